This design comes from an exercise in tuning for small area on the open sky130 flow, not from production work. Only simulation tests tie the RTL to the original design; equivalence was not proved. The runs stand in the order in which they began. Some may have run side by side, so a run need not build on the results above it, and the first need not be the original design. The series may have gaps, and a smaller design here may also do less where the tests do not look. Power and IR drop assume default switching activity.

==> flow/run.sh <==
#!/bin/bash
# synth_recipe.tcl (not shown) runs the flow's synth.tcl, then flattens the netlist and writes it again
# the make line also repeats each setting of config.mk as NAME=value (left out here)
make -C /OpenROAD-flow-scripts/flow DESIGN_CONFIG=/design/flow/config.mk WORK_HOME=/design/flow/orfs CLKGATE_MAP_FILE= SYNTH_SCRIPT=/design/flow/synth_recipe.tcl finish
==> flow/config.mk <==
export PLATFORM = sky130hd
export DESIGN_NAME = cpu
export DESIGN_NICKNAME = cpu
export VERILOG_FILES = /design/flow/design.v
export SDC_FILE = /design/flow/constraint.sdc
export NUM_CORES = 4
export LEC_CHECK = 0
export ABC_AREA = 1
export CAP_MARGIN = 20
export CORE_MARGIN = 2
export CORE_UTILIZATION = 40
export CTS_BUF_LIST = sky130_fd_sc_hd__clkbuf_4 sky130_fd_sc_hd__clkbuf_8
export GPL_TIMING_DRIVEN = 0
export SLEW_MARGIN = 20
==> flow/constraint.sdc <==
create_clock -name core_clock -period 4.2 [get_ports {clk}]
set_input_delay 0.8400 -clock core_clock [delete_from_list [all_inputs] [get_ports {clk}]]
set_output_delay 0.8400 -clock core_clock [all_outputs]
set_load 0.01 [all_outputs]
==> flow/design.v <==
module cpu(input clk, reset, interrupt,
           input [7:0] datamem_data, usermem_data_in,
           output [7:0] datamem_address, usermem_address, usermem_data_out,
           output rw);
    localparam S0  = 4'b0000;   
    localparam S1S = 4'b0001;   
    localparam S1L = 4'b0100;   
    localparam S1U = 4'b0110;   
    localparam S3  = 4'b0010;   
    localparam S2J = 4'b1000;   
    localparam S2N = 4'b1010;   
    localparam S4  = 4'b1100;   
    localparam S5  = 4'b1110;   
    reg [7:0] pc, jaddr, sp, ua, udo, wbdata;
    reg [7:0] r0, r1, r2, r3;
    reg [3:0] st;
    reg [3:0] ins;
    reg rw_r, wbwrite;
    assign datamem_address = pc;
    assign usermem_address = ua;
    assign usermem_data_out = udo;
    assign rw = rw_r;
    wire [7:0] dd = datamem_data;
    wire [7:0] udi = usermem_data_in;
    wire s0  = ~|st;
    wire s1s = st[0];
    wire s1l = ~st[3] & st[2] & ~st[1];
    wire s1u = ~st[3] & st[2] & st[1];
    wire s1  = st[0] | (~st[3] & st[2]);
    wire s3  = ~st[3] & ~st[2] & st[1];
    wire s4  = st[3] & st[2] & ~st[1];
    wire s5  = st[3] & st[2] & st[1];
    wire jump = st[3] & ~st[1];
    wire [1:0] ra = s1s ? ins[3:2] : dd[3:2];
    wire [1:0] rb = dd[1:0];
    reg [7:0] a, b;
    always @* begin
        case (ra)
            2'd0: a = r0;
            2'd1: a = r1;
            2'd2: a = r2;
            default: a = r3;
        endcase
        case (rb)
            2'd0: b = r0;
            2'd1: b = r1;
            2'd2: b = r2;
            default: b = r3;
        endcase
    end
    wire [3:0] op = dd[7:4];
    reg [3:0] tt;
    always @* begin
        case (op[2:0])
            3'd0: tt = 4'b1110;   
            3'd1: tt = 4'b1000;   
            3'd2: tt = 4'b0011;   
            3'd3: tt = 4'b0110;   
            3'd4: tt = 4'b0110;   
            3'd5: tt = 4'b1001;   
            3'd6: tt = 4'b1010;   
            default: tt = 4'b0000;   
        endcase
    end
    wire arith = op[2] & ~op[1];
    wire [8:0] cy;
    wire [7:0] lg;
    assign cy[0] = op[0];
    genvar i;
    generate for (i = 0; i < 8; i = i + 1) begin : g_alu
        assign lg[i] = tt[{a[i], b[i]}] ^ (arith & cy[i]);
        assign cy[i+1] = (a[i] & (b[i] ^ op[0])) | (cy[i] & (a[i] ^ b[i] ^ op[0]));
    end endgenerate
    wire sh_en = (op[2:0] == 3'd7) & ~|b[7:3];
    wire [7:0] sh1 = b[0] ? {1'b0, a[7:1]} : a;
    wire [7:0] sh2 = b[1] ? {2'b0, sh1[7:2]} : sh1;
    wire [7:0] sh3 = b[2] ? {4'b0, sh2[7:4]} : sh2;
    wire [7:0] alu = lg | (sh3 & {8{sh_en}});
    wire eq = (a == b);
    wire sp_down = op[0] & ~dd[3];
    wire [8:0] spc, pcc;
    wire [7:0] sp_pm, pc_inc;
    assign spc[0] = 1'b1;
    assign pcc[0] = 1'b1;
    generate for (i = 0; i < 8; i = i + 1) begin : g_inc
        assign sp_pm[i] = sp[i] ^ spc[i];
        assign spc[i+1] = spc[i] & (sp[i] ^ sp_down);
        assign pc_inc[i] = pc[i] ^ pcc[i];
        assign pcc[i+1] = pcc[i] & pc[i];
    end endgenerate
    wire act = ~interrupt & ~reset;
    wire x0 = act & s0;
    wire o_alu = ~op[3];
    wire o_ld  = (op == 4'h8);
    wire o_jmp = (op == 4'h9);
    wire o_call = (op == 4'ha);
    wire o_b   = (op == 4'hb);
    wire o_ieq = (op == 4'hc);
    wire o_ine = (op == 4'hd);
    wire o_st  = (op == 4'he);
    wire o_ldu = (op == 4'hf);
    wire o_rts  = o_b & (dd[3:0] == 4'h0);
    wire o_stsp = o_b & (dd[3:0] == 4'h1);
    wire o_pop  = o_b & (dd[3:0] == 4'h2);
    wire o_ldsp = o_b & (dd[3:0] == 4'h4);
    wire o_push = o_b & (dd[3:0] == 4'h8);
    wire sp_step = x0 & (o_call | o_push | o_rts | o_pop);
    wire sp_lda  = x0 & o_ldsp;
    wire sp_en   = reset | sp_step | sp_lda;
    wire [7:0] sp_d = ({8{sp_step}} & sp_pm) | ({8{sp_lda}} & a);
    wire ua_sp  = x0 & (o_call | o_rts | o_pop);
    wire ua_spi = x0 & o_push;
    wire ua_dd  = act & (s1s | s1u);
    wire ua_en  = reset | ua_sp | ua_spi | ua_dd;
    wire [7:0] ua_d = ({8{ua_sp}} & sp) | ({8{ua_spi}} & sp_pm) | ({8{ua_dd}} & dd);
    wire udo_pc = x0 & o_call;
    wire udo_a  = (x0 & o_push) | (act & s1s);
    wire udo_en = reset | udo_pc | udo_a;
    wire [7:0] udo_d = ({8{udo_pc}} & pc) | ({8{udo_a}} & a);
    wire ja_b   = x0 & (o_jmp | o_call);
    wire ja_udi = act & s4;
    wire ja_en  = interrupt | reset | ja_b | ja_udi;
    wire [7:0] ja_d = {interrupt, interrupt, interrupt, interrupt, interrupt, interrupt, 1'b0, interrupt}
                    | ({8{ja_b}} & b) | ({8{ja_udi}} & udi);
    wire wb_alu = x0 & o_alu;
    wire wb_sp  = x0 & o_stsp;
    wire wb_dd  = act & s1l;
    wire wb_udi = act & s5;
    wire wb_en  = reset | wb_alu | wb_sp | wb_dd | wb_udi;
    wire [7:0] wb_d = ({8{wb_alu}} & alu) | ({8{wb_sp}} & sp) | ({8{wb_dd}} & dd) | ({8{wb_udi}} & udi);
    wire wbw_set = (x0 & (o_alu | o_stsp)) | (act & (s1l | s1u));
    wire wbw_clr = reset | (x0 & (o_jmp | o_call | o_rts | o_pop | o_ldsp | o_ieq | o_ine)) | (act & s1s);
    wire wbwrite_d = wbw_set | (wbwrite & ~wbw_clr);
    wire rw_d = interrupt ? rw_r : ((x0 & (o_call | o_push)) | (act & s1s));
    reg [3:0] st_d;
    always @* begin
        st_d = S0;
        if (interrupt | reset)
            st_d = S2J;
        else if (s0) begin
            if (o_ld) st_d = S1L;
            else if (o_jmp | o_call) st_d = S2J;
            else if (o_rts) st_d = S4;
            else if (o_pop) st_d = S5;
            else if ((o_ieq & eq) | (o_ine & ~eq)) st_d = S3;
            else if (o_st) st_d = S1S;
            else if (o_ldu) st_d = S1U;
        end else if (s1u)
            st_d = S5;
        else if (s3) begin
            if (op[3] & op[2] & op[1]) st_d = S2N;
        end else if (s4)
            st_d = S2J;
    end
    wire [1:0] wsel = s1 ? ins[1:0] : dd[1:0];
    wire rf_we = wbwrite_d & ~interrupt;
    wire [7:0] rf_d = wb_en ? wb_d : wbdata;
    always @(posedge clk) begin
        if (sp_en) sp <= sp_d;
        if (ua_en) ua <= ua_d;
        if (udo_en) udo <= udo_d;
        if (ja_en) jaddr <= ja_d;
        if (wb_en) wbdata <= wb_d;
        wbwrite <= wbwrite_d;
        rw_r <= rw_d;
        st <= st_d;
        if (!s1) ins <= dd[3:0];
        if (reset | ~s5) pc <= reset ? 8'h00 : jump ? jaddr : pc_inc;
        if (rf_we && wsel == 2'd0) r0 <= rf_d;
        if (rf_we && wsel == 2'd1) r1 <= rf_d;
        if (rf_we && wsel == 2'd2) r2 <= rf_d;
        if (rf_we && wsel == 2'd3) r3 <= rf_d;
    end
endmodule  
==> impl.org, run 1 <==
** Timing
- Static timing analysis puts the maximum clock frequency at 253 MHz.
- Setup slack on the critical path of the routed design comes to between 0.2 and 0.25 ns.
- Hold is met by roughly 0.52 ns.
- The final number of hold-violating endpoints was 0.
- Transition time of the tightest slew-check pin :: 0.792 ns
- Setup violators final :: 0
- The clock arrives with 0.0113 ns of skew.
- The final critical path takes up between 90% and 100% of the cycle.
- Minimum clock period after layout :: 3.95 ns
- Pins over their slew limit :: 0
- Setup repair after global routing missed its margin :: false
- Headroom to the max-slew limit came out at 46.8%.

** Layout
- The number of antenna diodes in the final layout is 0.
- Share of layout cells above drive strength 1 :: 10.3%
- The multi-input combinational cells in the finished layout cover a total of between 0.002 and 0.003 sq mm.
- Measured on the finished design, the core utilization comes to 47.2%.
- Fill cells in the final layout number 1366.
- Layout area overhead :: 16.0%
- FF+latch area :: 0.00257 sq mm
- After the last flow step, the layout net total stands at around 760.

** Worst setup path
- Worst-case reg-to-reg path depth :: 16
- Worst Setup Start Kind :: primary input
- Of all nets on the critical path, the largest fanout is 6.
- At the worst endpoint, the required time is 4.24 ns.
- STA classifies the critical path endpoint as a flop.
- The setup path with the least slack is of type in2reg.
- Arrival time at the worst endpoint :: 3.99 ns

** Yosys
- Yosys mapped a number of flops with a built-in enable equal to 77.
- Most instantiated cells after synthesis :: sky130_fd_sc_hd__nand2_1, sky130_fd_sc_hd__edfxtp_1, sky130_fd_sc_hd__nor2_1
- The number of different library cells used by synthesis comes to 48.
- The cell area that synthesis handed to floorplanning was 0.00560 sq mm.
- In the synthesized netlist the dominant register cell turns out to be sky130_fd_sc_hd__edfxtp_1.
- In the post-synthesis netlist, the biggest area contributors are sky130_fd_sc_hd__edfxtp_1, sky130_fd_sc_hd__nand2_1, sky130_fd_sc_hd__o21ai_0, sky130_fd_sc_hd__dfxtp_1, sky130_fd_sc_hd__nor2_1.
- Synthesis produced a netlist with a net count of around 700.
- Warning count from the yosys run :: 1
- Top-area cell type share of the netlist area :: 41.3%
- Sequential-to-total area share from yosys stat :: 45.9%
- Counting every instance in the synthesized netlist gives 678.
- In the synthesized netlist the async set-or-reset flop fraction comes to 0%.
- The biggest area contributor in the post-synthesis netlist is sky130_fd_sc_hd__edfxtp_1.
- Among all cell types in the netlist, the one instantiated most often is sky130_fd_sc_hd__nand2_1.
- Number of register bits inferred by synthesis :: 90
- Avg Cell Area, Syn :: 8.26 sq um

** Clock tree
- Cts bufs inserted :: 9
- Post-CTS Resized :: 0
- Clock slew at reported path FFs :: about 0.090 ns
- Quantity of hold-fixing buffers added after cts :: 0
- TritonCTS built the clock tree.
- Worst-case clock buffer depth :: 2
- Post-CTS Repair Setup Buffers :: 0
- Clock tree synthesis selected as its root buffer the cell sky130_fd_sc_hd__clkbuf_8.
- For this design, the sink count on the clock tree is 90.
- The later pin in the worst-skew pair is clocked with a latency of 0.38 ns.
- The clock tree synthesis step divided the H-tree into 3 levels.

** Placed design
- Worst Setup Slack post-DPL :: -0.133 ns
- Number of input and output port buffers inserted :: 41
- Gp weighted congestion :: around 0.97
- Final HPWL DP :: 13400 um

** Global routing
- The initial antenna violation count was 0.
- In the global route stage, met3 resource usage came out at 4.60%.
- The first global-routing pass estimated ~27000 um of wire.
- Global routing used 40.0% of the available met2 tracks.
- Overall fraction of global-route tracks in use :: roughly a quarter
- Busiest metal layer after global routing :: met2
- Largest net degree at the start of global routing :: 17
- M1 GR Usage :: 30.9%
- Global-route congestion overflow total :: 0
- The number of global-route vias before repair came to 4885.

** Floorplanning
- In this run the horizontal extent of the chip is around 120 um.
- Area of the core :: 0.0138 sq mm
- Floorplan die area :: 0.0150 sq mm
- Row generation in the floorplan step produced 43 rows.
- The initial utilization of the core area, before any placement, comes to 40.7%.
- I/O pins :: 44
- The die is around 120 um tall.

** Run status
- The run finished with no timing, DRC or antenna violations.

** Drt
- Across all layers, the routed design uses 5107 vias.
- In the final routed layout, each cell accounts on average for 19.0 um.
- Count of antenna-violating nets left after detailed routing :: 0
- For this run, design rule violations remaining after detail routing come to 0.
- After detailed routing, the number of vias per cell comes to approximately 5.6.
- Summed over all layers, the routed wires come to ~17000 um.
- For this block, the initial DRC count from the detailed router was 554.
- The first detailed-routing pass took 5 iterations.

** Power
- In this run the power density over the cells is 319 mW/mm^2.
- Total power :: 2.07 mW
- Leakage Power :: 2.52 nW
- VDD sags by at most 0.201 mV.

** Flow run
- Number of max-cap violations :: 0

** Hold path
- Number of stages on the worst hold path :: 2
- Hold/Removal Path Class :: reg2reg
[placed cells by master, fill, tap and decap left out, drive strengths merged, types with 2 or more instances in the layout]
cell             n
nor3            11
ha               6
a22oi            3
buf              7
o221ai           7
clkbuf          12
o21ai           79
inv             76
xnor2            5
o211ai          17
nand4            5
edfxtp          77
a21oi           24
clkdlybuf4s50   41
nor2            71
o2111ai          2
nor4             4
bufinv           2
xor2            21
nand2          176
o22ai            9
or2             10
nand3           42
clkinv           4
a211oi           2
dfxtp           13
a2111oi          3
[path summary, 6_finish.rpt]
path,slack [ns],end,startpoint
min,0.52,wbwrite,wbwrite
min reg2reg,0.52,wbwrite,wbwrite
max reg2reg,1.01,r3[1],st[0]
max,0.25,r3[3],datamem_data[3]
[where the power goes]
group	internal, mW	total (mW)	switching (mW)
registers	0.999	1.01	0.0155
logic	0.126	0.384	0.258
clock network	0.340	0.673	0.333
total	1.46	2.07	0.606
[flip-flops by register name, summed over array words and instances, names as in the netlist]
register / flops
ins: 4
jaddr: 8
pc: 8
r0: 8
r1: 8
r2: 8
r3: 8
rw_r: 1
sp: 8
st: 4
ua: 8
udo: 8
wbdata: 8
wbwrite: 1
[layer usage]
layer,wire [um],share of wire (%),vias up
met5,0,0,-
met1,7270,42,2409
met3,1260,7.2,40
met4,535,3.1,0
met2,8290,48,222
li1,-,-,2436
[cells by family after synthesis]
kind of cell    count (synthesis)  synth area share, %
mux                             1                0.179
xor+xnor                       26                 4.07
fa+ha+maj                       6                 1.34
simple gates                  320                 25.4
buf+inv                        86                 6.43
flops                          90                 45.9
compound gates                149                 16.6
[critical path: stages]
cell and delay [ns]:
sky130_fd_sc_hd__clkdlybuf4s50_1 0.66, sky130_fd_sc_hd__inv_2 0.16, sky130_fd_sc_hd__nand2_1 0.11, sky130_fd_sc_hd__nand2_2 0.08
sky130_fd_sc_hd__nor2_2 0.22, sky130_fd_sc_hd__inv_2 0.11, sky130_fd_sc_hd__or2_0 0.20, sky130_fd_sc_hd__nand2_1 0.29
sky130_fd_sc_hd__inv_2 0.11, sky130_fd_sc_hd__nand2_1 0.07, sky130_fd_sc_hd__o21ai_1 0.08, sky130_fd_sc_hd__a21oi_1 0.14
sky130_fd_sc_hd__o21ai_1 0.08, sky130_fd_sc_hd__o211ai_1 0.08, sky130_fd_sc_hd__nand2_1 0.12, sky130_fd_sc_hd__a21oi_1 0.28
sky130_fd_sc_hd__o2111ai_1 0.33
[layout make-up]
| cell class | instances | share of cell area (%) |
|---|---|---|
| clock buffer | 9 | 1.91 |
| multi-input combinational | 502 | 41.7 |
| inverter | 76 | 4.47 |
| buffer | 10 | 1.08 |
| sequential | 90 | 39.6 |
| timing repair buffer | 41 | 6.32 |
| clock inverter | 7 | 1.52 |
| tap | 180 | 3.47 |
[per-stage QoR]
step,area [sq um],std cells,TNS (ns)
2_1_floorplan,5600,678,0
4_1_cts,6470,915,0
3_3_place_gp,6240,899,-6.89
5_1_grt,6500,915,0
3_5_place_dp,6250,899,-4.59
6_report,6500,915,0
==> run 2, diff against run 1 <==
==> flow/flow/run.sh (new file) <==
#!/bin/bash
# Own layout flow: the standard flow (standard.sh) with three changes:
#  - synthesis maps the combinational logic with an area-oriented ABC script
#    (flow/area.abc) instead of ORFS's; registers are mapped exactly as in the
#    standard synthesis (dfflibmap runs before ABC), so names and cells match;
#  - port buffers use the smallest buffer cell (every port still gets one);

# Each tool's output stays in orfs/logs/ as ORFS writes it; make's own output
# goes to flow_make.log here.
set -euo pipefail
W=$PWD
F=$W/flow
sed "s|log_cmd abc {\*}\$abc_args|log_cmd abc -script $F/area.abc {*}[lrange \$abc_args 2 end]|" \
    "$FLOW_HOME/scripts/synth.tcl" > "$W/synth_area.tcl"
grep -q "area.abc" "$W/synth_area.tcl"
sed "s|\$::env(SCRIPTS_DIR)/synth.tcl|$W/synth_area.tcl|" "$W/synth_recipe.tcl" > "$W/synth_recipe_area.tcl"
grep -q "synth_area.tcl" "$W/synth_recipe_area.tcl"
sed "s|SYNTH_SCRIPT=[^ ]*|SYNTH_SCRIPT=$W/synth_recipe_area.tcl|; s|CLKGATE_MAP_FILE= |CLKGATE_MAP_FILE= 'BUFFER_PORTS_ARGS=-buffer_cell sky130_fd_sc_hd__buf_1' |" \
    "$W/standard.sh" > "$W/own_standard.sh"
grep -q "synth_recipe_area.tcl" "$W/own_standard.sh"
bash "$W/own_standard.sh" > "$W/flow_make.log" 2>&1
==> flow/flow/area.abc (new file) <==
strash; dc2; dch -f; map -D 2800; topo; stime -c; buffer -c; upsize -c; dnsize -c
==> flow/standard.sh (new file) <==
#!/bin/bash
# synth_recipe.tcl (not shown) runs the flow's synth.tcl, then flattens the netlist and writes it again
# the make line also repeats each setting of config.mk as NAME=value (left out here)
make -C /OpenROAD-flow-scripts/flow DESIGN_CONFIG=/design/flow/config.mk WORK_HOME=/design/flow/orfs CLKGATE_MAP_FILE= SYNTH_SCRIPT=/design/flow/synth_recipe.tcl "${@:-finish}"
removed: flow/run.sh
==> run 2 against run 1 <==
Non-clock buffer count increased by 3. First-iteration DRC count grew 1.6%. Routed wire length rose by 0.92%. Clock power shrank 3%. Sequential share of layout area up 3.2 points. Global-route usage grew 0.51 points. Maximum frequency fell by 2.1%. Register-to-register slack lost 0.58 ns. Design area down 7.4%. Clock skew up 0.010 ns.
==> impl.org, run 2 <==
** Power
- Register share of total power :: 50.6% (was 49.0%)
- The reported leakage power came to 2.27 nW (was 2.52 nW).
- Power per standard cell area :: 335 mW/mm^2 (was 319 mW/mm^2)
- The post-route total power was 2.01 mW (was 2.07 mW).
- Fraction of power spent switching nets :: 31.3% (was 29.3%)
- Fraction of power consumed by the clock network :: 32.6% (was 32.5%)
- The combinational power share is 16.8% (was 18.5%).
- Switching power of the nets :: 629 uW (was 606 uW)
- Max IR drop VDD :: 0.170 mV (was 0.201 mV)
- The internal power is 1.38 mW (was 1.46 mW).

** Yosys
- The portion of synthesized cell area occupied by the leading cell type was 43.5% (was 41.3%).
- Avg Cell Area, Syn :: 8.51 sq um (was 8.26 sq um)
- Most instantiated cells after synthesis :: sky130_fd_sc_hd__nand2_1, sky130_fd_sc_hd__edfxtp_1, sky130_fd_sc_hd__inv_1 (was sky130_fd_sc_hd__nand2_1, sky130_fd_sc_hd__edfxtp_1, sky130_fd_sc_hd__nor2_1)
- Post-synthesis instance total :: 625 (was 678)
- The count of cell types in the netlist came to 43 (was 48).
- The xor and xnor area share after synthesis was 3.13% (was 4.07%).
- The count of flip-flops with a built-in enable after synthesis is 77 (unchanged).
- The sequential element share of the synthesized area came to 48.4% (was 45.9%).
- Multiplexer fraction of the synthesized cell area :: 0% (was 0.179%)
- Number of register bits inferred by synthesis :: 90 (unchanged)
- Warning count from the yosys run :: 1 (unchanged)
- The dominant combinational cell family by area after synthesis was compound AO/OA/AOI/OAI gates (was simple AND/OR/NAND/NOR gates).
- Cell area after technology mapping :: 0.00532 sq mm (was 0.00560 sq mm)
- Adder-Cell Fraction of Synth Area :: 1.84% (was 1.34%)
- Synth Flop Type :: sky130_fd_sc_hd__edfxtp_1 (unchanged)
- Synthesized Nets :: 650 (was 703)
- Share of flip-flops with an asynchronous set or reset after synthesis :: 0% (unchanged)
- Synth top area cells: sky130_fd_sc_hd__edfxtp_1, sky130_fd_sc_hd__nand2_1, sky130_fd_sc_hd__o21ai_0, sky130_fd_sc_hd__inv_1, sky130_fd_sc_hd__nor2_1 (was sky130_fd_sc_hd__edfxtp_1, sky130_fd_sc_hd__nand2_1, sky130_fd_sc_hd__o21ai_0, sky130_fd_sc_hd__dfxtp_1, sky130_fd_sc_hd__nor2_1).
- The most used standard cell by instance count after synthesis is sky130_fd_sc_hd__nand2_1 (unchanged).
- The complex-gate fraction of the synthesized area is 23.3% (was 16.6%).
- The fraction of the mapped netlist area in simple logic gates came to 16.4% (was 25.4%).
- Cell type contributing the most total cell area after synthesis :: sky130_fd_sc_hd__edfxtp_1 (unchanged)

** Placed design
- The global placer's final weighted congestion came to 1.00 (was 0.972).
- Number of input and output port buffers inserted :: 41 (unchanged)
- The post-detailed-placement half-perimeter wirelength came to 12900 um (was 13400 um).

** Drt
- Routed via count divided by cell count :: 5.83 (was 5.58)
- The routed wire length per instance is 20.3 um (was 19.0 um).
- The count of TritonRoute iterations in the first routing pass came to 6 (was 5).
- Count of antenna-violating nets left after detailed routing :: 0 (unchanged)
- The post-detailed-route DRC marker count is 0 (unchanged).
- The count of vias placed by the detailed router is 5020 (was 5107).
- Initial drt markers :: 563 (was 554)
- The overall routed net length was 17500 um (was 17400 um).

** Clock tree
- The deepest clock path buffer count came to 2 (unchanged).
- Quantity of hold-fixing buffers added after cts :: 0 (unchanged)
- Clock net sink count :: 90 (unchanged)
- The TritonCTS buffer count is 9 (unchanged).
- The buffer type at the clock tree root is sky130_fd_sc_hd__clkbuf_8 (unchanged).
- The clock latency on the worst-skew pair came to 0.40 ns (was 0.38 ns).
- H-tree depth :: 3 (unchanged)
- The clock-pin slew of the registers on the worst-case setup and hold paths came to 0.11 ns (was 0.09 ns).
- TritonCTS clock tree :: yes (unchanged)

** Floorplanning
- The number of top-level design ports is 44 (unchanged).
- Row count :: 42 (was 43)
- The floorplan die area was 0.0142 sq mm (was 0.0150 sq mm).
- The die span in y was 119 um (was 122 um).
- Area of the core :: 0.0131 sq mm (was 0.0138 sq mm)
- The die width came to 119 um (was 122 um).
- The starting density of the core is 40.6% (was 40.7%).

** Timing
- Final hold violation count :: 0 (unchanged)
- The worst hold slack came to 0.561 ns (was 0.522 ns).
- Pins over their slew limit :: 0 (unchanged)
- Slew HR :: 46.4% (was 46.8%)
- Tcrit/Tclk final :: 96.1% (was 94.0%)
- Minimum clock period after layout :: 4.04 ns (was 3.95 ns)
- Worst Skew :: 0.0214 ns (was 0.0113 ns)
- The maximum clock frequency was 248 MHz (was 253 MHz).
- Setup violators final :: 0 (unchanged)
- The slew at the pin closest to its max-slew limit is 0.800 ns (was 0.792 ns).

** Hold path
- The path class of the lowest-slack min-delay path is reg2reg (unchanged).

** Global routing
- The total track usage is 24.6% (was 24.1%).
- The remaining global-route overflow came to 0 (unchanged).
- The initial antenna violation count was 0 (unchanged).
- Via count of the first global-routing pass :: 4710 (was 4885)
- Global-route wire length before repair :: 26200 um (was 26600 um)
- Largest net degree at the start of global routing :: 18 (was 17)

** Worst setup path
- The category of the critical setup timing path is in2reg (unchanged).
- The maximum fanout along the worst path is 10 (was 6).
- Required time reported for the critical path endpoint :: 4.30 ns (was 4.24 ns)
- Worst Setup Start Kind :: primary input (unchanged)
- Kind of end point of the critical path :: flop (unchanged)
- The arrival time reported for the critical path endpoint came to 4.14 ns (was 3.99 ns).

** Flow run
- The count of max-cap constraint violations was 0 (unchanged).

** Layout
- The number of antenna repair diodes came to 0 (unchanged).
- The fraction of layout cells with a size suffix above 1 is 9.64% (was 10.3%).
- The layout-stage area growth over the synthesis result is 13.1% (was 16.0%).
- Number of nets in the final layout :: 705 (was 755)
- Leading cell types in the layout, fill and taps excluded: sky130_fd_sc_hd__nand2_1, sky130_fd_sc_hd__edfxtp_1, sky130_fd_sc_hd__inv_1, sky130_fd_sc_hd__nor2_1, sky130_fd_sc_hd__o21ai_0 (was sky130_fd_sc_hd__nand2_1, sky130_fd_sc_hd__edfxtp_1, sky130_fd_sc_hd__nor2_1, sky130_fd_sc_hd__inv_1, sky130_fd_sc_hd__o21ai_0).
- The most common cell after layout, fill and taps aside is sky130_fd_sc_hd__nand2_1 (unchanged).

** Run status
- Result of the run :: no timing/DRC/antenna violations (unchanged)
==> run 2: kinds of logic (layout without fill, tap and decap cells) <==
family          Yosys count  in the layout
flops                    90             90
xor+xnor                 19             19
compound gates          204            204
fa+ha+maj                 8              8
simple gates            208            208
buf+inv                  96            156
==> run 2: routing by layer <==
metal  GRT usage [%]  vias to the layer above  wire (um)  share of wire (%)
met5               0                        -          0                  0
met4            12.3                        0        637                3.6
met3            5.08                       40       1590                9.1
met2            38.6                      289       8050                 46
met1            32.3                     2371       7230                 41
li1                -                     2320          -                  -
==> run 2: timing repair <==
item,in CTS,in global routing
buffers inserted,0,3
gates resized for setup,6,20
endpoints found under the setup margin,28,46
pin swaps,0,2
==> run 2: layout make-up <==
type                    count  area (sq um)
clock buffers               9           124
fillers                  1306          7070
plain buffers              10          47.5
multi-input cells         439          2460
repair buffers             44           178
clock inverters             7          85.1
inverters                  86           323
well taps                 176           220
flip-flops and latches     90          2570
==> run 2: worst max-delay path: stages <==
cell and delay (ns):
sky130_fd_sc_hd__buf_1 0.13, sky130_fd_sc_hd__buf_2 0.29, sky130_fd_sc_hd__inv_1 0.14, sky130_fd_sc_hd__nor2_1 0.24, sky130_fd_sc_hd__inv_1 0.28, sky130_fd_sc_hd__o21ai_2 0.28, sky130_fd_sc_hd__xor2_1 0.12, sky130_fd_sc_hd__nor2_1 0.13
sky130_fd_sc_hd__o21ai_1 0.13, sky130_fd_sc_hd__maj3_2 0.33, sky130_fd_sc_hd__maj3_2 0.33, sky130_fd_sc_hd__nand2_2 0.07, sky130_fd_sc_hd__o21ai_2 0.07, sky130_fd_sc_hd__nand2_2 0.07, sky130_fd_sc_hd__o21ai_2 0.07, sky130_fd_sc_hd__o21ai_2 0.06
sky130_fd_sc_hd__nand2_1 0.08, sky130_fd_sc_hd__a22o_1 0.18, sky130_fd_sc_hd__o21ai_1 0.14, sky130_fd_sc_hd__a31oi_2 0.15
==> run 2: power groups by stage <==
stage	Sequential, mW	Clock [mW]	Combinational [mW]
6_report	1.02	0.656	0.339
5_1_grt	1.02	0.698	0.366
4_1_cts	1.02	0.664	0.321
3_5_place_dp	1.04	0	0.317
3_3_place_gp	1.04	0	0.314
2_1_floorplan	1.04	0	0.205
==> run 2: final timing paths <==
check                           depth (start not counted)             from   endpoint  slack (ns)
worst max-delay path                                   20  datamem_data[1]      r0[7]        0.16
worst min-delay path                                    2        wbdata[3]  wbdata[3]        0.56
worst max register to register                         23            st[0]      r0[7]        0.43
worst min register to register                          2        wbdata[3]  wbdata[3]        0.56
==> run 2: metrics by stage <==
stage	utilization (%)	setup slack, ns	cell area, sq um	instances	setup TNS (ns)
after floorplan	-	0.609	5320	625	0
after global placement	43.5	-0.847	5690	842	-23.13
after detailed placement	43.5	-0.791	5690	842	-24.73
after CTS	45.3	0.00987	5920	858	0
after global routing	46.0	-0.0163	6010	861	-0.0638
final	46.0	0.164	6010	861	0
==> run 3, diff against run 2 <==
--- a/flow/design.v
+++ b/flow/design.v
@@ -154,18 +154,23 @@
     end
     wire [1:0] wsel = s1 ? ins[1:0] : dd[1:0];
     wire rf_we = wbwrite_d & ~interrupt;
-    wire [7:0] rf_d = wb_en ? wb_d : wbdata;
+    wire [7:0] rf_d = wb_d | ({8{~wb_en}} & wbdata);
+    wire [7:0] sp_n  = sp_d  | ({8{~sp_en}}  & sp);
+    wire [7:0] ua_n  = ua_d  | ({8{~ua_en}}  & ua);
+    wire [7:0] udo_n = udo_d | ({8{~udo_en}} & udo);
+    wire [7:0] ja_n  = ja_d  | ({8{~ja_en}}  & jaddr);
+    wire [7:0] pc_n  = {8{~reset}} & (({8{jump}} & jaddr) | ({8{s5}} & pc) | ({8{~jump & ~s5}} & pc_inc));
     always @(posedge clk) begin
-        if (sp_en) sp <= sp_d;
-        if (ua_en) ua <= ua_d;
-        if (udo_en) udo <= udo_d;
-        if (ja_en) jaddr <= ja_d;
-        if (wb_en) wbdata <= wb_d;
+        sp <= sp_n;
+        ua <= ua_n;
+        udo <= udo_n;
+        jaddr <= ja_n;
+        wbdata <= rf_d;
+        pc <= pc_n;
         wbwrite <= wbwrite_d;
         rw_r <= rw_d;
         st <= st_d;
         if (!s1) ins <= dd[3:0];
-        if (reset | ~s5) pc <= reset ? 8'h00 : jump ? jaddr : pc_inc;
         if (rf_we && wsel == 2'd0) r0 <= rf_d;
         if (rf_we && wsel == 2'd1) r1 <= rf_d;
         if (rf_we && wsel == 2'd2) r2 <= rf_d;
==> flow/run.sh (new file) <==
#!/bin/bash
# synth_recipe.tcl (not shown) runs the flow's synth.tcl, then flattens the netlist and writes it again
# the make line also repeats each setting of config.mk as NAME=value (left out here)
make -C /OpenROAD-flow-scripts/flow DESIGN_CONFIG=/design/flow/config.mk WORK_HOME=/design/flow/orfs CLKGATE_MAP_FILE= SYNTH_SCRIPT=/design/flow/synth_recipe.tcl finish
removed: flow/flow/run.sh
removed: flow/flow/area.abc
removed: flow/standard.sh
==> run 3 against run 2 <==
Design area grew 6.0%. Core utilization grew 2.0 points. Via count grew 8.5%. Sequential power shrank 8%. Total power shrank 0.45%. Worst hold slack lost 0.084 ns. Critical path type unchanged.
==> impl.org, run 3 <==
** Floorplanning
- Initial core utilization :: 41.2% (was 40.6%)
- I/O pins :: 44 (unchanged)
- The floorplan die area is 0.0147 sq mm (was 0.0142 sq mm).
- The die width came to 121 um (was 119 um).
- The row count was 42 (unchanged).
- The core footprint was 0.0133 sq mm (was 0.0131 sq mm).
- Die Ht :: 121 um (was 119 um)

** Global routing
- Global-route wire length before repair :: 28300 um (was 26200 um)
- The maximum number of pins on one net before global-route repair came to 16 (was 18).
- The total track usage came to 25.6% (was 24.6%).
- Via count of the first global-routing pass :: 5240 (was 4710)
- Initial antenna violation count :: 0 (unchanged)
- The remaining global-route overflow was 0 (unchanged).

** Worst setup path
- Reg2reg start :: st[0] (unchanged)
- Arrival time at the worst endpoint :: 4.07 ns (was 4.14 ns)
- Cell class contributing the biggest share of worst-path delay :: buffers and inverters (was compound AO/OA/AOI/OAI gates)
- The flop-to-flop setup slack was 0.96 ns (was 0.43 ns).
- Cell with the largest stage delay on the worst path :: sky130_fd_sc_hd__clkdlybuf4s50_1 (was sky130_fd_sc_hd__maj3_2)
- List of cells traversed by the critical path: clkdlybuf4s50_1, clkbuf_1, o21ai_0, nand3_1, nand2_2, inv_2, buf_2, nand2_1, o211ai_1, xor2_1, nand2_1, a22oi_1, nand4_1 (was buf_1, buf_2, inv_1, nor2_1, inv_1, o21ai_2, xor2_1, nor2_1, o21ai_1, maj3_2, maj3_2, nand2_2, o21ai_2, nand2_2, o21ai_2, o21ai_2, nand2_1, a22o_1, o21ai_1, a31oi_2).
- Worst Setup Start Kind :: primary input (unchanged)
- The category of the critical setup timing path was in2reg (unchanged).
- Origin of the worst setup path :: datamem_data[1] (unchanged)
- The cell seen most often among critical-path stages was sky130_fd_sc_hd__nand2_1 (was sky130_fd_sc_hd__o21ai_2).
- The largest stage delay on the critical path came to 0.62 ns (was 0.33 ns).
- The buffers plus inverters on the worst setup path came to 4 (unchanged).
- Largest fanout on the critical path :: 10 (unchanged)
- Required time reported for the critical path endpoint :: 4.26 ns (was 4.30 ns)
- Kind of end point of the critical path :: flop (unchanged)

** Run status
- Result of the run :: no timing/DRC/antenna violations (unchanged)

** Timing
- Worst Skew :: 0.0144 ns (was 0.0214 ns)
- The final cycle utilization of the critical path is 95.3% (was 96.1%).
- Final hold violation count :: 0 (unchanged)
- The tightest slew margin relative to the limit is 43.5% (was 46.4%).
- Setup repair after global routing missed its margin :: false
- Setup violators final :: 0 (unchanged)
- Transition time of the tightest slew-check pin :: 0.841 ns (was 0.800 ns)
- Achievable clock frequency :: 250 MHz (was 248 MHz)
- The number of pins exceeding their max-slew limit in the final report is 0 (unchanged).
- The post-layout worst setup margin came to 0.196 ns (was 0.164 ns).
- The clock period minus worst slack is 4.00 ns (was 4.04 ns).

** Yosys
- The number of nets in the synthesized netlist is 791 (was 650).
- EDFF count, synth :: 37 (was 77)
- The count of cell types in the netlist is 45 (was 43).
- Share of flip-flops with an asynchronous set or reset after synthesis :: 0% (unchanged)
- The xor and xnor area share after synthesis is 4.31% (was 3.13%).
- The fraction of the mapped netlist area in simple logic gates was 32.1% (was 16.4%).
- Multiplexer fraction of the synthesized cell area :: 0.183% (was 0%)
- Synth top area cells: sky130_fd_sc_hd__edfxtp_1, sky130_fd_sc_hd__dfxtp_1, sky130_fd_sc_hd__nand2_1, sky130_fd_sc_hd__inv_1, sky130_fd_sc_hd__nand3_1 (was sky130_fd_sc_hd__edfxtp_1, sky130_fd_sc_hd__nand2_1, sky130_fd_sc_hd__o21ai_0, sky130_fd_sc_hd__inv_1, sky130_fd_sc_hd__nor2_1).
- The post-synthesis share of cell area spent on full adders, half adders and majority gates was 1.37% (was 1.84%).
- Number of register bits inferred by synthesis :: 90 (unchanged)
- Synthesized-area fraction occupied by ao, oa, aoi and oai cells :: 14.8% (was 23.3%)
- The dominant combinational cell family by area after synthesis is simple AND/OR/NAND/NOR gates (was compound AO/OA/AOI/OAI gates).
- Post-synthesis instance total :: 766 (was 625)
- Avg Cell Area, Syn :: 7.16 sq um (was 8.51 sq um)
- The most used standard cell by instance count after synthesis is sky130_fd_sc_hd__nand2_1 (unchanged).
- Cell area after technology mapping :: 0.00548 sq mm (was 0.00532 sq mm)
- Synth Flop Type :: sky130_fd_sc_hd__dfxtp_1 (was sky130_fd_sc_hd__edfxtp_1)
- The leading area contributor after synthesis was sky130_fd_sc_hd__edfxtp_1 (unchanged).
- Most instantiated cells after synthesis :: sky130_fd_sc_hd__nand2_1, sky130_fd_sc_hd__inv_1, sky130_fd_sc_hd__nand3_1 (was sky130_fd_sc_hd__nand2_1, sky130_fd_sc_hd__edfxtp_1, sky130_fd_sc_hd__inv_1)
- Top-area cell type share of the netlist area :: 20.3% (was 43.5%)
- Warning count from the yosys run :: 1 (unchanged)
- The sequential element share of the synthesized area was 39.6% (was 48.4%).

** Hold path
- Worst hold path startpoint :: udo[7] (was wbdata[3])
- Hold/Removal Path Class :: reg2reg (unchanged)

** Placed design
- The total of buffers placed on input and output ports was 40 (was 41).
- The setup slack at placement came to -0.209 ns (was -0.791 ns).
- Placed standard-cell area :: 0.00612 sq mm (was 0.00569 sq mm)
- The global placer's final weighted congestion was 0.946 (was 1.00).
- The post-detailed-placement half-perimeter wirelength was 13700 um (was 12900 um).
- The total placed cells including tap cells is 982 (was 842).

** Power
- The relative contribution of the clock network to total power is 35.8% (was 32.6%).
- Cell-internal power :: 1.44 mW (was 1.38 mW)
- Register share of total power :: 46.8% (was 50.6%)
- The power per cell area is 314 mW/mm^2 (was 335 mW/mm^2).
- Total power :: 2.00 mW (was 2.01 mW)
- Switching power of the nets :: 563 uW (was 629 uW)
- The combinational power share was 17.3% (was 16.8%).
- The reported leakage power was 2.63 nW (was 2.27 nW).
- Fraction of power spent switching nets :: 28.1% (was 31.3%)
- Max IR drop VDD :: 0.231 mV (was 0.170 mV)

** Drt
- Routed via count divided by cell count :: 5.46 (was 5.83)
- The initial DRC count is 457 (was 563).
- The post-detailed-route DRC marker count was 0 (unchanged).
- Routed wire length :: 17900 um (was 17500 um)
- Count of antenna-violating nets left after detailed routing :: 0 (unchanged)
- Number of vias in the routed layout :: 5449 (was 5020)
- The routed wire length per instance came to 17.9 um (was 20.3 um).
- The count of TritonRoute iterations in the first routing pass is 5 (was 6).

** Clock tree
- The clock latency on the worst-skew pair came to 0.38 ns (was 0.40 ns).
- The CTS tree was yes (unchanged).
- CTS Root Cell :: sky130_fd_sc_hd__clkbuf_8 (unchanged)
- The clock-pin slew of the registers on the worst-case setup and hold paths was 0.09 ns (was 0.11 ns).
- Worst-case clock buffer depth :: 2 (unchanged)
- The TritonCTS buffer count was 9 (unchanged).
- H-tree depth :: 3 (unchanged)
- Clock net sink count :: 90 (unchanged)

** Layout
- The final layout net count is 842 (was 705).
- The number of antenna repair diodes came to 0 (unchanged).
- Finished layout cell area :: 0.00637 sq mm (was 0.00601 sq mm)
- Most common library cell in the layout ignoring fill and taps :: sky130_fd_sc_hd__nand2_1 (unchanged)
- Cell Count, Final, Fillers Out :: 998 (was 861)
- Leading cell types in the layout, fill and taps excluded: sky130_fd_sc_hd__nand2_1, sky130_fd_sc_hd__inv_1, sky130_fd_sc_hd__nand3_1, sky130_fd_sc_hd__dfxtp_1, sky130_fd_sc_hd__nor2_1 (was sky130_fd_sc_hd__nand2_1, sky130_fd_sc_hd__edfxtp_1, sky130_fd_sc_hd__inv_1, sky130_fd_sc_hd__nor2_1, sky130_fd_sc_hd__o21ai_0).
- The layout-stage area growth over the synthesis result was 16.3% (was 13.1%).
- The final design utilization is 47.9% (was 46.0%).
- The fraction of layout cells with a size suffix above 1 was 6.81% (was 9.64%).
- Layout fillers :: 1334 (was 1306)

** Flow run
- The count of max-cap constraint violations is 0 (unchanged).
run 3: repair_timing:
action / CTS / global route
resized for setup: 0 / 1
hold buffers: 0 / 0
buffers inserted: 0 / 0
setup endpoints to repair: 0 / 8
run 3: power groups by stage:
stage	clock network, mW	registers, mW	logic, mW
4_1_cts	0.735	0.938	0.341
6_report	0.718	0.938	0.347
3_3_place_gp	0	0.958	0.334
3_5_place_dp	0	0.958	0.339
2_1_floorplan	0	0.957	0.217
5_1_grt	0.772	0.941	0.385
run 3: final cells by class:
type	count	area, sq um	area share [%]
inverters	94	353	5.53
flip-flops and latches	90	2170	34.1
repair buffers	40	400	6.28
clock buffers	10	131	2.06
clock inverters	6	114	1.79
multi-input cells	569	2920	45.8
well taps	176	220	3.45
plain buffers	13	62.6	0.981
run 3: per-stage QoR:
step | hold WS, ns | TNS [ns]
floorplan | 0.424 | 0
CTS | 0.484 | 0
finish | 0.478 | 0
global route | 0.497 | 0
global placement | 0.453 | -8.25
detailed placement | 0.462 | -2.47
run 3: worst min-delay path: cells and delay by family, from the launching register on:
kind / cells / cell delay, ns
and+or+nand+nor: 1 / 0.05
DFF: 1 / 0.33
AOI/OAI and AO/OA: 1 / 0.06
run 3: per-layer routing:
layer | vias up | track usage (%) | part of all wire (%)
met3 | 47 | 7.33 | 8.3
met1 | 2506 | 31.9 | 42
li1 | 2663 | - | -
met5 | - | 0 | 0
met2 | 233 | 40.6 | 46
met4 | 0 | 12.7 | 3.9
run 3: worst paths after layout:
kind            end  cells past startpoint
min reg2reg  udo[7]                      2
min          udo[7]                      2
max           r2[0]                     13
max reg2reg   r2[0]                     17
run 3: logic make-up after synthesis:
family	count (synthesis)
and+or+nand+nor	407
AOI/OAI and AO/OA	128
buffers and inverters	107
DFF	90
xor gates and xnor gates	27
adders and majority gates	6
muxes	1
==> run 4, diff against run 3 <==
==> flow/flow/run.sh (new file) <==
#!/bin/bash
# Own layout flow: the standard flow (standard.sh) with two changes:
#  - synthesis maps the combinational logic with an area-oriented ABC script
#    (flow/area.abc) instead of ORFS's; registers are mapped exactly as in the
#    standard synthesis (dfflibmap runs before ABC), so names and cells match;
#  - port buffers use the smallest buffer cell (every port still gets one).
# Each tool's output stays in orfs/logs/ as ORFS writes it; make's own output
# goes to flow_make.log here.
set -euo pipefail
W=$PWD
F=$W/flow
sed "s|log_cmd abc {\*}\$abc_args|log_cmd abc -script $F/area.abc {*}[lrange \$abc_args 2 end]|" \
    "$FLOW_HOME/scripts/synth.tcl" > "$W/synth_area.tcl"
grep -q "area.abc" "$W/synth_area.tcl"
sed "s|\$::env(SCRIPTS_DIR)/synth.tcl|$W/synth_area.tcl|" "$W/synth_recipe.tcl" > "$W/synth_recipe_area.tcl"
grep -q "synth_area.tcl" "$W/synth_recipe_area.tcl"
sed "s|SYNTH_SCRIPT=[^ ]*|SYNTH_SCRIPT=$W/synth_recipe_area.tcl|; s|CLKGATE_MAP_FILE= |CLKGATE_MAP_FILE= 'BUFFER_PORTS_ARGS=-buffer_cell sky130_fd_sc_hd__buf_1' |" \
    "$W/standard.sh" > "$W/own_standard.sh"
grep -q "synth_recipe_area.tcl" "$W/own_standard.sh"
bash "$W/own_standard.sh" > "$W/flow_make.log" 2>&1
==> flow/flow/area.abc (new file) <==
strash; dc2; dch -f; map -D 2800; topo; stime -c; buffer -c; upsize -c; dnsize -c
==> flow/standard.sh (new file) <==
#!/bin/bash
# synth_recipe.tcl (not shown) runs the flow's synth.tcl, then flattens the netlist and writes it again
# the make line also repeats each setting of config.mk as NAME=value (left out here)
make -C /OpenROAD-flow-scripts/flow DESIGN_CONFIG=/design/flow/config.mk WORK_HOME=/design/flow/orfs CLKGATE_MAP_FILE= SYNTH_SCRIPT=/design/flow/synth_recipe.tcl "${@:-finish}"
removed: flow/run.sh
==> run 4 against run 3 <==
Still clean. Clock skew grew 0.00080 ns. Core utilization shrank 2.0 points. Synthesized cell count shrank 17%. Critical path type unchanged. Highest routed layer unchanged.
==> impl.org, run 4 <==
** Drt
- The vias per cell came to 5.85 (was 5.46).
- Length of the first detailed-routing pass in iterations :: 5 (unchanged)
- Initial drt markers :: 489 (was 457)
- The overall routed net length came to 17400 um (was 17900 um).
- Number of vias in the routed layout :: 5070 (was 5449)
- The post-detailed-route DRC marker count came to 0 (unchanged).
- The remaining antenna violation count was 0 (unchanged).
- The routed wire length per instance was 20.0 um (was 17.9 um).

** Hold path
- The path class of the lowest-slack min-delay path is reg2reg (unchanged).
- The hold path depth was 2 (unchanged).

** Floorplanning
- The core footprint was 0.0126 sq mm (was 0.0133 sq mm).
- Floorplan die area :: 0.0137 sq mm (was 0.0147 sq mm)
- The die span in y came to 117 um (was 121 um).
- Row count :: 41 (was 42)
- The starting density of the core is 40.8% (was 41.2%).
- The number of top-level design ports came to 44 (unchanged).
- The die width came to 117 um (was 121 um).

** Timing
- Tcrit/Tclk final :: 96.3% (was 95.3%)
- Achievable clock frequency :: 247 MHz (was 250 MHz)
- Minimum clock period after layout :: 4.04 ns (was 4.00 ns)
- Transition time of the tightest slew-check pin :: 1.10 ns (was 0.841 ns)
- Slew HR :: 26.0% (was 43.5%)
- The final number of hold-violating endpoints came to 0 (unchanged).
- Pins over their slew limit :: 0 (unchanged)
- Setup violators final :: 0 (unchanged)
- Setup repair after global routing missed its margin: false (unchanged).
- The post-layout worst setup margin came to 0.156 ns (was 0.196 ns).
- Worst Skew :: 0.0152 ns (was 0.0144 ns)
- The worst hold slack came to 0.466 ns (was 0.478 ns).

** Clock tree
- The TritonCTS buffer count came to 9 (unchanged).
- TritonCTS clock tree :: yes (unchanged)
- CTS Root Cell :: sky130_fd_sc_hd__clkbuf_8 (unchanged)
- Quantity of hold-fixing buffers added after cts :: 0 (unchanged)
- Clock slew at reported path FFs :: 0.10 ns (was 0.09 ns)
- The deepest clock path buffer count came to 2 (unchanged).
- Worst-Skew Late Latency :: 0.38 ns (about the same)
- The number of clock sinks is 90 (unchanged).
- H-tree depth :: 3 (unchanged)

** Yosys
- Synth top area cells: sky130_fd_sc_hd__edfxtp_1, sky130_fd_sc_hd__dfxtp_1, sky130_fd_sc_hd__nand2_1, sky130_fd_sc_hd__a22oi_1, sky130_fd_sc_hd__o21ai_0 (was sky130_fd_sc_hd__edfxtp_1, sky130_fd_sc_hd__dfxtp_1, sky130_fd_sc_hd__nand2_1, sky130_fd_sc_hd__inv_1, sky130_fd_sc_hd__nand3_1).
- The count of cell types in the netlist was 45 (unchanged).
- The count of flip-flops with a built-in enable after synthesis was 37 (unchanged).
- Sequential-to-total area share from yosys stat :: 42.4% (was 39.6%)
- Share of flip-flops with an asynchronous set or reset after synthesis :: 0% (unchanged)
- Number of register bits inferred by synthesis :: 90 (unchanged)
- Avg Cell Area, Syn :: 8.07 sq um (was 7.16 sq um)
- The post-synthesis instance area is 0.00513 sq mm (was 0.00548 sq mm).
- The portion of synthesized cell area occupied by the leading cell type was 21.7% (was 20.3%).
- Synth Flop Type :: sky130_fd_sc_hd__dfxtp_1 (unchanged)
- Most instantiated library cell after synthesis :: sky130_fd_sc_hd__nand2_1 (unchanged)
- Most instantiated cells after synthesis: sky130_fd_sc_hd__nand2_1, sky130_fd_sc_hd__nor2_1, sky130_fd_sc_hd__inv_1 (was sky130_fd_sc_hd__nand2_1, sky130_fd_sc_hd__inv_1, sky130_fd_sc_hd__nand3_1).
- The leading area contributor after synthesis was sky130_fd_sc_hd__edfxtp_1 (unchanged).
- Synthesized Nets :: 660 (was 791)
- Post-synthesis instance total :: 635 (was 766)
- The Yosys warning count is 1 (unchanged).

** Worst setup path
- The type of destination of the critical path is a flop (unchanged).
- Worst-case reg-to-reg path depth :: 21 (was 17)
- The buffers plus inverters on the worst setup path is 3 (was 4).
- Arrival time at the worst endpoint :: 4.14 ns (was 4.07 ns)
- Biggest cell delay along the critical path :: 0.32 ns (was 0.62 ns)
- The data required time of the worst path came to 4.29 ns (was 4.26 ns).
- The count of cell instances traversed by the critical path is 21 (was 13).
- The critical path's top delay family is simple AND/OR/NAND/NOR gates (was buffers and inverters).
- Cell with the largest stage delay on the worst path :: sky130_fd_sc_hd__maj3_2 (was sky130_fd_sc_hd__clkdlybuf4s50_1)
- The maximum fanout along the worst path was 9 (was 10).
- Worst Setup Start Kind :: primary input (unchanged)
- List of cells traversed by the critical path :: buf_2, inv_2, nor2_1, nor2_4, inv_2, nor2_2, a22oi_1, nand2_1, o21ai_4, nor2_1, o21ai_2, maj3_2, maj3_2, maj3_2, nand2_1, o21ai_2, o21ai_2, nand2_1, xor2_1, o21ai_2, nand3_2 (was clkdlybuf4s50_1, clkbuf_1, o21ai_0, nand3_1, nand2_2, inv_2, buf_2, nand2_1, o211ai_1, xor2_1, nand2_1, a22oi_1, nand4_1)
- The category of the critical setup timing path is in2reg (unchanged).
- Most Frequent Cell on Critical Path :: sky130_fd_sc_hd__o21ai_2 (was sky130_fd_sc_hd__nand2_1)

** Placed design
- The post-detailed-placement half-perimeter wirelength was 12800 um (was 13700 um).
- The total of buffers placed on input and output ports is 41 (was 40).
- The setup slack at placement was -0.667 ns (was -0.209 ns).
- The global placer's final weighted congestion was 0.983 (was 0.946).
- Placed standard-cell area :: 0.00551 sq mm (was 0.00612 sq mm)

** Global routing
- GR Layer Usage met2 :: 39.5% (was 40.6%)
- The number of global-route vias before repair is 4632 (was 5240).
- Global-route wire length before repair :: 26100 um (was 28300 um)
- Overall fraction of global-route tracks in use :: 25.8% (was 25.6%)
- Largest net degree at the start of global routing :: 18 (was 16)
- Global-route congestion overflow total :: 0 (unchanged)
- M3 GR Usage :: 4.69% (was 7.33%)
- The met1 track demand over resource in global routing is 35.7% (was 31.9%).
- Initial antenna violation count :: 0 (unchanged)
- Busiest metal layer after global routing :: met2 (unchanged)

** Layout
- The fraction of layout cells with a size suffix above 1 was 9.65% (was 6.81%).
- The number of antenna repair diodes came to 0 (unchanged).
- The area of all placed cells without fillers is 0.00577 sq mm (was 0.00637 sq mm).
- Number of nets in the final layout :: 714 (was 842)
- The layout-stage area growth over the synthesis result was 12.6% (was 16.3%).
- Leading cell types in the layout, fill and taps excluded :: sky130_fd_sc_hd__nand2_1, sky130_fd_sc_hd__nor2_1, sky130_fd_sc_hd__inv_1, sky130_fd_sc_hd__o21ai_0, sky130_fd_sc_hd__dfxtp_1 (was sky130_fd_sc_hd__nand2_1, sky130_fd_sc_hd__inv_1, sky130_fd_sc_hd__nand3_1, sky130_fd_sc_hd__dfxtp_1, sky130_fd_sc_hd__nor2_1)
- The most common cell after layout, fill and taps aside is sky130_fd_sc_hd__nand2_1 (unchanged).

** Run status
- Result of the run: no timing/DRC/antenna violations (unchanged).

** Power
- Leakage Power :: 2.15 nW (was 2.63 nW)
- Max IR drop VDD :: 0.134 mV (was 0.231 mV)
- Power per standard cell area :: 317 mW/mm^2 (was 314 mW/mm^2)

** Flow run
- The count of max-cap constraint violations is 0 (unchanged).
[run 4: timing repair]
action | CTS | global route
pin swaps | 1 | 3
setup endpoints to repair | 13 | 32
buffers inserted | 1 | 1
cloned | 0 | 0
hold endpoints to repair | 0 | 0
resized for setup | 7 | 13
[run 4: routing by layer]
layer / wire length (um) / part of all wire [%]
met5: 0 / 0
met4: 616 / 3.5
met3: 1180 / 6.8
met2: 7890 / 45
met1: 7670 / 44
[run 4: final timing paths]
kind	slack, ns	end	from
hold / removal	0.47	jaddr[1]	jaddr[1]
setup / recovery	0.16	r0[7]	datamem_data[3]
setup reg to reg	0.38	r0[7]	st[0]
hold reg to reg	0.47	jaddr[1]	jaddr[1]
[run 4: cell families (layout without fill, tap and decap cells)]
group                      count (synthesis)  after routing  share of synthesized area, %
buffers and inverters                     92            151                          6.91
DFF                                       90             90                          42.4
AOI/OAI and AO/OA                        208            208                          27.0
xor gates and xnor gates                  20             20                          3.42
muxes                                      2              2                         0.415
and+or+nand+nor                          214            214                          17.8
adders and majority gates                  9              9                          2.12
[run 4: layout make-up]
| class | instances | area (sq um) |
|---|---|---|
| fillers | 1248 | 6800 |
| clock buffers | 9 | 124 |
| multi-input cells | 453 | 2670 |
| plain buffers | 9 | 36.3 |
| flip-flops and latches | 90 | 2170 |
| inverters | 83 | 322 |
| repair buffers | 43 | 171 |
| clock inverters | 7 | 58.8 |
| well taps | 172 | 215 |
[run 4: worst reg2reg max path: stages (launching register included)]
cell                       delay, ns
sky130_fd_sc_hd__dfxtp_1        0.41
sky130_fd_sc_hd__inv_2          0.09
sky130_fd_sc_hd__o21ai_4        0.25
sky130_fd_sc_hd__inv_6          0.11
sky130_fd_sc_hd__nor2_4         0.23
sky130_fd_sc_hd__a22oi_2        0.12
sky130_fd_sc_hd__nand2_2        0.08
sky130_fd_sc_hd__o21ai_4        0.12
sky130_fd_sc_hd__clkinv_4       0.09
sky130_fd_sc_hd__nor2_4         0.04
sky130_fd_sc_hd__a21oi_4        0.13
sky130_fd_sc_hd__o21ai_2        0.09
sky130_fd_sc_hd__maj3_2         0.32
sky130_fd_sc_hd__maj3_2         0.31
sky130_fd_sc_hd__maj3_2         0.32
sky130_fd_sc_hd__nand2_1        0.08
sky130_fd_sc_hd__o21ai_2        0.08
sky130_fd_sc_hd__o21ai_2        0.09
sky130_fd_sc_hd__nand2_1        0.07
sky130_fd_sc_hd__xor2_1         0.15
sky130_fd_sc_hd__o21ai_2        0.21
sky130_fd_sc_hd__nand3_2        0.13
[run 4: power breakdown]
| part | switching (mW) | total, mW | internal, mW |
|---|---|---|---|
| clock | 0.345 | 0.570 | 0.226 |
| combinational | 0.226 | 0.320 | 0.0938 |
| sequential | 0.0136 | 0.938 | 0.924 |
| total | 0.584 | 1.83 | 1.24 |
[run 4: stage by stage]
stage	util [%]	total power [mW]	setup TNS, ns	instances
after floorplan	-	1.16	0	635
final	45.9	1.83	0	866
after detailed placement	43.8	1.26	-14.21	848
after global routing	45.9	1.91	0	866
after CTS	45.5	1.83	0	865
after global placement	43.7	1.26	-10.97	848
==> run 5, diff against run 4 <==
--- a/flow/design.v
+++ b/flow/design.v
@@ -14,7 +14,7 @@
     reg [7:0] pc, jaddr, sp, ua, udo, wbdata;
     reg [7:0] r0, r1, r2, r3;
     reg [3:0] st;
-    reg [3:0] ins;
+    reg [1:0] ins;
     reg rw_r, wbwrite;
     assign datamem_address = pc;
     assign usermem_address = ua;
@@ -31,7 +31,7 @@
     wire s4  = st[3] & st[2] & ~st[1];
     wire s5  = st[3] & st[2] & st[1];
     wire jump = st[3] & ~st[1];
-    wire [1:0] ra = s1s ? ins[3:2] : dd[3:2];
+    wire [1:0] ra = s1s ? ins : dd[3:2];
     wire [1:0] rb = dd[1:0];
     reg [7:0] a, b;
     always @* begin
@@ -56,7 +56,7 @@
             3'd1: tt = 4'b1000;   
             3'd2: tt = 4'b0011;   
             3'd3: tt = 4'b0110;   
-            3'd4: tt = 4'b0110;   
+            3'd4: tt = op[3] ? 4'b1001 : 4'b0110;   
             3'd5: tt = 4'b1001;   
             3'd6: tt = 4'b1010;   
             default: tt = 4'b0000;   
@@ -64,30 +64,20 @@
     end
     wire arith = op[2] & ~op[1];
     wire [8:0] cy;
-    wire [7:0] lg;
+    wire [7:0] t, lg;
     assign cy[0] = op[0];
     genvar i;
     generate for (i = 0; i < 8; i = i + 1) begin : g_alu
-        assign lg[i] = tt[{a[i], b[i]}] ^ (arith & cy[i]);
-        assign cy[i+1] = (a[i] & (b[i] ^ op[0])) | (cy[i] & (a[i] ^ b[i] ^ op[0]));
+        assign t[i] = tt[{a[i], b[i]}];
+        assign lg[i] = t[i] ^ (arith & cy[i]);
+        assign cy[i+1] = t[i] ? cy[i] : a[i];
     end endgenerate
     wire sh_en = (op[2:0] == 3'd7) & ~|b[7:3];
     wire [7:0] sh1 = b[0] ? {1'b0, a[7:1]} : a;
     wire [7:0] sh2 = b[1] ? {2'b0, sh1[7:2]} : sh1;
     wire [7:0] sh3 = b[2] ? {4'b0, sh2[7:4]} : sh2;
     wire [7:0] alu = lg | (sh3 & {8{sh_en}});
-    wire eq = (a == b);
-    wire sp_down = op[0] & ~dd[3];
-    wire [8:0] spc, pcc;
-    wire [7:0] sp_pm, pc_inc;
-    assign spc[0] = 1'b1;
-    assign pcc[0] = 1'b1;
-    generate for (i = 0; i < 8; i = i + 1) begin : g_inc
-        assign sp_pm[i] = sp[i] ^ spc[i];
-        assign spc[i+1] = spc[i] & (sp[i] ^ sp_down);
-        assign pc_inc[i] = pc[i] ^ pcc[i];
-        assign pcc[i+1] = pcc[i] & pc[i];
-    end endgenerate
+    wire eq = &t;
     wire act = ~interrupt & ~reset;
     wire x0 = act & s0;
     wire o_alu = ~op[3];
@@ -105,9 +95,19 @@
     wire o_ldsp = o_b & (dd[3:0] == 4'h4);
     wire o_push = o_b & (dd[3:0] == 4'h8);
     wire sp_step = x0 & (o_call | o_push | o_rts | o_pop);
+    wire sp_down = op[0] & ~dd[3];
+    wire [8:0] spc, pcc;
+    wire [7:0] sp_pm, pc_inc;
+    assign spc[0] = sp_step;
+    assign pcc[0] = ~s5;
+    generate for (i = 0; i < 8; i = i + 1) begin : g_inc
+        assign sp_pm[i] = sp[i] ^ spc[i];
+        assign spc[i+1] = spc[i] & (sp[i] ^ sp_down);
+        assign pc_inc[i] = pc[i] ^ pcc[i];
+        assign pcc[i+1] = pcc[i] & pc[i];
+    end endgenerate
     wire sp_lda  = x0 & o_ldsp;
-    wire sp_en   = reset | sp_step | sp_lda;
-    wire [7:0] sp_d = ({8{sp_step}} & sp_pm) | ({8{sp_lda}} & a);
+    wire [7:0] sp_n = {8{~reset}} & (sp_lda ? a : sp_pm);
     wire ua_sp  = x0 & (o_call | o_rts | o_pop);
     wire ua_spi = x0 & o_push;
     wire ua_dd  = act & (s1s | s1u);
@@ -152,14 +152,13 @@
         end else if (s4)
             st_d = S2J;
     end
-    wire [1:0] wsel = s1 ? ins[1:0] : dd[1:0];
+    wire [1:0] wsel = s1 ? ins : dd[1:0];
     wire rf_we = wbwrite_d & ~interrupt;
     wire [7:0] rf_d = wb_d | ({8{~wb_en}} & wbdata);
-    wire [7:0] sp_n  = sp_d  | ({8{~sp_en}}  & sp);
     wire [7:0] ua_n  = ua_d  | ({8{~ua_en}}  & ua);
     wire [7:0] udo_n = udo_d | ({8{~udo_en}} & udo);
     wire [7:0] ja_n  = ja_d  | ({8{~ja_en}}  & jaddr);
-    wire [7:0] pc_n  = {8{~reset}} & (({8{jump}} & jaddr) | ({8{s5}} & pc) | ({8{~jump & ~s5}} & pc_inc));
+    wire [7:0] pc_n  = {8{~reset}} & (jump ? jaddr : pc_inc);
     always @(posedge clk) begin
         sp <= sp_n;
         ua <= ua_n;
@@ -170,7 +169,7 @@
         wbwrite <= wbwrite_d;
         rw_r <= rw_d;
         st <= st_d;
-        if (!s1) ins <= dd[3:0];
+        if (!s1) ins <= o_st ? dd[3:2] : dd[1:0];
         if (rf_we && wsel == 2'd0) r0 <= rf_d;
         if (rf_we && wsel == 2'd1) r1 <= rf_d;
         if (rf_we && wsel == 2'd2) r2 <= rf_d;
==> flow/flow/area.abc (replaced) <==
strash; dc2; dch -f; map -D 2400; topo; stime -c; buffer -c; upsize -c; dnsize -c
==> run 5 against run 4 <==
Via count down 6.5%. Largest cell class unchanged. Worst hold slack worse by 0.013 ns. Design area decreased by 6.4%.
==> impl.org, run 5 <==
** Placed design
- Gp weighted congestion :: 0.995 (was 0.983)
- The total of buffers placed on input and output ports came to 40 (was 41).
- The post-detailed-placement half-perimeter wirelength was 12000 um (was 12800 um).
- Worst Setup Slack post-DPL :: -0.0463 ns (was -0.667 ns)

** Drt
- Number of vias in the routed layout :: 4738 (was 5070)
- The initial DRC count was 385 (was 489).
- DRC violations left :: 0 (unchanged)
- The routed wire length per instance was 18.3 um (was 20.0 um).
- Count of antenna-violating nets left after detailed routing :: 0 (unchanged)
- The overall routed net length was 15200 um (was 17400 um).
- The count of TritonRoute iterations in the first routing pass is 5 (unchanged).
- Routed via count divided by cell count :: 5.71 (was 5.85)

** Layout
- The final design utilization was 45.3% (was 45.9%).
- Number of nets in the final layout :: 704 (was 714)
- Layout area overhead :: 11.5% (was 12.6%)
- The fraction of layout cells with a size suffix above 1 came to 6.00% (was 9.65%).
- Layout fillers :: 1235 (was 1248)
- Leading cell types in the layout, fill and taps excluded :: sky130_fd_sc_hd__nand2_1, sky130_fd_sc_hd__nor2_1, sky130_fd_sc_hd__o21ai_0, sky130_fd_sc_hd__inv_1, sky130_fd_sc_hd__dfxtp_1 (was sky130_fd_sc_hd__nand2_1, sky130_fd_sc_hd__nor2_1, sky130_fd_sc_hd__inv_1, sky130_fd_sc_hd__o21ai_0, sky130_fd_sc_hd__dfxtp_1)
- Final antenna diode count :: 0 (unchanged)
- The most common cell after layout, fill and taps aside is sky130_fd_sc_hd__nand2_1 (unchanged).

** Clock tree
- The maximum level of the CTS H-tree came to 3 (unchanged).
- Worst-case clock buffer depth :: 2 (unchanged)
- The CTS tree is yes (unchanged).
- Worst-Skew Late Latency :: 0.37 ns (was 0.38 ns)
- The clock-pin slew of the registers on the worst-case setup and hold paths came to 0.09 ns (was 0.10 ns).
- Post-CTS Resized :: 0 (was 7)
- Cts bufs inserted :: 9 (unchanged)
- The buffer type at the clock tree root is sky130_fd_sc_hd__clkbuf_8 (unchanged).
- The post-CTS setup-driven buffer insertion count came to 0 (was 1).
- The number of clock sinks is 88 (was 90).
- The number of buffers inserted for hold repair after clock tree synthesis was 0 (unchanged).

** Floorplanning
- Initial core utilization :: 40.7% (was 40.8%)
- The row count is 40 (was 41).
- The die width came to 114 um (was 117 um).
- Area of the core :: 0.0119 sq mm (was 0.0126 sq mm)
- I/O pins :: 44 (unchanged)
- Die Ht :: 114 um (was 117 um)
- The floorplan die area is 0.0130 sq mm (was 0.0137 sq mm).

** Power
- The reported leakage power is 2.13 nW (was 2.15 nW).
- The power per cell area is 338 mW/mm^2 (was 317 mW/mm^2).
- Total power :: 1.83 mW (about the same)
- Max IR drop VDD :: 0.273 mV (was 0.134 mV)

** Global routing
- The remaining global-route overflow was 0 (unchanged).
- The number of global-route vias before repair came to 4386 (was 4632).
- Largest net degree at the start of global routing :: 15 (was 18)
- Initial antenna violation count :: 0 (unchanged)
- The global-route wire length before repair came to 23300 um (was 26100 um).
- The total track usage was 23.7% (was 25.8%).

** Yosys
- The portion of synthesized cell area occupied by the leading cell type is 21.9% (was 21.7%).
- The flop and latch count out of synthesis is 88 (was 90).
- Count of distinct cell types in the synthesized netlist :: 43 (was 45)
- Cell area after technology mapping :: 0.00485 sq mm (was 0.00513 sq mm)
- Synth top area cells :: sky130_fd_sc_hd__dfxtp_1, sky130_fd_sc_hd__edfxtp_1, sky130_fd_sc_hd__nand2_1, sky130_fd_sc_hd__o21ai_0, sky130_fd_sc_hd__a22oi_1 (was sky130_fd_sc_hd__edfxtp_1, sky130_fd_sc_hd__dfxtp_1, sky130_fd_sc_hd__nand2_1, sky130_fd_sc_hd__a22oi_1, sky130_fd_sc_hd__o21ai_0)
- The fraction of registers with async set or reset after synthesis is 0% (unchanged).
- Sequential-to-total area share from yosys stat :: 43.6% (was 42.4%)
- The main flop type after synthesis is sky130_fd_sc_hd__dfxtp_1 (unchanged).
- Avg Cell Area, Syn :: 7.73 sq um (was 8.07 sq um)
- Most instantiated cells after synthesis: sky130_fd_sc_hd__nand2_1, sky130_fd_sc_hd__nor2_1, sky130_fd_sc_hd__o21ai_0 (was sky130_fd_sc_hd__nand2_1, sky130_fd_sc_hd__nor2_1, sky130_fd_sc_hd__inv_1).
- The leading area contributor after synthesis is sky130_fd_sc_hd__dfxtp_1 (was sky130_fd_sc_hd__edfxtp_1).
- Most instantiated library cell after synthesis :: sky130_fd_sc_hd__nand2_1 (unchanged)
- The count of flip-flops with a built-in enable after synthesis was 35 (was 37).
- The Yosys warning count is 1 (unchanged).
- The number of nets in the synthesized netlist came to 653 (was 660).
- The number of instances in the synthesized netlist came to 627 (was 635).

** Hold path
- The hold-critical path endpoint is udo[0] (was jaddr[1]).
- The hold path depth was 2 (unchanged).
- The startpoint of the lowest-slack hold path is udo[0] (was jaddr[1]).
- Hold/Removal Path Class :: reg2reg (unchanged)

** Flow run
- Number of max-cap violations :: 0 (unchanged)

** Timing
- The final number of hold-violating endpoints is 0 (unchanged).
- Setup repair after global routing missed its margin: false (unchanged).
- The count of endpoints failing setup in the final report came to 0 (unchanged).
- Final sum of negative setup slack :: 0 ns (unchanged)
- The worst clock skew came to 0.0144 ns (was 0.0152 ns).
- The clock period minus worst slack was 3.98 ns (was 4.04 ns).
- Transition time of the tightest slew-check pin :: 1.14 ns (was 1.10 ns)
- The post-layout worst setup margin was 0.221 ns (was 0.156 ns).
- Pins over their slew limit :: 0 (unchanged)
- The tightest slew margin relative to the limit came to 23.5% (was 26.0%).
- The maximum clock frequency is 251 MHz (was 247 MHz).
- The final cycle utilization of the critical path was 94.7% (was 96.3%).

** Run status
- Result of the run: no timing/DRC/antenna violations (unchanged).

** Worst setup path
- The worst flop-to-flop path startpoint is st[0] (unchanged).
- The arrival time reported for the critical path endpoint is 4.02 ns (was 4.14 ns).
- The capture point of the worst reg-to-reg path is r2[7] (was r0[7]).
- The number of cells on the worst reg-to-reg path came to 22 (was 21).
- Largest fanout on the critical path :: 7 (was 9)
- Worst Setup Start Kind :: primary input (unchanged)
- The data required time of the worst path was 4.24 ns (was 4.29 ns).
- Reg-to-reg setup timing slack :: 0.42 ns (was 0.38 ns)
- Kind of end point of the critical path :: flop (unchanged)
- The category of the critical setup timing path is in2reg (unchanged).
[run 5: cell type report]
type,count,area [sq um],share of cell area [%]
clock inverter,6,83.8,1.55
tap,147,184,3.41
sequential,88,2110,39.1
inverter,70,263,4.86
timing repair buffer,40,150,2.78
clock buffer,10,131,2.43
multi-input combinational,458,2420,44.9
buffer,11,52.6,0.973
[run 5: cells by family after synthesis]
group,count (synthesis),synth area share [%]
AOI/OAI and AO/OA,205,26.0
xor gates and xnor gates,15,2.71
adders and majority gates,7,1.81
buffers and inverters,81,6.51
DFF,88,43.6
and+or+nand+nor,231,19.4
[run 5: metal layers]
layer,up-vias,track usage [%],share of wire (%)
li1,2291,-,-
met1,2226,32.0,44
met2,192,36.9,45
met3,29,4.76,7.2
met4,0,10.3,3.3
met5,-,0,0
[run 5: worst max path at each step]
stage | endpoint | cells past startpoint | from
floorplan | r0[7] | 25 | datamem_data[1]
global placement | r1[6] | 23 | datamem_data[2]
detailed placement | r0[7] | 23 | datamem_data[2]
CTS | r2[7] | 23 | datamem_data[2]
global route | r2[3] | 12 | datamem_data[0]
finish | r2[7] | 23 | datamem_data[2]
[run 5: critical path: stages]
cell	delay [ns]
sky130_fd_sc_hd__buf_1	0.23
sky130_fd_sc_hd__inv_2	0.10
sky130_fd_sc_hd__nand2_1	0.08
sky130_fd_sc_hd__o21ai_2	0.09
sky130_fd_sc_hd__inv_1	0.18
sky130_fd_sc_hd__nor2_4	0.10
sky130_fd_sc_hd__a22oi_1	0.17
sky130_fd_sc_hd__o211ai_1	0.12
sky130_fd_sc_hd__o21ai_1	0.30
sky130_fd_sc_hd__inv_1	0.21
sky130_fd_sc_hd__a21oi_1	0.15
sky130_fd_sc_hd__o21ai_0	0.16
sky130_fd_sc_hd__nand2_1	0.16
sky130_fd_sc_hd__nand2_1	0.06
sky130_fd_sc_hd__nand2_1	0.09
sky130_fd_sc_hd__nand2_1	0.06
sky130_fd_sc_hd__nand2_1	0.08
sky130_fd_sc_hd__nand2_1	0.06
sky130_fd_sc_hd__nand2_2	0.07
sky130_fd_sc_hd__a21oi_2	0.06
sky130_fd_sc_hd__a22o_1	0.18
sky130_fd_sc_hd__o21ai_1	0.20
sky130_fd_sc_hd__nand3_1	0.26
[run 5: per-stage QoR]
stage | instance area [sq um] | std cells | hold WS, ns
after floorplan | 4850 | 627 | 0.431
after global placement | 5180 | 814 | 0.438
after detailed placement | 5190 | 814 | 0.439
after CTS | 5400 | 830 | 0.456
after global routing | 5400 | 830 | 0.490
final | 5400 | 830 | 0.453
[run 5: where the power goes]
part           internal (mW)  switching (mW)  leakage (nW)  total, mW
clock network          0.339           0.306         0.105      0.644
logic                 0.0762           0.194          1.27      0.270
registers              0.902          0.0105         0.749      0.913
==> run 6, diff against run 5 <==
--- a/flow/config.mk
+++ b/flow/config.mk
@@ -8,7 +8,7 @@
 export ABC_AREA = 1
 export CAP_MARGIN = 20
 export CORE_MARGIN = 2
-export CORE_UTILIZATION = 40
+export CORE_UTILIZATION = 65
 export CTS_BUF_LIST = sky130_fd_sc_hd__clkbuf_4 sky130_fd_sc_hd__clkbuf_8
 export GPL_TIMING_DRIVEN = 0
 export SLEW_MARGIN = 20
==> run 6 against run 5 <==
Still clean on timing, DRC and antenna. Non-clock buffer count unchanged. Worst hold slack improved by 0.0046 ns. Final cell count fell by 5.8%. Largest cell class unchanged.
==> impl.org, run 6 <==
** Yosys
- The average footprint of a synthesized cell was 7.73 sq um (unchanged).
- The number of instances in the synthesized netlist came to 627 (unchanged).
- Synth top area cells :: sky130_fd_sc_hd__dfxtp_1, sky130_fd_sc_hd__edfxtp_1, sky130_fd_sc_hd__nand2_1, sky130_fd_sc_hd__o21ai_0, sky130_fd_sc_hd__a22oi_1 (unchanged)
- Top-area cell type share of the netlist area :: 21.9% (unchanged)
- Cell type contributing the most total cell area after synthesis :: sky130_fd_sc_hd__dfxtp_1 (unchanged)
- Number of register bits inferred by synthesis :: 88 (unchanged)
- Synthesized Nets :: 653 (unchanged)
- The count of flip-flops with a built-in enable after synthesis was 35 (unchanged).
- Most instantiated cells after synthesis :: sky130_fd_sc_hd__nand2_1, sky130_fd_sc_hd__nor2_1, sky130_fd_sc_hd__o21ai_0 (unchanged)
- Warning count from the yosys run :: 1 (unchanged)
- The fraction of registers with async set or reset after synthesis is 0% (unchanged).
- Most instantiated library cell after synthesis :: sky130_fd_sc_hd__nand2_1 (unchanged)
- Count of distinct cell types in the synthesized netlist :: 43 (unchanged)
- Cell area after technology mapping :: 0.00485 sq mm (unchanged)
- Synth Flop Type :: sky130_fd_sc_hd__dfxtp_1 (unchanged)
- The sequential element share of the synthesized area was 43.6% (unchanged).

** Placed design
- The total of buffers placed on input and output ports is 40 (unchanged).
- Gp weighted congestion :: 1.03 (was 0.995)
- Inst Count DP :: 766 (was 814)
- The post-detailed-placement half-perimeter wirelength was 11500 um (was 12000 um).
- The cell area after placement was 0.00512 sq mm (was 0.00519 sq mm).

** Global routing
- Largest net degree at the start of global routing :: 19 (was 15)
- The remaining global-route overflow is 0 (unchanged).
- Global-route wire length before repair :: 23700 um (was 23300 um)
- The total track usage is 37.4% (was 23.7%).
- Initial antenna violation count :: 0 (unchanged)
- The number of global-route vias before repair came to 4605 (was 4386).

** Layout
- Final antenna diode count :: 0 (unchanged)
- The area of all placed cells without fillers came to 0.00532 sq mm (was 0.00540 sq mm).
- The fraction of layout cells with a size suffix above 1 is 6.30% (was 6.00%).
- Number of nets in the final layout :: 704 (unchanged)
- Leading cell types in the layout, fill and taps excluded: sky130_fd_sc_hd__nand2_1, sky130_fd_sc_hd__nor2_1, sky130_fd_sc_hd__o21ai_0, sky130_fd_sc_hd__inv_1, sky130_fd_sc_hd__dfxtp_1 (unchanged).
- Most common library cell in the layout ignoring fill and taps :: sky130_fd_sc_hd__nand2_1 (unchanged)
- The layout-stage area growth over the synthesis result was 9.84% (was 11.5%).
- The non-filler instance count after layout was 782 (was 830).

** Worst setup path
- The cell with the largest stage delay on the worst path is sky130_fd_sc_hd__o21ai_0 (was sky130_fd_sc_hd__o21ai_1).
- Cell class contributing the biggest share of worst-path delay :: compound AO/OA/AOI/OAI gates (unchanged)
- Worst-case reg-to-reg path depth :: 15 (was 22)
- List of cells traversed by the critical path :: buf_1, inv_2, nand2_1, o21ai_2, nor2_1, inv_2, o21ai_0, inv_1, nand2_1, o21ai_0, nand2_1, o21ai_0, nand2_1, nand2_1, o21ai_0, o2111ai_1 (was buf_1, inv_2, nand2_1, o21ai_2, inv_1, nor2_4, a22oi_1, o211ai_1, o21ai_1, inv_1, a21oi_1, o21ai_0, nand2_1, nand2_1, nand2_1, nand2_1, nand2_1, nand2_1, nand2_2, a21oi_2, a22o_1, o21ai_1, nand3_1)
- Critical path class :: in2reg (unchanged)
- The data required time of the worst path came to 4.23 ns (was 4.24 ns).
- Biggest cell delay along the critical path :: 0.80 ns (was 0.30 ns)
- Kind of end point of the critical path :: flop (unchanged)
- The startpoint class of the critical path is a primary input (unchanged).
- The maximum fanout along the worst path came to 10 (was 7).
- The flop-to-flop setup slack came to 0.56 ns (was 0.42 ns).
- Most Frequent Cell on Critical Path :: sky130_fd_sc_hd__nand2_1 (unchanged)
- Number of buffer and inverter stages on the critical path :: 4 (unchanged)
- The arrival time reported for the critical path endpoint is 3.97 ns (was 4.02 ns).
- The count of cell instances traversed by the critical path was 16 (was 23).

** Hold path
- Number of stages on the worst hold path :: 2 (unchanged)
- The path class of the lowest-slack min-delay path is reg2reg (unchanged).

** Power
- The power per cell area came to 334 mW/mm^2 (was 338 mW/mm^2).
- Combinational group share of total power :: 15.6% (was 14.8%)
- Switching power of the nets :: 563 uW (was 510 uW)
- The reported leakage power was 2.12 nW (was 2.13 nW).
- The worst voltage drop across the vdd grid came to 0.228 mV (was 0.273 mV).
- Cell-internal power :: 1.21 mW (was 1.32 mW)
- Register share of total power :: 51.5% (was 50.0%)
- The fraction of power spent switching nets is 31.7% (was 27.9%).
- The relative contribution of the clock network to total power was 32.9% (was 35.3%).
- The post-route total power came to 1.78 mW (was 1.83 mW).

** Run status
- Result of the run :: no timing/DRC/antenna violations (unchanged)

** Drt
- Number of vias in the routed layout :: 5102 (was 4738)
- Routed wire length :: 15300 um (was 15200 um)
- Routed via count divided by cell count :: 6.52 (was 5.71)
- The routed wire length per instance is 19.6 um (was 18.3 um).
- DRC violations left :: 0 (unchanged)
- The initial DRC count came to 915 (was 385).
- Length of the first detailed-routing pass in iterations :: 6 (was 5)
- Count of antenna-violating nets left after detailed routing :: 0 (unchanged)

** Floorplanning
- The number of top-level design ports is 44 (unchanged).
- The die span in y came to 90.3 um (was 114 um).
- Initial core utilization :: 66.8% (was 40.7%)
- The die width was 90.3 um (was 114 um).
- Floorplan die area :: 0.00816 sq mm (was 0.0130 sq mm)
- The row count came to 31 (was 40).
- Area of the core :: 0.00725 sq mm (was 0.0119 sq mm)

** Timing
- Worst Skew :: 0.0127 ns (was 0.0144 ns)
- The total negative setup slack was 0 ns (unchanged).
- Final hold violation count :: 0 (unchanged)
- Achievable clock frequency :: 254 MHz (was 251 MHz)
- Tcrit/Tclk final :: 93.9% (was 94.7%)
- Post-route worst hold slack :: 0.458 ns (was 0.453 ns)
- Transition time of the tightest slew-check pin :: 1.00 ns (was 1.14 ns)
- Setup repair after global routing missed its margin: false (unchanged).
- The clock period minus worst slack is 3.94 ns (was 3.98 ns).
- The number of pins exceeding their max-slew limit in the final report is 0 (unchanged).
- Slew HR :: 32.4% (was 23.5%)
- The count of endpoints failing setup in the final report came to 0 (unchanged).

** Clock tree
- Clock net sink count :: 88 (unchanged)
- Worst-Skew Late Latency :: 0.37 ns (about the same)
- CTS Root Cell :: sky130_fd_sc_hd__clkbuf_8 (unchanged)
- The CTS tree was yes (unchanged).
- The count of instances resized after the clock tree is built is 0 (unchanged).
- The deepest clock path buffer count was 2 (unchanged).
- The maximum level of the CTS H-tree was 3 (unchanged).
- The TritonCTS buffer count is 9 (unchanged).
- Clock slew at reported path FFs :: 0.10 ns (was 0.09 ns)
- The post-CTS setup-driven buffer insertion count came to 0 (unchanged).
- The number of buffers inserted for hold repair after clock tree synthesis came to 0 (unchanged).

** Flow run
- Number of max-cap violations :: 0 (unchanged)
[run 6: cell counts after synthesis]
Identical to the previous run, type by type.
[run 6: path summary, 6_finish.rpt]
kind,from,end
worst min-delay path,udo[0],udo[0]
worst max-delay path,datamem_data[2],r1[1]
worst min register to register,udo[0],udo[0]
worst max register to register,st[0],r1[1]
[run 6: routing by layer]
metal | GRT usage, % | up-vias | wire length [um]
li1 | - | 2305 | -
met1 | 49.0 | 2320 | 5680
met2 | 61.3 | 396 | 7010
met3 | 5.51 | 81 | 1730
met4 | 18.1 | 0 | 881
met5 | 0 | - | 0
[run 6: worst register-to-register path: stages, from the launching register on]
cell                        delay [ns]
sky130_fd_sc_hd__dfxtp_1          0.44
sky130_fd_sc_hd__inv_2            0.09
sky130_fd_sc_hd__nand2_1          0.09
sky130_fd_sc_hd__o21ai_2          0.10
sky130_fd_sc_hd__nor2_1           0.16
sky130_fd_sc_hd__inv_2            0.13
sky130_fd_sc_hd__o21ai_0          0.80
sky130_fd_sc_hd__inv_1            0.21
sky130_fd_sc_hd__nand2_1          0.10
sky130_fd_sc_hd__o21ai_0          0.15
sky130_fd_sc_hd__nand2_1          0.10
sky130_fd_sc_hd__o21ai_0          0.11
sky130_fd_sc_hd__nand2_1          0.09
sky130_fd_sc_hd__nand2_1          0.05
sky130_fd_sc_hd__o21ai_0          0.34
sky130_fd_sc_hd__o2111ai_1        0.36
[run 6: stage by stage]
step / worst slack [ns] / utilization [%]
after detailed placement: 0.0593 / 70.6
after floorplan: 0.851 / -
after CTS: 0.437 / 73.3
after global routing: 0.00154 / 73.4
final: 0.257 / 73.4
after global placement: 0.0701 / 70.6
[run 6: final cells by class]
cell class | count | area (sq um)
Multi-Input combinational cell | 458 | 2420
Sequential cell | 88 | 2110
Fill cell | 597 | 1930
Inverter | 70 | 263
Timing Repair Buffer | 40 | 150
Clock buffer | 9 | 124
Tap cell | 99 | 124
Clock inverter | 7 | 72.6
Buffer | 11 | 52.6
[run 6: power by group through the flow]
stage                     Sequential, mW  Combinational, mW  Clock (mW)
after floorplan                    0.934              0.176           0
after global placement             0.932              0.260           0
after detailed placement           0.934              0.265           0
after CTS                          0.914              0.267       0.578
after global routing               0.916              0.303       0.607
final                              0.914              0.277       0.584
[run 6: cells by family after synthesis]
group                    after synthesis  share of synthesized area [%]
XOR/XNOR                              15                           2.71
adder cells (fa/ha/maj)                7                           1.81
AND/OR/NAND/NOR                      231                           19.4
flip-flops                            88                           43.6
buffers and inverters                 81                           6.51
AO/OA/AOI/OAI                        205                           26.0
==> run 7, diff against run 6 <==
==> flow/flow/run.sh (replaced) <==
#!/bin/bash
# Own layout flow: the standard flow (standard.sh) with these changes:
#  - synthesis maps the combinational logic with an area-oriented ABC script
#    (flow/area.abc) instead of ORFS's; registers are mapped exactly as in the
#    standard synthesis (dfflibmap runs before ABC), so names and cells match;
#  - port buffers use the smallest buffer cell (every port still gets one);
#  - extra ORFS make variables, one NAME=value per line, from flow/make_vars.txt
#    (if present), e.g. the clock-tree options.
# Each tool's output stays in orfs/logs/ as ORFS writes it; make's own output
# goes to flow_make.log here.
set -euo pipefail
W=$PWD
F=$W/flow
sed "s|log_cmd abc {\*}\$abc_args|log_cmd abc -script $F/area.abc {*}[lrange \$abc_args 2 end]|" \
    "$FLOW_HOME/scripts/synth.tcl" > "$W/synth_area.tcl"
grep -q "area.abc" "$W/synth_area.tcl"
sed "s|\$::env(SCRIPTS_DIR)/synth.tcl|$W/synth_area.tcl|" "$W/synth_recipe.tcl" > "$W/synth_recipe_area.tcl"
grep -q "synth_area.tcl" "$W/synth_recipe_area.tcl"
EXTRA="'BUFFER_PORTS_ARGS=-buffer_cell sky130_fd_sc_hd__buf_1'"
if [[ -f "$F/make_vars.txt" ]]; then
    while IFS= read -r line; do
        [[ -n "$line" ]] && EXTRA="$EXTRA '$line'"
    done < "$F/make_vars.txt"
fi
sed "s|SYNTH_SCRIPT=[^ ]*|SYNTH_SCRIPT=$W/synth_recipe_area.tcl|; s|CLKGATE_MAP_FILE= |CLKGATE_MAP_FILE= $EXTRA |" \
    "$W/standard.sh" > "$W/own_standard.sh"
grep -q "synth_recipe_area.tcl" "$W/own_standard.sh"
bash "$W/own_standard.sh" > "$W/flow_make.log" 2>&1
==> flow/flow/make_vars.txt (new file) <==
CTS_ARGS=-sink_clustering_enable -repair_clock_nets -dont_use_dummy_load -sink_clustering_size 30 -buf_list {sky130_fd_sc_hd__clkbuf_4 sky130_fd_sc_hd__clkbuf_8}
--- a/flow/config.mk
+++ b/flow/config.mk
@@ -8,7 +8,7 @@
 export ABC_AREA = 1
 export CAP_MARGIN = 20
 export CORE_MARGIN = 2
-export CORE_UTILIZATION = 65
+export CORE_UTILIZATION = 40
 export CTS_BUF_LIST = sky130_fd_sc_hd__clkbuf_4 sky130_fd_sc_hd__clkbuf_8
 export GPL_TIMING_DRIVEN = 0
 export SLEW_MARGIN = 20
==> run 7 against run 6 <==
Still clean. Sequential share of layout area grew 0.093 points. Critical path type unchanged. Core utilization fell by 29 points. Synthesized cell count is the same. Critical endpoint is now r1[7]. Largest power group unchanged. Total power fell by 7.5%.
==> impl.org, run 7 <==
** Yosys
- The number of instances in the synthesized netlist is 627 (unchanged).
- The sequential element share of the synthesized area came to 43.6% (unchanged).
- Cell area after technology mapping :: 0.00485 sq mm (unchanged)
- The count of cell types in the netlist came to 43 (unchanged).
- The main flop type after synthesis is sky130_fd_sc_hd__dfxtp_1 (unchanged).
- Cell type contributing the most total cell area after synthesis :: sky130_fd_sc_hd__dfxtp_1 (unchanged)
- The average footprint of a synthesized cell came to 7.73 sq um (unchanged).
- The count of flip-flops with a built-in enable after synthesis is 35 (unchanged).
- The flop and latch count out of synthesis was 88 (unchanged).
- Most instantiated cells after synthesis: sky130_fd_sc_hd__nand2_1, sky130_fd_sc_hd__nor2_1, sky130_fd_sc_hd__o21ai_0 (unchanged).
- Synth top area cells: sky130_fd_sc_hd__dfxtp_1, sky130_fd_sc_hd__edfxtp_1, sky130_fd_sc_hd__nand2_1, sky130_fd_sc_hd__o21ai_0, sky130_fd_sc_hd__a22oi_1 (unchanged).
- The fraction of registers with async set or reset after synthesis was 0% (unchanged).
- Top-area cell type share of the netlist area :: 21.9% (unchanged)
- The most used standard cell by instance count after synthesis was sky130_fd_sc_hd__nand2_1 (unchanged).
- Synthesized Nets :: 653 (unchanged)
- The Yosys warning count is 1 (unchanged).

** Global routing
- Largest net degree at the start of global routing :: 15 (was 19)
- M3 GR Usage :: 4.61% (was 5.51%)
- Busiest metal layer after global routing :: met2 (unchanged)
- Global-route congestion overflow total :: 0 (unchanged)
- The number of global-route vias before repair is 4357 (was 4605).
- M1 GR Usage :: 31.7% (was 49.0%)
- GR Layer Usage met2 :: 36.9% (was 61.3%)
- Global-route wire length before repair :: 23200 um (was 23700 um)
- The initial antenna violation count is 0 (unchanged).
- The total track usage was 23.5% (was 37.4%).

** Power
- The reported leakage power came to 2.09 nW (was 2.12 nW).
- Cell-internal power :: 1.17 mW (was 1.21 mW)
- The combinational power share was 16.4% (was 15.6%).
- Switching power of the nets :: 471 uW (was 563 uW)
- Power per standard cell area :: 309 mW/mm^2 (was 334 mW/mm^2)
- The worst voltage drop across the vdd grid is 0.264 mV (was 0.228 mV).
- Fraction of power spent switching nets :: 28.7% (was 31.7%)
- Fraction of power consumed by the clock network :: 28.0% (was 32.9%)
- Register share of total power :: 55.6% (was 51.5%)
- Total power :: 1.64 mW (was 1.78 mW)

** Clock tree
- The clock latency on the worst-skew pair is 0.36 ns (was 0.37 ns).
- The number of clock sinks came to 88 (unchanged).
- Cts bufs inserted :: 9 (unchanged)
- TritonCTS clock tree :: yes (unchanged)
- Post-CTS Resized :: 0 (unchanged)
- The maximum level of the CTS H-tree came to 3 (unchanged).
- The number of buffers inserted for hold repair after clock tree synthesis was 0 (unchanged).
- Worst-case clock buffer depth :: 2 (unchanged)
- Clock slew at reported path FFs :: 0.08 ns (was 0.10 ns)
- Post-CTS Repair Setup Buffers :: 0 (unchanged)
- CTS Root Cell :: sky130_fd_sc_hd__clkbuf_8 (unchanged)

** Flow run
- The count of max-cap constraint violations came to 0 (unchanged).

** Layout
- The fraction of layout cells with a size suffix above 1 was 5.33% (was 6.30%).
- Most common library cell in the layout ignoring fill and taps :: sky130_fd_sc_hd__nand2_1 (unchanged)
- Layout fillers :: 1244 (was 597)
- Final antenna diode count :: 0 (unchanged)
- Leading cell types in the layout, fill and taps excluded :: sky130_fd_sc_hd__nand2_1, sky130_fd_sc_hd__nor2_1, sky130_fd_sc_hd__o21ai_0, sky130_fd_sc_hd__inv_1, sky130_fd_sc_hd__dfxtp_1 (unchanged)
- Number of nets in the final layout :: 704 (unchanged)
- Final Core Density :: 44.6% (was 73.4%)
- Finished layout cell area :: 0.00531 sq mm (was 0.00532 sq mm)
- Layout area overhead :: 9.58% (was 9.84%)

** Placed design
- The total of buffers placed on input and output ports was 40 (unchanged).
- Placed standard-cell area :: 0.00519 sq mm (was 0.00512 sq mm)
- The setup slack at placement came to -0.0463 ns (was 0.0593 ns).
- Gp weighted congestion :: 0.995 (was 1.03)
- Final HPWL DP :: 12000 um (was 11500 um)

** Worst setup path
- Arrival time at the worst endpoint :: 4.03 ns (was 3.97 ns)
- Required time reported for the critical path endpoint :: 4.22 ns (was 4.23 ns)
- The category of the critical setup timing path was in2reg (unchanged).
- The maximum fanout along the worst path was 7 (was 10).
- The startpoint class of the critical path was a primary input (unchanged).
- The type of destination of the critical path was a flop (unchanged).

** Timing
- The post-layout worst setup margin is 0.185 ns (was 0.257 ns).
- The number of pins exceeding their max-slew limit in the final report is 0 (unchanged).
- Achievable clock frequency :: 249 MHz (was 254 MHz)
- Setup repair after global routing missed its margin :: false (unchanged)
- The final number of hold-violating endpoints is 0 (unchanged).
- Transition time of the tightest slew-check pin :: 1.11 ns (was 1.00 ns)
- The total negative setup slack came to 0 ns (unchanged).
- Worst Skew :: 0.0221 ns (was 0.0127 ns)
- The count of endpoints failing setup in the final report came to 0 (unchanged).
- The tightest slew margin relative to the limit came to 25.4% (was 32.4%).
- The clock period minus worst slack is 4.01 ns (was 3.94 ns).
- Tcrit/Tclk final :: 95.6% (was 93.9%)

** Drt
- The remaining antenna violation count was 0 (unchanged).
- The count of vias placed by the detailed router was 4707 (was 5102).
- Initial drt markers :: 423 (was 915)
- The count of TritonRoute iterations in the first routing pass is 7 (was 6).
- The post-detailed-route DRC marker count came to 0 (unchanged).
- The overall routed net length came to 15200 um (was 15300 um).
- Wire length per cell after detailed routing :: 18.4 um (was 19.6 um)
- Routed via count divided by cell count :: 5.72 (was 6.52)

** Hold path
- Hold/Removal Path Class :: reg2reg (unchanged)

** Floorplanning
- Die Ht :: 114 um (was 90.3 um)
- The starting density of the core was 40.7% (was 66.8%).
- The floorplan die area was 0.0130 sq mm (was 0.00816 sq mm).
- I/O pins :: 44 (unchanged)
- Area of the core :: 0.0119 sq mm (was 0.00725 sq mm)
- The row count came to 40 (was 31).
- Horiz. Die Dim :: 114 um (was 90.3 um)

** Run status
- Result of the run: no timing/DRC/antenna violations (unchanged).
[run 7: cell counts after synthesis]
No cell type changed its count.
[run 7: cells by family after synthesis]
kind of cell               Yosys count  share of synthesized area [%]
adders and majority gates            7                           1.81
and+or+nand+nor                    231                           19.4
xor gates and xnor gates            15                           2.71
buffers and inverters               81                           6.51
DFF                                 88                           43.6
AOI/OAI and AO/OA                  205                           26.0
[run 7: power groups by stage]
stage	clock network [mW]	registers, mW	logic (mW)
final	0.459	0.913	0.270
after floorplan	0	0.934	0.176
after CTS	0.469	0.913	0.264
after detailed placement	0	0.933	0.263
after global routing	0.491	0.915	0.299
after global placement	0	0.932	0.261
[run 7: worst paths after layout]
check / start / endpoint / slack, ns / cells past startpoint
min: udo[0] / udo[0] / 0.45 / 2
max: datamem_data[2] / r1[7] / 0.19 / 23
min reg2reg: udo[0] / udo[0] / 0.45 / 2
max reg2reg: st[0] / r1[7] / 0.41 / 22
[run 7: final cells by class]
type                       count  area [sq um]  share of cell area [%]
multi-input combinational    458          2420                    45.7
sequential                    88          2110                    39.8
inverter                      70           263                    4.95
tap                          147           184                    3.46
timing repair buffer          40           150                    2.83
clock buffer                   9           124                    2.33
buffer                        11          52.6                   0.990
[run 7: critical path: stages]
cell and delay (ns):
sky130_fd_sc_hd__buf_1 0.23, sky130_fd_sc_hd__inv_2 0.10, sky130_fd_sc_hd__nand2_1 0.08, sky130_fd_sc_hd__o21ai_2 0.09, sky130_fd_sc_hd__inv_1 0.18, sky130_fd_sc_hd__nor2_4 0.10, sky130_fd_sc_hd__a22oi_1 0.16, sky130_fd_sc_hd__o211ai_1 0.11
sky130_fd_sc_hd__o21ai_1 0.31, sky130_fd_sc_hd__inv_1 0.22, sky130_fd_sc_hd__a21oi_1 0.16, sky130_fd_sc_hd__o21ai_0 0.16, sky130_fd_sc_hd__nand2_1 0.15, sky130_fd_sc_hd__nand2_1 0.06, sky130_fd_sc_hd__nand2_1 0.08, sky130_fd_sc_hd__nand2_1 0.06
sky130_fd_sc_hd__nand2_1 0.08, sky130_fd_sc_hd__nand2_1 0.06, sky130_fd_sc_hd__nand2_2 0.07, sky130_fd_sc_hd__a21oi_2 0.06, sky130_fd_sc_hd__a22o_1 0.18, sky130_fd_sc_hd__o21ai_1 0.20, sky130_fd_sc_hd__nand3_1 0.26
[run 7: stage by stage]
| stage | cells | hold slack, ns |
|---|---|---|
| floorplan | 627 | 0.431 |
| global placement | 814 | 0.438 |
| detailed placement | 814 | 0.439 |
| CTS | 823 | 0.456 |
| global route | 823 | 0.475 |
| finish | 823 | 0.453 |
[run 7: metal layers]
layer  part of all wire, %  up-vias
li1                      -     2285
met2                    45      191
met4                   3.2        0
met1                    45     2203
met3                   6.8       28
met5                     0        -
==> run 8, diff against run 7 <==
==> flow/flow/make_vars.txt (replaced) <==
CTS_ARGS=-sink_clustering_enable -repair_clock_nets -dont_use_dummy_load -buf_list {sky130_fd_sc_hd__clkbuf_4 sky130_fd_sc_hd__clkbuf_8}
==> run 8 against run 7 <==
Combinational power about the same. Die area unchanged. Design area unchanged. Worst hold slack unchanged. Setup slack unchanged. Still clean on timing, DRC and antenna.
==> impl.org, run 8 <==
** Global routing
- The maximum number of pins on one net before global-route repair came to 15 (unchanged).
- Global-route wire length before repair :: 23200 um (unchanged)
- The number of global-route vias before repair came to 4357 (unchanged).
- Initial antenna violation count :: 0 (unchanged)
- Global-route congestion overflow total :: 0 (unchanged)
- The total track usage is 23.5% (unchanged).

** Clock tree
- Post-CTS Repair Setup Buffers :: 0 (unchanged)
- Quantity of hold-fixing buffers added after cts :: 0 (unchanged)
- The clock-pin slew of the registers on the worst-case setup and hold paths came to 0.08 ns (about the same).
- TritonCTS clock tree :: yes (unchanged)
- The maximum level of the CTS H-tree is 3 (unchanged).
- Post-CTS Resized :: 0 (unchanged)
- Clock net sink count :: 88 (unchanged)
- Worst-Skew Late Latency :: 0.36 ns (about the same)
- Worst-case clock buffer depth :: 2 (unchanged)
- CTS Root Cell :: sky130_fd_sc_hd__clkbuf_8 (unchanged)
- The TritonCTS buffer count came to 9 (unchanged).

** Power
- The relative contribution of the clock network to total power was 28.0% (about the same).
- The power dissipated by switching net loads was 471 uW (unchanged).
- The power per cell area came to 309 mW/mm^2 (unchanged).
- The combinational power share was 16.4% (about the same).
- The worst voltage drop across the vdd grid came to 0.264 mV (unchanged).
- Cell-internal power :: 1.17 mW (unchanged)
- Fraction of power spent switching nets :: 28.7% (unchanged)
- Leakage Power :: 2.09 nW (unchanged)
- Register share of total power :: 55.6% (about the same)

** Floorplanning
- The die span in y was 114 um (unchanged).
- I/O pins :: 44 (unchanged)
- The starting density of the core came to 40.7% (unchanged).
- The floorplan die area is 0.0130 sq mm (unchanged).
- The row count was 40 (unchanged).
- Horiz. Die Dim :: 114 um (unchanged)
- Area of the core :: 0.0119 sq mm (unchanged)

** Yosys
- Top-area cell type share of the netlist area :: 21.9% (unchanged)
- EDFF count, synth :: 35 (unchanged)
- The post-synthesis instance area came to 0.00485 sq mm (unchanged).
- Post-synthesis instance total :: 627 (unchanged)
- Warning count from the yosys run :: 1 (unchanged)
- The average footprint of a synthesized cell came to 7.73 sq um (unchanged).
- Number of register bits inferred by synthesis :: 88 (unchanged)
- Most instantiated library cell after synthesis :: sky130_fd_sc_hd__nand2_1 (unchanged)
- Synth top area cells :: sky130_fd_sc_hd__dfxtp_1, sky130_fd_sc_hd__edfxtp_1, sky130_fd_sc_hd__nand2_1, sky130_fd_sc_hd__o21ai_0, sky130_fd_sc_hd__a22oi_1 (unchanged)
- Cell type contributing the most total cell area after synthesis :: sky130_fd_sc_hd__dfxtp_1 (unchanged)
- Share of flip-flops with an asynchronous set or reset after synthesis :: 0% (unchanged)
- Synth Flop Type :: sky130_fd_sc_hd__dfxtp_1 (unchanged)
- Most instantiated cells after synthesis: sky130_fd_sc_hd__nand2_1, sky130_fd_sc_hd__nor2_1, sky130_fd_sc_hd__o21ai_0 (unchanged).
- The count of cell types in the netlist is 43 (unchanged).
- The number of nets in the synthesized netlist was 653 (unchanged).
- Sequential-to-total area share from yosys stat :: 43.6% (unchanged)

** Flow run
- The count of max-cap constraint violations is 0 (unchanged).

** Drt
- Wire length per cell after detailed routing :: 18.4 um (unchanged)
- Count of antenna-violating nets left after detailed routing :: 0 (unchanged)
- Initial drt markers :: 423 (unchanged)
- The overall routed net length is 15200 um (unchanged).
- DRC violations left :: 0 (unchanged)
- Routed via count divided by cell count :: 5.72 (unchanged)
- The count of vias placed by the detailed router was 4707 (unchanged).
- The count of TritonRoute iterations in the first routing pass was 7 (unchanged).

** Timing
- Achievable clock frequency :: 249 MHz (unchanged)
- Worst Skew :: 0.0221 ns (unchanged)
- The number of pins exceeding their max-slew limit in the final report came to 0 (unchanged).
- Minimum clock period after layout :: 4.01 ns (unchanged)
- The final cycle utilization of the critical path was 95.6% (unchanged).
- Setup repair after global routing missed its margin: false (unchanged).
- Slew HR :: 25.4% (unchanged)
- The count of endpoints failing setup in the final report was 0 (unchanged).
- Post-route worst hold slack :: 0.453 ns (unchanged)
- Crit path setup slack, layout :: 0.185 ns (unchanged)
- Transition time of the tightest slew-check pin :: 1.11 ns (unchanged)
- The final number of hold-violating endpoints came to 0 (unchanged).

** Worst setup path
- The startpoint class of the critical path was a primary input (unchanged).
- The type of destination of the critical path was a flop (unchanged).
- The maximum fanout along the worst path was 7 (unchanged).
- Critical path class :: in2reg (unchanged)
- Arrival time at the worst endpoint :: 4.03 ns (about the same)
- Required time reported for the critical path endpoint :: 4.22 ns (about the same)

** Run status
- Result of the run: no timing/DRC/antenna violations (unchanged).

** Placed design
- The global placer's final weighted congestion came to 0.995 (unchanged).
- Number of input and output port buffers inserted :: 40 (unchanged)
- The post-detailed-placement half-perimeter wirelength came to 12000 um (unchanged).
- The setup slack at placement was -0.0463 ns (unchanged).

** Layout
- The number of antenna repair diodes came to 0 (unchanged).
- Share of layout cells above drive strength 1 :: 5.33% (unchanged)
- The final layout net count came to 704 (unchanged).
- Leading cell types in the layout, fill and taps excluded :: sky130_fd_sc_hd__nand2_1, sky130_fd_sc_hd__nor2_1, sky130_fd_sc_hd__o21ai_0, sky130_fd_sc_hd__inv_1, sky130_fd_sc_hd__dfxtp_1 (unchanged)
- Layout area overhead :: 9.58% (unchanged)
- Most common library cell in the layout ignoring fill and taps :: sky130_fd_sc_hd__nand2_1 (unchanged)

** Hold path
- Hold/Removal Path Class :: reg2reg (unchanged)
[run 8: cell counts in the layout (fill, tap and decap cells not counted)]
Identical to the previous run, type by type.
[run 8: routing by layer]
layer | vias up | global-route usage, % | share of wire, %
li1 | 2285 | - | -
met2 | 191 | 36.9 | 45
met3 | 28 | 4.61 | 6.8
met5 | - | 0 | 0
met4 | 0 | 9.67 | 3.2
met1 | 2203 | 31.7 | 45
[run 8: worst max-delay path, cell delays in order]
cell and delay, ns:
sky130_fd_sc_hd__buf_1 0.23, sky130_fd_sc_hd__inv_2 0.10, sky130_fd_sc_hd__nand2_1 0.08, sky130_fd_sc_hd__o21ai_2 0.09
sky130_fd_sc_hd__inv_1 0.18, sky130_fd_sc_hd__nor2_4 0.10, sky130_fd_sc_hd__a22oi_1 0.16, sky130_fd_sc_hd__o211ai_1 0.11
sky130_fd_sc_hd__o21ai_1 0.31, sky130_fd_sc_hd__inv_1 0.22, sky130_fd_sc_hd__a21oi_1 0.16, sky130_fd_sc_hd__o21ai_0 0.16
sky130_fd_sc_hd__nand2_1 0.15, sky130_fd_sc_hd__nand2_1 0.06, sky130_fd_sc_hd__nand2_1 0.08, sky130_fd_sc_hd__nand2_1 0.06
sky130_fd_sc_hd__nand2_1 0.08, sky130_fd_sc_hd__nand2_1 0.06, sky130_fd_sc_hd__nand2_2 0.07, sky130_fd_sc_hd__a21oi_2 0.06
sky130_fd_sc_hd__a22o_1 0.18, sky130_fd_sc_hd__o21ai_1 0.20, sky130_fd_sc_hd__nand3_1 0.26
[run 8: power by group through the flow]
| stage | sequential (mW) | combinational [mW] | clock, mW |
|---|---|---|---|
| after floorplan | 0.934 | 0.176 | 0 |
| after global placement | 0.932 | 0.261 | 0 |
| after detailed placement | 0.933 | 0.263 | 0 |
| after CTS | 0.913 | 0.264 | 0.469 |
| after global routing | 0.915 | 0.299 | 0.491 |
| final | 0.913 | 0.270 | 0.459 |
[run 8: final cells by class]
type	instances	area [sq um]
fill	1244	6600
multi-input combinational	458	2420
sequential	88	2110
inverter	70	263
tap	147	184
timing repair buffer	40	150
clock buffer	9	124
buffer	11	52.6
[run 8: cell families after synthesis]
| family | Yosys count | synth area share, % |
|---|---|---|
| AO/OA/AOI/OAI | 205 | 26.0 |
| XOR/XNOR | 15 | 2.71 |
| adder cells (fa/ha/maj) | 7 | 1.81 |
| buffers and inverters | 81 | 6.51 |
| flip-flops | 88 | 43.6 |
| AND/OR/NAND/NOR | 231 | 19.4 |
[run 8: worst paths after layout]
check                                     start     end  cells past startpoint  slack, ns
worst max register to register            st[0]   r1[7]                     22       0.41
worst max-delay path            datamem_data[2]   r1[7]                     23       0.19
worst min-delay path                     udo[0]  udo[0]                      2       0.45
worst min register to register           udo[0]  udo[0]                      2       0.45
[run 8: stage by stage]
stage	TNS (ns)	instances	cell area, sq um	total power, mW	utilization (%)
floorplan	0	627	4850	1.11	-
global placement	0	814	5180	1.19	43.5
detailed placement	-0.290	814	5190	1.20	43.5
CTS	0	823	5310	1.65	44.6
global route	0	823	5310	1.70	44.6
finish	0	823	5310	1.64	44.6
==> run 9, diff against run 8 <==
==> flow/flow/area.abc (replaced) <==
strash; dc2; dch -f; map -D 2800; topo; stime -c; buffer -c; upsize -c; dnsize -c
==> run 9 against run 8 <==
Still clean. Sequential share of layout area is 0.72 points lower. Non-clock buffer count increased by 1. Clock skew increased by 0.0040 ns. Design area rose by 1.8%. Clock power is essentially flat. Register-to-register slack got worse by 0.04 ns. Critical endpoint is now r3[1]. Highest routed layer unchanged.
==> impl.org, run 9 <==
** Run status
- Result of the run :: no timing/DRC/antenna violations (unchanged)

** Layout
- Layout area overhead :: 10.5% (was 9.58%)
- The area of the multi-input gates was 0.00251 sq mm (was 0.00242 sq mm).
- The number of filler instances in the final layout is 1232 (was 1244).
- Final antenna diode count :: 0 (unchanged)
- Leading cell types in the layout, fill and taps excluded :: sky130_fd_sc_hd__nand2_1, sky130_fd_sc_hd__o21ai_0, sky130_fd_sc_hd__nor2_1, sky130_fd_sc_hd__inv_1, sky130_fd_sc_hd__dfxtp_1 (was sky130_fd_sc_hd__nand2_1, sky130_fd_sc_hd__nor2_1, sky130_fd_sc_hd__o21ai_0, sky130_fd_sc_hd__inv_1, sky130_fd_sc_hd__dfxtp_1)
- Most common library cell in the layout ignoring fill and taps :: sky130_fd_sc_hd__nand2_1 (unchanged)
- FF+latch area :: 0.00211 sq mm (unchanged)
- Number of nets in the final layout :: 703 (was 704)
- The fraction of layout cells with a size suffix above 1 is 6.96% (was 5.33%).

** Yosys
- The number of nets in the synthesized netlist is 650 (was 653).
- Top-area cell type share of the netlist area :: 21.7% (was 21.9%)
- Most instantiated library cell after synthesis :: sky130_fd_sc_hd__nand2_1 (unchanged)
- The count of cell types in the netlist is 47 (was 43).
- Warning count from the yosys run :: 1 (unchanged)
- Sequential-to-total area share from yosys stat :: 43.1% (was 43.6%)
- Most instantiated cells after synthesis :: sky130_fd_sc_hd__nand2_1, sky130_fd_sc_hd__o21ai_0, sky130_fd_sc_hd__nor2_1 (was sky130_fd_sc_hd__nand2_1, sky130_fd_sc_hd__nor2_1, sky130_fd_sc_hd__o21ai_0)
- The main flop type after synthesis was sky130_fd_sc_hd__dfxtp_1 (unchanged).
- Post-synthesis instance total :: 624 (was 627)
- Synth top area cells :: sky130_fd_sc_hd__dfxtp_1, sky130_fd_sc_hd__edfxtp_1, sky130_fd_sc_hd__nand2_1, sky130_fd_sc_hd__o21ai_0, sky130_fd_sc_hd__a22oi_1 (unchanged)
- The leading area contributor after synthesis is sky130_fd_sc_hd__dfxtp_1 (unchanged).
- Cell area after technology mapping :: 0.00490 sq mm (was 0.00485 sq mm)
- Avg Cell Area, Syn :: 7.85 sq um (was 7.73 sq um)
- The flop and latch count out of synthesis was 88 (unchanged).
- The fraction of registers with async set or reset after synthesis was 0% (unchanged).
- EDFF count, synth :: 35 (unchanged)

** Global routing
- The global-route wire length before repair came to 24400 um (was 23200 um).
- The initial antenna violation count was 0 (unchanged).
- The total track usage came to 24.6% (was 23.5%).
- Busiest metal layer after global routing :: met2 (unchanged)
- The number of global-route vias before repair is 4384 (was 4357).
- The met3 routing resource usage after global routing came to 3.12% (was 4.61%).
- The met2 layer usage reported by global route came to 40.6% (was 36.9%).
- The met1 track demand over resource in global routing was 34.2% (was 31.7%).
- Largest net degree at the start of global routing :: 17 (was 15)
- The remaining global-route overflow is 0 (unchanged).

** Floorplanning
- Row count :: 40 (unchanged)
- The die width was 115 um (was 114 um).
- The floorplan die area came to 0.0131 sq mm (was 0.0130 sq mm).
- Initial core utilization :: 40.9% (was 40.7%)
- Die Ht :: 115 um (was 114 um)
- The number of top-level design ports came to 44 (unchanged).
- The core footprint was 0.0120 sq mm (was 0.0119 sq mm).

** Worst setup path
- List of cells traversed by the critical path: buf_1, buf_2, nand2_1, clkbuf_1, o21ai_0, nand4_1, nor4_1, inv_1, nor2_1, inv_1, o21ai_0, o21ai_0, o2111ai_1 (was buf_1, inv_2, nand2_1, o21ai_2, inv_1, nor2_4, a22oi_1, o211ai_1, o21ai_1, inv_1, a21oi_1, o21ai_0, nand2_1, nand2_1, nand2_1, nand2_1, nand2_1, nand2_1, nand2_2, a21oi_2, a22o_1, o21ai_1, nand3_1).
- Largest fanout on the critical path :: 10 (was 7)
- The largest stage delay on the critical path is 0.68 ns (was 0.31 ns).
- Cell class contributing the biggest share of worst-path delay :: compound AO/OA/AOI/OAI gates (unchanged)
- The category of the critical setup timing path is in2reg (unchanged).
- The data required time of the worst path is 4.31 ns (was 4.22 ns).
- Reg-to-reg setup timing slack :: 0.37 ns (was 0.41 ns)
- Kind of end point of the critical path :: flop (unchanged)
- Cell with the largest stage delay on the worst path :: sky130_fd_sc_hd__o21ai_0 (was sky130_fd_sc_hd__o21ai_1)
- The startpoint class of the critical path was a primary input (unchanged).
- Arrival time at the worst endpoint :: 4.05 ns (was 4.03 ns)
- The cell seen most often among critical-path stages is sky130_fd_sc_hd__o21ai_0 (was sky130_fd_sc_hd__nand2_1).
- Number of buffer and inverter stages on the critical path :: 5 (was 4)

** Timing
- The worst hold slack came to 0.454 ns (was 0.453 ns).
- The clock period minus worst slack was 3.94 ns (was 4.01 ns).
- The post-layout worst setup margin came to 0.261 ns (was 0.185 ns).
- Setup violators final :: 0 (unchanged)
- Setup repair after global routing missed its margin: false (unchanged).
- Final sum of negative setup slack :: 0 ns (unchanged)
- Final hold violation count :: 0 (unchanged)
- Tcrit/Tclk final :: 93.8% (was 95.6%)
- Achievable clock frequency :: 254 MHz (was 249 MHz)
- Slew HR :: 42.8% (was 25.4%)
- The number of pins exceeding their max-slew limit in the final report is 0 (unchanged).
- Transition time of the tightest slew-check pin :: 0.852 ns (was 1.11 ns)
- The worst clock skew came to 0.0260 ns (was 0.0221 ns).

** Clock tree
- The count of instances resized after the clock tree is built was 0 (unchanged).
- TritonCTS clock tree :: yes (unchanged)
- Clock slew at reported path FFs :: 0.08 ns (about the same)
- The maximum level of the CTS H-tree came to 3 (unchanged).
- Quantity of hold-fixing buffers added after cts :: 0 (unchanged)
- The number of clock sinks came to 88 (unchanged).
- The buffer type at the clock tree root is sky130_fd_sc_hd__clkbuf_8 (unchanged).
- The TritonCTS buffer count came to 9 (unchanged).
- The post-CTS setup-driven buffer insertion count was 0 (unchanged).
- The clock latency on the worst-skew pair came to 0.36 ns (about the same).
- The deepest clock path buffer count came to 2 (unchanged).

** Flow run
- Number of max-cap violations :: 0 (unchanged)

** Drt
- The count of vias placed by the detailed router is 4723 (was 4707).
- Routed via count divided by cell count :: 5.75 (was 5.72)
- Wire length per cell after detailed routing :: 19.3 um (was 18.4 um)
- Initial drt markers :: 450 (was 423)
- The count of TritonRoute iterations in the first routing pass was 5 (was 7).
- The post-detailed-route DRC marker count came to 0 (unchanged).
- The remaining antenna violation count was 0 (unchanged).
- The overall routed net length came to 15800 um (was 15200 um).

** Placed design
- Number of input and output port buffers inserted :: 41 (was 40)
- Gp weighted congestion :: 0.983 (was 0.995)
- The post-detailed-placement half-perimeter wirelength came to 12300 um (was 12000 um).
- Worst Setup Slack post-DPL :: -0.341 ns (was -0.0463 ns)

** Power
- Leakage Power :: 2.09 nW (about the same)
- Power per standard cell area :: 308 mW/mm^2 (was 309 mW/mm^2)
- Total power :: 1.66 mW (was 1.64 mW)
- The worst voltage drop across the vdd grid came to 0.231 mV (was 0.264 mV).

** Hold path
- Hold/Removal Path Class :: reg2reg (unchanged)
## run 9: worst register-to-register path, stage by stage, from the launching register on
cell and delay [ns]:
sky130_fd_sc_hd__dfxtp_1 0.53, sky130_fd_sc_hd__inv_2 0.09, sky130_fd_sc_hd__or2_1 0.23, sky130_fd_sc_hd__o21ai_2 0.11, sky130_fd_sc_hd__inv_2 0.09, sky130_fd_sc_hd__nor2_2 0.34, sky130_fd_sc_hd__a22oi_1 0.16, sky130_fd_sc_hd__o211ai_1 0.13
sky130_fd_sc_hd__o21ai_2 0.15, sky130_fd_sc_hd__inv_1 0.22, sky130_fd_sc_hd__o211ai_1 0.16, sky130_fd_sc_hd__nand2_1 0.10, sky130_fd_sc_hd__nand2_1 0.07, sky130_fd_sc_hd__nand2_1 0.07, sky130_fd_sc_hd__nand2_1 0.06, sky130_fd_sc_hd__nand2_1 0.08
sky130_fd_sc_hd__nand2_2 0.06, sky130_fd_sc_hd__a21oi_2 0.17, sky130_fd_sc_hd__a21oi_2 0.05, sky130_fd_sc_hd__nor2_2 0.16, sky130_fd_sc_hd__nor2_1 0.06, sky130_fd_sc_hd__o21ai_1 0.27, sky130_fd_sc_hd__nand3_2 0.18
## run 9: report_power, final
| group | internal, mW | switching [mW] |
|---|---|---|
| combinational | 0.0821 | 0.209 |
| sequential | 0.903 | 0.0120 |
| clock | 0.192 | 0.265 |
## run 9: per-layer routing
layer / share of wire [%] / up-vias
met4: 1.7 / 0
met3: 6.5 / 19
met2: 47 / 170
met5: 0 / -
met1: 45 / 2241
li1: - / 2293
## run 9: final timing paths
| path | start | end | cells past startpoint |
|---|---|---|---|
| min | jaddr[1] | pc[1] | 2 |
| max | datamem_data[1] | r3[1] | 13 |
| min reg2reg | jaddr[1] | pc[1] | 2 |
| max reg2reg | st[0] | r3[7] | 22 |
## run 9: kinds of logic (layout without fill, tap and decap cells)
logic type | count (synthesis) | after routing | share of synthesized area, %
adders and majority gates | 7 | 7 | 1.79
xor gates and xnor gates | 15 | 15 | 2.68
and+or+nand+nor | 225 | 225 | 18.9
buffers and inverters | 79 | 130 | 6.44
DFF | 88 | 88 | 43.1
AOI/OAI and AO/OA | 210 | 210 | 27.1
## run 9: layout make-up
class,count,share of cell area (%)
multi-input cells,457,46.5
repair buffers,42,2.94
flip-flops and latches,88,39.1
well taps,147,3.40
inverters,69,4.79
clock buffers,9,2.29
plain buffers,10,1.06
## run 9: metrics by stage
stage / instances / area, sq um / utilization [%]
finish: 822 / 5410 / 45.2
global route: 822 / 5410 / 45.2
CTS: 822 / 5360 / 44.8
detailed placement: 813 / 5240 / 43.8
global placement: 812 / 5230 / 43.8
floorplan: 624 / 4900 / -

what the ideal ports hide:
Ports are ideal in the flow. The routed layouts listed here were re-timed in OpenROAD. Step 1 assumes that a clkbuf_16 drives the clock port and a buf_2 every other input. Step 2 also shifts input and output timing later by t, the mid clock arrival at the registers, as if the neighbouring blocks saw the same clock. Slacks: ideal / step 1 / step 2; pairs: ideal / step 1.
| run | t (ns) | slack for setup (ns) | worst hold slack (ns) |
|---|---|---|---|
| run 1 | 0.410 | 0.250 / 0.263 / -0.147 | 0.522 / 0.522 / 0.522 |
| run 2 | 0.420 | 0.164 / 0.175 / -0.246 | 0.561 / 0.561 / 0.561 |
| run 3 | 0.411 | 0.196 / 0.209 / -0.202 | 0.478 / 0.478 / 0.478 |
| run 4 | 0.407 | 0.156 / 0.172 / -0.236 | 0.466 / 0.466 / 0.466 |
| run 5 | 0.401 | 0.221 / 0.237 / -0.165 | 0.453 / 0.453 / 0.453 |
| run 6 | 0.393 | 0.257 / 0.269 / -0.124 | 0.458 / 0.458 / 0.458 |
| run 7 | 0.389 | 0.185 / 0.201 / -0.188 | 0.453 / 0.453 / 0.453 |
| run 8 | 0.389 | 0.185 / 0.201 / -0.188 | 0.453 / 0.453 / 0.453 |
| run 9 | 0.383 | 0.261 / 0.268 / -0.115 | 0.454 / 0.454 / 0.454 |
With both steps, setup timing fails in every run listed, where it was met with ideal ports. The setup slack of run 2, which loses most, moves by +0.011 ns with the drivers and by -0.410 ns with both steps.
